What follows belongs to an exercise in optimizing a design on an open flow for small area and a short achievable clock period; a production flow would make more cautious choices. Only simulation tests tie the RTL to the original design; equivalence was not proved. Order is by start time. A run may have started before the one above it ended, and the first run may already hold edits. Some runs may be left out. An edit can pass the tests and still lose a function that they never use. Power is estimated from default activity; no workload was simulated.

===== run.sh =====
#!/bin/bash
# synth_recipe.tcl (not shown) runs the flow's synth.tcl, then flattens the netlist and writes it again
# the make line also repeats each setting of config.mk as NAME=value (left out here)
make -C /OpenROAD-flow-scripts/flow DESIGN_CONFIG=/design/flow/config.mk WORK_HOME=/design/flow/orfs CLKGATE_MAP_FILE= SYNTH_SCRIPT=/design/flow/synth_recipe.tcl finish

===== config.mk =====
export PLATFORM = sky130hd
export DESIGN_NAME = SingleCPU
export DESIGN_NICKNAME = SingleCPU
export VERILOG_FILES = /design/flow/design.v
export SDC_FILE = /design/flow/constraint.sdc
export NUM_CORES = 4
export LEC_CHECK = 0
export CAP_MARGIN = 20
export CELL_PAD_IN_SITES_DETAIL_PLACEMENT = 3
export CELL_PAD_IN_SITES_GLOBAL_PLACEMENT = 4
export CORE_MARGIN = 2
export CORE_UTILIZATION = 25
export SLEW_MARGIN = 20

===== constraint.sdc =====
create_clock -name core_clock -period 10.0 [get_ports {clk}]
set_input_delay 2.0000 -clock core_clock [delete_from_list [all_inputs] [get_ports {clk}]]
set_output_delay 2.0000 -clock core_clock [all_outputs]
set_load 0.01 [all_outputs]

===== design.v =====
`timescale 1ns/1ns
module Adder(data1, data2, data_o);
input [31:0]data1,data2;
output [31:0]data_o;
assign data_o = data1 + data2;
endmodule
`timescale 1ns/1ns
module MUX5(data1, data2, select, data_o);
input  [4:0] data1;
input  [4:0] data2;
input        select;
output [4:0] data_o;
assign data_o = (select == 0)?data1:data2;
endmodule
`timescale 1ns/1ns
module MUX32_2to1(data1, data2, select, data_o);
input  [31:0] data1;
input  [31:0] data2;
input         select;
output [31:0] data_o;
assign data_o = (select == 0)?data1:data2;
endmodule
`timescale 1ns/1ns
module Sign_Extend(data_i, data_o);
input  [15:0] data_i;
output [31:0] data_o;
assign data_o = (data_i[15] == 0)?{16'd0, data_i}:{16'd65535, data_i};
endmodule
module Control(
Op,
RegDst,
MemRead,
MemtoReg,
ALUOp,  
MemWrite,
ALUSrc,
RegWrite);
input [5:0]Op;
output reg RegDst,MemRead,MemtoReg,MemWrite,ALUSrc,RegWrite;
output reg [2:0]ALUOp;
always@(*)
begin
case(Op)
6'd20:		
begin
RegDst=1;
MemRead=0;
MemtoReg=1; 
ALUOp=2;
MemWrite=0;
ALUSrc=0;
RegWrite=1;
end
6'd41:
begin		 
RegDst=0;
MemRead=0;
MemtoReg=0; 
ALUOp=0;
MemWrite=1;
ALUSrc=1;
RegWrite=0;
end
6'd42:		 
begin
RegDst=0;
MemRead=1;
MemtoReg=0; 
ALUOp=0;
MemWrite=0;
ALUSrc=1;
RegWrite=1;
end
6'd39:		 
begin
RegDst=0;
MemRead=0;
MemtoReg=1; 
ALUOp=0;
MemWrite=0;
ALUSrc=1;
RegWrite=1;
end
6'd40:		 
begin
RegDst=0;
MemRead=0;
MemtoReg=1; 
ALUOp=1;
MemWrite=0;
ALUSrc=1;
RegWrite=1;
end
6'd25:		 
begin
RegDst=1;
MemRead=0;
MemtoReg=1; 
ALUOp=0;
MemWrite=0;
ALUSrc=1;
RegWrite=1;
end
6'd26:		 
begin
RegDst=1;
MemRead=0;
MemtoReg=1; 
ALUOp=0;
MemWrite=0;
ALUSrc=1;
RegWrite=1;
end
default:	 
begin
RegDst=0;
MemRead=0;
MemtoReg=0; 
ALUOp=0;
MemWrite=0;
ALUSrc=0;
RegWrite=0;
end
endcase
end
endmodule
module ALU_Control(
funct,
ALUOp,
operation);
input[5:0]funct;
input [2:0]ALUOp;
output reg [5:0]operation;
always@(*)
begin
case(ALUOp)
2:begin
	case(funct)
	9:operation=7;
	18:operation=14;
	27:operation=21;
	36:operation=28;
	default:operation=0;
	endcase
	end
0:operation=7;
1:operation=14;
default:operation=0;
endcase
end
endmodule
module ALUpro(
src1,
src2,
operation,
result,
zero);
input [31:0]src1,src2;
input [5:0]operation;
output reg [31:0]result;
output zero;
always@(*)
begin
case(operation)
7:result=src1+src2;
14:result=src1-src2;
21:result=src1&src2;
28:result=src1|src2;
default:result=32'b0;
endcase
end 
assign zero = (result==32'b0);
endmodule
module Register(
clk,
rst,
RSaddr,  
RTaddr,  
RDaddr,  
RDdata,  
RTdata,  
RegWrite,  
src1);  
input clk,rst,RegWrite;
input [4:0]RTaddr,RSaddr,RDaddr;
output reg [31:0]RDdata,RTdata;
input [31:0]src1;
reg [31:0]Register[31:0];
always@(negedge clk)
begin
if(rst)
begin
Register[0]<=0;
Register[1]<=75;
Register[2]<=543;
Register[3]<=74;
Register[4]<=57;
Register[5]<=29;
Register[6]<=77;
Register[7]<=83;
Register[8]<=117;
Register[9]<=82;
Register[10]<=37;
Register[11]<=53;
Register[12]<=43;
Register[13]<=107;
Register[14]<=122;
Register[15]<=305;
Register[16]<=123;
Register[17]<=171;
Register[18]<=307;
Register[19]<=24;
Register[20]<=32;
Register[21]<=75;
Register[22]<=369;
Register[23]<=374;
Register[24]<=75;
Register[25]<=75;
Register[26]<=74;
Register[27]<=369;
Register[28]<=22;
Register[29]<=500;
Register[30]<=1000;
Register[31]<=21;
end
else if(RegWrite)
	begin
	Register[RDaddr]<=src1;
	end
end
always@(*)
begin
RDdata=Register[RSaddr];
RTdata=Register[RTaddr];
end
endmodule
`timescale 1ns/1ns
module Data_Memory(clk, rst, addr, data, MemRead, MemWrite, DM_data);
input MemRead,MemWrite,clk,rst;
input [31:0]addr,data;
output [31:0]DM_data;
reg [7:0] Mem0 [31:0];
reg [7:0] Mem1 [31:0];
reg [7:0] Mem2 [31:0];
reg [7:0] Mem3 [31:0];
wire [1:0]off;
wire [4:0]row,rowp;
wire [4:0]r0,r1,r2,r3;
wire [7:0]q0,q1,q2,q3;
reg [7:0]b0,b1,b2,b3;
reg [7:0]d0,d1,d2,d3;
assign off = addr[1:0];
assign row = addr[6:2];
assign rowp = addr[6:2]+5'd1;
assign r0 = (off > 2'd0) ? rowp : row;
assign r1 = (off > 2'd1) ? rowp : row;
assign r2 = (off > 2'd2) ? rowp : row;
assign r3 = row;
assign q0 = Mem0[r0];
assign q1 = Mem1[r1];
assign q2 = Mem2[r2];
assign q3 = Mem3[r3];
always@(*)
begin
case(off)
2'd0: {b0,b1,b2,b3} = {q0,q1,q2,q3};
2'd1: {b0,b1,b2,b3} = {q1,q2,q3,q0};
2'd2: {b0,b1,b2,b3} = {q2,q3,q0,q1};
default: {b0,b1,b2,b3} = {q3,q0,q1,q2};
endcase
end
assign DM_data = (MemRead==1'b1)?{b0,b1,b2,b3}:32'b0;
always@(*)
begin
case(off)
2'd0: {d0,d1,d2,d3} = {data[31:24],data[23:16],data[15:8],data[7:0]};
2'd1: {d1,d2,d3,d0} = {data[31:24],data[23:16],data[15:8],data[7:0]};
2'd2: {d2,d3,d0,d1} = {data[31:24],data[23:16],data[15:8],data[7:0]};
default: {d3,d0,d1,d2} = {data[31:24],data[23:16],data[15:8],data[7:0]};
endcase
end
integer i;
always@(negedge clk)begin
		if(rst) begin
			for (i=0;i<32;i=i+1) begin
				Mem0[i] <= 8'b0;
				Mem1[i] <= 8'b0;
				Mem2[i] <= 8'b0;
				Mem3[i] <= 8'b0;
			end
		end
		else if(MemWrite==1'b1) begin
			Mem0[r0] <= d0;
			Mem1[r1] <= d1;
			Mem2[r2] <= d2;
			Mem3[r3] <= d3;
    		end
			end
endmodule
module IFID(intr,clk,rst,intrReg);
input clk,rst;
input [31:0]intr;
output reg [31:0]intrReg;
always@(posedge clk)
begin
if(rst)
intrReg<=32'b0;
else
intrReg<=intr;
end
endmodule
module IDEX(RegWrite,MemToReg,MemRead,MemWrite,RegDst,ALUOp,ALUSrc,
	clk,rst,RegWriteREG,MemToRegREG,MemReadREG,MemWriteREG,RegDstREG,ALUOpREG,ALUSrcREG,
	ReadData1,ReadData2,SignEx,In2016,IN1511,
	ReadData1REG,ReadData2REG,SignExREG,In2016REG,IN1511REG);
input clk,rst;
input [31:0]ReadData1,ReadData2,SignEx;
input	[4:0] In2016,IN1511;
input RegWrite,MemToReg,	MemRead,MemWrite,	RegDst,ALUSrc;
input [2:0]ALUOp;
output reg RegWriteREG,MemToRegREG,	MemReadREG,MemWriteREG,	RegDstREG,ALUSrcREG;
output reg[2:0]ALUOpREG;
output reg[31:0]ReadData1REG,ReadData2REG,SignExREG;
output	reg[4:0] In2016REG,IN1511REG;
always@(posedge clk)
begin
if(rst)
begin
RegWriteREG<=0;
MemToRegREG<=0;
MemReadREG<=0;
MemWriteREG<=0;
end
else
begin
RegWriteREG<=RegWrite;
MemToRegREG<=MemToReg;
MemReadREG<=MemRead;
MemWriteREG<=MemWrite;
end
RegDstREG<=RegDst;
ALUOpREG<=ALUOp;
ALUSrcREG<=ALUSrc;
ReadData1REG<=ReadData1;
ReadData2REG<=ReadData2;
SignExREG<=SignEx;
In2016REG<=In2016;
IN1511REG<=IN1511;
end
endmodule
module EXMEM(RegWrite,MemToReg,MemRead,MemWrite,clk,rst,RegWriteREG,MemToRegREG,MemReadREG,MemWriteREG
		,ALUresult,ReadData2,intr2011,ALUresultREG,ReadData2REG,intr2011REG);
input clk,rst;
input RegWrite,MemToReg,	MemRead,MemWrite;
input [31:0]ALUresult,ReadData2;
input [4:0]intr2011;
output reg RegWriteREG,MemToRegREG,	MemReadREG,MemWriteREG;
output reg[31:0]ALUresultREG,ReadData2REG;
output reg[4:0]intr2011REG;
always@(posedge clk)
begin
if(rst)
begin
RegWriteREG<=0;
MemToRegREG<=0;
MemReadREG<=0;
MemWriteREG<=0;
end
else
begin
RegWriteREG<=RegWrite;
MemToRegREG<=MemToReg;
MemReadREG<=MemRead;
MemWriteREG<=MemWrite;
end
ALUresultREG<=ALUresult;
ReadData2REG<=ReadData2;
intr2011REG<=intr2011;
end
endmodule
module MEMWB(RegWrite,MemToReg,clk,rst,RegWriteREG,MemToRegREG,
		ReadData,ALUresult,intr2011,ReadDataREG,ALUresultREG,intr2011REG);
input clk,rst;
input RegWrite,MemToReg;
input [31:0]ReadData,ALUresult;
input [4:0]intr2011;
output reg RegWriteREG,MemToRegREG;
output reg[31:0]ReadDataREG,ALUresultREG;
output reg[4:0]intr2011REG;
always@(posedge clk)
begin
if(rst)
begin
RegWriteREG<=0;
MemToRegREG<=0;
end
else
begin
RegWriteREG<=RegWrite;
MemToRegREG<=MemToReg;
end
ReadDataREG<=ReadData;
ALUresultREG<=ALUresult;
intr2011REG<=intr2011;
end
endmodule
module SingleCPU(
Addr_in,
clk,
rst,
instr_i,
Addr_o,
wb_we,
wb_addr,
wb_data);
input [31:0]Addr_in;
input clk;
input rst;
input [31:0]instr_i;
output  [31:0]Addr_o;
output wb_we;
output [4:0]wb_addr;
output [31:0]wb_data;
wire [31:0]intrO;
wire [31:0]intrA;
wire [31:0]SignexA;
wire RegWriteA,MemToRegA,	MemReadA,MemWriteA,RegDstA,ALUSrcA;
wire [31:0]ReadData1A,ReadData2A;
wire [2:0]ALUOpA;
wire RegWriteB,MemToRegB,	MemReadB,MemWriteB,RegDstB,ALUSrcB;
wire [2:0]ALUOpB;
wire [31:0]ReadData1B,ReadData2B;
wire [20:0]instrB;
wire [31:0]SignexB;
wire [31:0]mux321B;
wire [5:0]ALUopB;
wire [4:0]mux5B;
wire [31:0]ALUresultB;
wire a;
wire MemReadC,MemWriteC,RegWriteC,MemToRegC;
wire [31:0]ALUresultC;
wire [31:0]ReadData2C;
wire [31:0]ReaddataC;
wire [4:0]mux5C;
wire RegWriteD,MemToRegD;
wire [31:0]ReaddataD;
wire [31:0]ALUresultD;
wire [31:0]mux322D;
wire [4:0]mux5D;
assign wb_we = RegWriteD;
assign wb_addr = mux5D;
assign wb_data = mux322D;
Adder Adder1(.data1(Addr_in),
 .data2(32'b100),
 .data_o(Addr_o));
assign intrO = instr_i;
IFID IFID1(.intr(intrO),.intrReg(intrA),.clk(clk),.rst(rst));
Register Register1 ( 
 .clk(clk), 
 .rst(rst),
 .RSaddr(intrA[25:21]),   
 .RTaddr(intrA[20:16]),   
 .RDaddr(mux5D),    
 .RDdata(ReadData1A),   
 .RTdata(ReadData2A),   
 .RegWrite(RegWriteD),    
 .src1(mux322D));   
Sign_Extend Sign_Extend1(.data_i(intrA[15:0]),
.data_o(SignexA));
Control Control1(
.Op(intrA[31:26]),
.RegDst(RegDstA),
.MemRead(MemReadA),
.MemtoReg(MemToRegA),
.ALUOp(ALUOpA), 			
.MemWrite(MemWriteA),
.ALUSrc(ALUSrcA),
.RegWrite(RegWriteA));
IDEX IDEX1(.RegWrite(RegWriteA),.MemToReg(MemToRegA),.MemRead(MemReadA),.MemWrite(MemWriteA),.RegDst(RegDstA),.ALUOp(ALUOpA),.ALUSrc(ALUSrcA),
	.clk(clk),.rst(rst),.RegWriteREG(RegWriteB),.MemToRegREG(MemToRegB),.MemReadREG(MemReadB),.MemWriteREG(MemWriteB),.RegDstREG(RegDstB),.ALUOpREG(ALUOpB),.ALUSrcREG(ALUSrcB),
	.ReadData1(ReadData1A),.ReadData2(ReadData2A),.SignEx(SignexA),.In2016(intrA[20:16]),.IN1511(intrA[15:11]),
	.ReadData1REG(ReadData1B),.ReadData2REG(ReadData2B),.SignExREG(SignexB),.In2016REG(instrB[20:16]),.IN1511REG(instrB[15:11]));
MUX32_2to1 MUX32_2to11(.data1(ReadData2B),
.data2(SignexB),
.select(ALUSrcB),
.data_o(mux321B));
MUX5 MUX51(.data1(instrB[20:16]),
.data2(instrB[15:11]),
.select(RegDstB), 
.data_o(mux5B));
ALU_Control ALU_Control(
.funct(SignexB[5:0]),
.ALUOp(ALUOpB),
.operation(ALUopB));
ALUpro ALU_pro1(
.src1(ReadData1B),
.src2(mux321B),
.operation(ALUopB),
.result(ALUresultB),
.zero(a));
EXMEM EXMEM1(.RegWrite(RegWriteB),.MemToReg(MemToRegB),.MemRead(MemReadB),.MemWrite(MemWriteB),.clk(clk),.rst(rst),.RegWriteREG(RegWriteC),.MemToRegREG(MemToRegC),.MemReadREG(MemReadC),.MemWriteREG(MemWriteC)
,.ALUresult(ALUresultB),.ReadData2(ReadData2B),.intr2011(mux5B),.ALUresultREG(ALUresultC),.ReadData2REG(ReadData2C),.intr2011REG(mux5C));
Data_Memory Data_Memory1(.clk(clk), 
.rst(rst),
.addr(ALUresultC),
.data(ReadData2C),
.MemRead(MemReadC),
.MemWrite(MemWriteC),
.DM_data(ReaddataC));
MEMWB MEMWB1(.RegWrite(RegWriteC),.MemToReg(MemToRegC),.clk(clk),.rst(rst),.RegWriteREG(RegWriteD),.MemToRegREG(MemToRegD),.ReadData(ReaddataC),.ALUresult(ALUresultC),.intr2011(mux5C),.ReadDataREG(ReaddataD),.ALUresultREG(ALUresultD),.intr2011REG(mux5D));
MUX32_2to1 MUX32_2to12(.data1(ReaddataD),
.data2(ALUresultD),
.select(MemToRegD),
.data_o(mux322D));
endmodule

==> results of run 1 <==
-- layout make-up --
type	instances	area (sq um)
Inverter	108	410
Timing Repair Buffer	447	4130
Multi-Input combinational cell	5360	45800
Fill cell	51500	316000
Clock buffer	348	8370
Antenna cell	12	30.0
Clock inverter	2262	9790
Tap cell	6149	7690
Sequential cell	2317	66900
-- path summary, 6_finish.rpt --
path / startpoint / endpoint / cells after the start
hold / removal: EXMEM1.ALUresultREG[28] / MEMWB1.ALUresultREG[28] / 0
hold reg to reg: EXMEM1.ALUresultREG[28] / MEMWB1.ALUresultREG[28] / 0
setup / recovery: EXMEM1.ALUresultREG[3] / Data_Memory1.Mem2[28][4] / 8
setup reg to reg: EXMEM1.ALUresultREG[3] / Data_Memory1.Mem2[28][4] / 8
-- cells by family (layout without fill, tap and decap cells) --
kind of cell | Yosys count | in the layout | share of synthesized area [%]
multiplexers | 1546 | 1546 | 23.0
AO/OA/AOI/OAI | 565 | 565 | 3.48
AND/OR/NAND/NOR | 3111 | 3111 | 11.3
buffers and inverters | 802 | 3165 | 2.93
XOR/XNOR | 75 | 75 | 0.584
flip-flops | 2317 | 2317 | 58.1
adder cells (fa/ha/maj) | 63 | 63 | 0.641
other | 0 | 12 | 0
-- power by group through the flow --
| stage | registers (W) | clock network [W] | logic (W) |
|---|---|---|---|
| floorplan | 0.0113 | 0.00121 | 0.00684 |
| global placement | 0.0117 | 0.00121 | 0.0113 |
| detailed placement | 0.0118 | 0.00121 | 0.0115 |
| CTS | 0.0116 | 0.0160 | 0.0115 |
| global route | 0.0117 | 0.0170 | 0.0119 |
| finish | 0.0116 | 0.0154 | 0.0113 |
-- per-stage QoR --
stage / total power (W) / setup slack, ps / cell area [sq um] / hold WS [ps]
CTS: 0.0391 / 1030 / 143000 / 329
detailed placement: 0.0244 / 420 / 125000 / 314
global placement: 0.0242 / 400 / 125000 / 312
floorplan: 0.0194 / 788 / 115000 / 310
global route: 0.0405 / 925 / 143000 / 333
finish: 0.0384 / 1080 / 143000 / 328
-- state kept, by name, indices dropped and copies added, names as in the netlist, 256 cells and up --
register,count
Data_Memory1.Mem1,256
Register1.Register,1024
Data_Memory1.Mem3,256
Data_Memory1.Mem0,256
Data_Memory1.Mem2,256
-- critical path: stages (launching register included) --
cell      delay (ps)
dfxtp_4          460
inv_1            210
ha_4             460
nand3_1          270
nand2_1          420
nor3_1           670
buf_4            320
nand2_1          240
nand2b_1         440
-- metal layers --
layer / up-vias / share of wire [%] / GRT usage, %
met3: 694 / 3.9 / 3.73
met1: 45600 / 43 / 27.7
met4: 2 / 2.7 / 8.04
met5: - / 0.0025 / 0
met2: 2236 / 51 / 37.7
li1: 36100 / - / -
-- placed cells by master, fill, tap and decap left out, types with 88 or more instances in the layout --
cell type        netlist  routed
a21oi_1               93      92
buf_4                 59     280
clkbuf_16              0     329
clkdlybuf4s50_1        0     130
dfxtp_1              269     248
edfxtp_1            2048    2048
inv_1                106    2208
mux2_2               110     110
mux2i_1              568     534
mux4_2               865     865
nand2_1              508     468
nand2b_1             175     143
nand3_1               89      89
nor2_1              2061    2058
o21ai_0               91      88
==> summary.txt, run 1 <==
Status: complete, no violations
CTS H-tree depth: 5
Post-synth EDFFs: 2048
Seq/Total Area, Yosys: 58.1%
Worst EP arrival: 4500 ps
Maximum fanout along the worst path: 25
Largest net degree at the start of global routing: 113
Total track usage: 21.9%
Antenna viol nets, final: 0
Final Util: 31.2%
CTS tree: done
Post-DP HPWL: 344 mm
Drt wl/cell: 30.5 um
Cell count after placement: 14400
Die W: 683 um
Switching part of the total: 40.1%
Ys flop type: edfxtp_1
Grt total ovfl: 0
Cts repair resizes: 0
Fin. Hold Viols: 0
CTS clk-pin slew, worst paths: 60 ps
Area of the core: 459000 sq um
DRT Pass-1 Iters: 6
Switch Pwr: 0.0154 W
Yosys reg bits: 2317
Combinational share of power: 29.5%
Pleak: 56.8 nW
Synth area leader: edfxtp_1
Crit path required time: 5570 ps
First-pass GRT wire length: 736 mm
RSZ-0062 raised after global routing: no
CP Capture Type: flip-flop
DR vias/cell: 4.97
Cts hold-fix bufs: 0
Syn_area_per_cell: 13.6 sq um
Row count: 249
Synth Cell Area: 115000 sq um
Initial DRC Count: 5964
Internal power: 0.0230 W
Fin nets: 10700
Sink count of the clock tree: 2317
Startpoint Class: flip-flop
I/O pin cnt: 136
Initial cell density of the core: 25.1%
Setup violators final: 0
Power density over cell area: 268 nW/um^2
Die span in y: 683 um
Worst VDD drop: 0.361 mV
Ranking of synthesized cells by area: edfxtp_1 (53%), mux4_2 (17%), nor2_1 (6.7%), mux2i_1 (4.9%), dfxtp_1 (4.7%)
Clk pwr share: 40.2%
Seq pwr share: 30.3%
Initial antenna violation count: 43
Vias in the first global route: 99900
Worst-Skew Late Latency: 980 ps
Total routed wirelength: 518 mm
Slew @ Worst Pin: 1270 ps
Synth Instances: 8479
Cell variety after synth: 96
Critical path class: reg2reg
Gpl congestion: 0.816
Vias: 84600
Area added between synthesis and finish: 24.4%
Setup TNS: 0 ps
Yosys top cell area share: 53.4%
Mapped Nets: 8585
R2R Setup Slk: 1080 ps
Setup Buffers After CTS: 0
DRC Markers: 0
Layout Cells excl Fill: 17000
Top-count cell post-synth: nor2_1
Clock Tree Buf Depth: 4
Layout Skew: 63.3 ps
Max-slew violations: 0
Hold WC Path Type: reg2reg
Cts bufs inserted: 312
Yosys Warn Count: 9
Max Cap Viol: 0
Asr flop ratio synth: 0%
Relative max-transition margin: 15.5%
Number of buffers added on ports: 131
Root buffer cell: clkbuf_16
Layout cells sized above 1: 18.3%
Commonest cells in the netlist: nor2_1 (2061), edfxtp_1 (2048), mux4_2 (865)
Die Area: 466000 sq um
==> run 2, diff against run 1 <==
==> design.v (replaced) <==
module SingleCPU(
Addr_in,
clk,
rst,
instr_i,
Addr_o,
wb_we,
wb_addr,
wb_data);
input [31:0]Addr_in;
input clk;
input rst;
input [31:0]instr_i;
output [31:0]Addr_o;
output wb_we;
output [4:0]wb_addr;
output [31:0]wb_data;
assign Addr_o = Addr_in + 32'd4;
reg [5:0] op;
reg [25:0] fld;
always @(posedge clk) begin
  op <= rst ? 6'd0 : instr_i[31:26];
  fld <= instr_i[25:0];
end
wire [4:0] rs = fld[25:21];
wire [4:0] rt = fld[20:16];
wire [4:0] rd = fld[15:11];
wire [5:0] funct = fld[5:0];
wire [31:0] imm = {{16{fld[15]}}, fld[15:0]};
wire rtype = (op == 6'd20);
wire addi  = (op == 6'd39);
wire subi  = (op == 6'd40);
wire addrd = (op == 6'd25) | (op == 6'd26);
wire ld    = (op == 6'd42);
wire st    = (op == 6'd41);
wire we    = rtype | addi | subi | addrd | ld;
wire [4:0] dest = (rtype | addrd) ? rd : rt;
wire [31:0] R [0:31];
wire [31:0] a = R[rs];
wire [31:0] b = R[rt];
wire f_add = (funct == 6'd9);
wire f_sub = (funct == 6'd18);
wire f_and = (funct == 6'd27);
wire f_or  = (funct == 6'd36);
wire sub = subi | (rtype & f_sub);
wire [31:0] y = rtype ? b : imm;
wire [31:0] sum = a + (sub ? ~y : y) + {31'd0, sub};
wire [7:0] M0 [0:31];
wire [7:0] M1 [0:31];
wire [7:0] M2 [0:31];
wire [7:0] M3 [0:31];
wire [6:0] ma = sum[6:0];
wire [1:0] off = ma[1:0];
wire [4:0] row = ma[6:2];
wire [4:0] rowp = row + 5'd1;
wire [4:0] r0 = (off != 2'd0) ? rowp : row;
wire [4:0] r1 = off[1] ? rowp : row;
wire [4:0] r2 = (off == 2'd3) ? rowp : row;
wire [4:0] r3 = row;
wire [7:0] q0 = M0[r0];
wire [7:0] q1 = M1[r1];
wire [7:0] q2 = M2[r2];
wire [7:0] q3 = M3[r3];
reg [31:0] mword;
always @(*) begin
  case (off)
  2'd0: mword = {q0,q1,q2,q3};
  2'd1: mword = {q1,q2,q3,q0};
  2'd2: mword = {q2,q3,q0,q1};
  default: mword = {q3,q0,q1,q2};
  endcase
end
reg [7:0] d0,d1,d2,d3;
always @(*) begin
  case (off)
  2'd0: {d0,d1,d2,d3} = b;
  2'd1: {d1,d2,d3,d0} = b;
  2'd2: {d2,d3,d0,d1} = b;
  default: {d3,d0,d1,d2} = b;
  endcase
end
genvar g;
generate for (g = 0; g < 32; g = g + 1) begin : mrow
  reg [7:0] b0, b1, b2, b3;
  always @(posedge clk) begin
    if (rst | (st & (r0 == g))) b0 <= rst ? 8'd0 : d0;
    if (rst | (st & (r1 == g))) b1 <= rst ? 8'd0 : d1;
    if (rst | (st & (r2 == g))) b2 <= rst ? 8'd0 : d2;
    if (rst | (st & (r3 == g))) b3 <= rst ? 8'd0 : d3;
  end
  assign M0[g] = b0; assign M1[g] = b1; assign M2[g] = b2; assign M3[g] = b3;
end endgenerate
reg [31:0] res;
always @(*) begin
  if (ld) res = mword;
  else if (rtype & f_and) res = a & b;
  else if (rtype & f_or) res = a | b;
  else if (rtype & ~f_add & ~f_sub) res = 32'd0;
  else res = sum;
end
reg s1_we, s2_we, s3_we;
reg [4:0] s1_a, s2_a, s3_a;
reg [31:0] s1_d, s2_d, s3_d;
always @(posedge clk) begin
  s1_we <= ~rst & we;
  s2_we <= ~rst & s1_we;
  s3_we <= ~rst & s2_we;
  s1_a <= dest; s2_a <= s1_a; s3_a <= s2_a;
  s1_d <= res;  s2_d <= s1_d; s3_d <= s2_d;
end
function [31:0] rinit(input [4:0] k);
  case (k)
  0: rinit = 0;    1: rinit = 75;   2: rinit = 543;  3: rinit = 74;
  4: rinit = 57;   5: rinit = 29;   6: rinit = 77;   7: rinit = 83;
  8: rinit = 117;  9: rinit = 82;   10: rinit = 37;  11: rinit = 53;
  12: rinit = 43;  13: rinit = 107; 14: rinit = 122; 15: rinit = 305;
  16: rinit = 123; 17: rinit = 171; 18: rinit = 307; 19: rinit = 24;
  20: rinit = 32;  21: rinit = 75;  22: rinit = 369; 23: rinit = 374;
  24: rinit = 75;  25: rinit = 75;  26: rinit = 74;  27: rinit = 369;
  28: rinit = 22;  29: rinit = 500; 30: rinit = 1000; default: rinit = 21;
  endcase
endfunction
generate for (g = 0; g < 32; g = g + 1) begin : rf
  reg [31:0] q;
  always @(posedge clk)
    if (rst | (s2_we & (s2_a == g))) q <= rst ? rinit(g) : s2_d;
  assign R[g] = q;
end endgenerate
assign wb_we = s3_we;
assign wb_addr = s3_a;
assign wb_data = s3_d;
endmodule
==> run 2 against run 1 <==
  * Worst setup slack worse by 810 ps
  * Core utilization is 0.83 points lower
  * Hold slack worse by 3.7 ps
  * Clock power is 32% lower
  * Critical path depth is 23 higher
  * Register-to-register slack lost 810 ps
  * Non-clock buffer count up 172
  * Design area down 21%
  * Clock skew fell by 3.6 ps
  * Critical endpoint is now s1_d[15]
  * Largest power group is now sequential cells
==> summary.txt, run 2 <==
First-pass GRT wire length: 749 mm
Initial cell density of the core: 25.1%
Fin nets: 7244
Fin. Hold Viols: 0
R2R Setup Slk: 260 ps
Setup TNS: 0 ps
Max reg flops: 1024
Worst-Skew Late Latency: 990 ps
Die W: 617 um
Total routed wirelength: 566 mm
Critical-path top delay cell: a2111oi_2
Grt total ovfl: 0
RSZ-0062 raised after global routing: no
Top-count cell post-synth: edfxtp_1
Slew @ Worst Pin: 1240 ps
Antenna viol nets, final: 0
Gpl congestion: 0.912
Drt wl/cell: 45.6 um
Status: complete, no violations
Maximum fanout along the worst path: 22
Layout cells sized above 1: 15.7%
Worst R2R Start: fld[17]
CTS tree: done
DRC Markers: 0
I/O pin cnt: 136
Period utilisation layout: 97.4%
Synth Cell Area: 93900 sq um
Switching part of the total: 40.1%
Die span in y: 617 um
Commonest non-fill, non-tap cell in the layout: edfxtp_1
Max-slew violations: 0
Critical path class: reg2reg
Yosys reg bits: 2194
Cell variety after synth: 119
Cts hold-fix bufs: 0
Total track usage: 28.9%
Asr flop ratio synth: 0%
Internal power: 0.0218 W
CP Capture Type: flip-flop
Power density over cell area: 320 nW/um^2
Layout Cells excl Fill: 12400
Sink count of the clock tree: 2194
Top delay family on crit path: compound AO/OA/AOI/OAI gates
Synth Instances: 6729
Max Cap Viol: 0
Clk pwr share: 28.4%
Worst path max stage delay: 670 ps
Layout Skew: 59.7 ps
Yosys Warn Count: 1
Worst VDD drop: 0.176 mV
CTS H-tree depth: 5
DRT Pass-1 Iters: 7
DR vias/cell: 5.94
Ys flop type: edfxtp_1
Die Area: 380000 sq um
F_max: 103 MHz
Syn_area_per_cell: 14.0 sq um
Commonest non-fill, non-tap cells in the layout: edfxtp_1 (2048), a22oi_1 (498), nand2_1 (494)
Worst r2r dst: s1_d[15]
CTS clk-pin slew, worst paths: 70 ps
Vias in the first global route: 77600
Levels on crit path: 31
Worst path bufs/invs: 4
Mapped Nets: 6833
Initial antenna violation count: 33
Biggest register: rf.q
R2R cell count: 31
Final Util: 30.3%
Ranking of synthesized cells by area: edfxtp_1 (66%), a22oi_1 (4.0%), a221oi_1 (3.2%), dfxtp_1 (3.1%), a22o_1 (2.9%)
Cell count after placement: 11800
Vias: 73600
Largest net degree at the start of global routing: 79
Root buffer cell: clkbuf_16
Startpoint Class: flip-flop
Seq pwr share: 38.5%
Hold WC Path Type: reg2reg
Cts bufs inserted: 280
Number of buffers added on ports: 131
Switch Pwr: 0.0146 W
Pleak: 38.5 nW
Post-DP HPWL: 374 mm
Row count: 225
Synth area leader: edfxtp_1
Hold_ws: 324 ps
Commonest cells in the netlist: edfxtp_1 (2048), nand2_1 (512), a22oi_1 (498)
Combinational share of power: 33.1%
Crit path required time: 10670 ps
Area added between synthesis and finish: 21.1%
Post-synth EDFFs: 2048
Seq/Total Area, Yosys: 68.6%
Area of the core: 375000 sq um
Clock Tree Buf Depth: 4
Minimum clock period: 9740 ps
Setup crit end: s1_d[15]
Crit. Startpoint: fld[17]
Setup violators final: 0
Yosys top cell area share: 65.5%
Initial DRC Count: 8687
Relative max-transition margin: 17.3%
Worst EP arrival: 10400 ps
-- run 2: repair_timing --
action	in CTS	in global routing
gates cloned	0	0
pin swaps	0	1
endpoints found under the setup margin	2	8
setup buffers	0	3
resized for setup	1	6
-- run 2: layout make-up --
cell class	instances	area, sq um
inverter	43	170
multi-input combinational	4002	28600
antenna	33	82.6
sequential	2194	64400
clock buffer	355	7390
timing repair buffer	619	5120
clock inverter	150	1650
fill	40500	261000
tap	4994	6250
-- run 2: per-layer routing --
| metal | global-route usage, % | wire (um) | vias to the layer above |
|---|---|---|---|
| li1 | - | - | 28500 |
| met1 | 36.4 | 228000 | 40400 |
| met2 | 48.7 | 272000 | 3441 |
| met3 | 4.31 | 35400 | 1161 |
| met4 | 13.7 | 30800 | 18 |
| met5 | 0 | 112 | - |
-- run 2: worst min-delay path by stage --
stage | from | to | slack, ps | depth (start not counted)
6_report | s1_a[0] | s2_a[0] | 320 | 0
5_1_grt | s1_d[22] | s2_d[22] | 320 | 0
4_1_cts | s1_d[22] | s2_d[22] | 310 | 0
3_5_place_dp | s1_d[25] | s2_d[25] | 320 | 0
3_3_place_gp | s1_a[1] | s2_a[1] | 310 | 0
2_1_floorplan | s1_a[0] | s2_a[0] | 310 | 0
-- run 2: cell families after synthesis --
family	count (synthesis)	share of synthesized area, %
adder cells (fa/ha/maj)	38	0.514
XOR/XNOR	89	0.846
AND/OR/NAND/NOR	1562	8.27
flip-flops	2194	68.6
buffers and inverters	533	2.32
AO/OA/AOI/OAI	2186	18.0
multiplexers	127	1.44
-- run 2: power by group through the flow --
stage                     Clock, W  Sequential (W)  Combinational, W
final                       0.0104          0.0140            0.0120
after global routing        0.0108          0.0142            0.0124
after CTS                   0.0105          0.0140            0.0120
after detailed placement         0          0.0142            0.0119
after global placement           0          0.0141            0.0118
after floorplan                  0          0.0134           0.00540
-- run 2: per-stage QoR --
| stage | instance area, sq um | setup WS, ps | total power, W |
|---|---|---|---|
| after floorplan | 93900 | 1800 | 0.0188 |
| after global placement | 104000 | -163 | 0.0259 |
| after detailed placement | 104000 | -4.61 | 0.0261 |
| after CTS | 114000 | 15.1 | 0.0365 |
| after global routing | 114000 | 9.44 | 0.0374 |
| final | 114000 | 265 | 0.0364 |
==> run 3, diff against run 2 <==
==> design.v (replaced) <==
module Adder(data1, data_o);
input [31:0] data1;
output [31:0] data_o;
assign data_o = {data1[31:2] + 30'd1, data1[1:0]};
endmodule
module AOI222(a1, a2, b1, b2, c1, c2, y);
input a1, a2, b1, b2, c1, c2;
output y;
assign y = ~((a1 & a2) | (b1 & b2) | (c1 & c2));
endmodule
module AOI22(a1, a2, b1, b2, y);
input a1, a2, b1, b2;
output y;
assign y = ~((a1 & a2) | (b1 & b2));
endmodule
module RDBIT(sel, d, q);
input [31:0] sel, d;
output q;
wire [10:0] t;
genvar j;
generate for (j = 0; j < 10; j = j + 1) begin : g
  AOI222 u(.a1(sel[3*j]), .a2(d[3*j]), .b1(sel[3*j+1]), .b2(d[3*j+1]),
           .c1(sel[3*j+2]), .c2(d[3*j+2]), .y(t[j]));
end endgenerate
AOI22 u10(.a1(sel[30]), .a2(d[30]), .b1(sel[31]), .b2(d[31]), .y(t[10]));
assign q = ~&t;
endmodule
module SingleCPU(
Addr_in,
clk,
rst,
instr_i,
Addr_o,
wb_we,
wb_addr,
wb_data);
input [31:0]Addr_in;
input clk;
input rst;
input [31:0]instr_i;
output [31:0]Addr_o;
output wb_we;
output [4:0]wb_addr;
output [31:0]wb_data;
Adder Adder1(.data1(Addr_in), .data_o(Addr_o));
reg [5:0] op;
reg [25:0] fld;
always @(posedge clk) begin
  op <= rst ? 6'd0 : instr_i[31:26];
  fld <= instr_i[25:0];
end
wire [4:0] rs = fld[25:21];
wire [4:0] rt = fld[20:16];
wire [4:0] rd = fld[15:11];
wire [5:0] funct = fld[5:0];
wire [31:0] imm = {{16{fld[15]}}, fld[15:0]};
wire rtype = (op == 6'd20);
wire addi  = (op == 6'd39);
wire subi  = (op == 6'd40);
wire addrd = (op == 6'd25) | (op == 6'd26);
wire ld    = (op == 6'd42);
wire st    = (op == 6'd41);
wire we    = rtype | addi | subi | addrd | ld;
wire [4:0] dest = (rtype | addrd) ? rd : rt;
wire f_add = (funct == 6'd9);
wire f_sub = (funct == 6'd18);
wire f_and = (funct == 6'd27);
wire f_or  = (funct == 6'd36);
wire [31:0] rq [0:31];
wire [31:0] ssel, tsel;
genvar g;
generate for (g = 0; g < 32; g = g + 1) begin : dec
  assign ssel[g] = (rs == g);
  assign tsel[g] = (rt == g);
end endgenerate
wire [31:0] ra, rb;
generate for (g = 0; g < 32; g = g + 1) begin : rport
  RDBIT ua(.sel(ssel), .d(rq[g]), .q(ra[g]));
  RDBIT ub(.sel(tsel), .d(rq[g]), .q(rb[g]));
end endgenerate
reg x_we, x_ld, x_st, x_sub, x_and, x_or, x_zero;
reg [4:0] x_dest;
reg [31:0] a, y;
reg [6:0] ma;
always @(posedge clk) begin
  x_we <= ~rst & we;
  x_st <= ~rst & st;
  x_ld <= ld;
  x_sub <= subi | (rtype & f_sub);
  x_and <= rtype & f_and;
  x_or <= rtype & f_or;
  x_zero <= rtype & ~f_add & ~f_sub & ~f_and & ~f_or;
  x_dest <= dest;
  a <= ra;
  y <= (rtype | st) ? rb : imm;
  ma <= ra[6:0] + fld[6:0];
end
wire [31:0] sum = a + (x_sub ? ~y : y) + {31'd0, x_sub};
wire [1:0] off = ma[1:0];
wire [4:0] row = ma[6:2];
wire [31:0] dr;
generate for (g = 0; g < 32; g = g + 1) begin : mdec
  assign dr[g] = (row == g);
end endgenerate
wire [31:0] drp = {dr[30:0], dr[31]};
wire [31:0] s0 = (off != 2'd0) ? drp : dr;
wire [31:0] s1 = off[1] ? drp : dr;
wire [31:0] s2 = (off == 2'd3) ? drp : dr;
wire [31:0] s3 = dr;
wire [31:0] mq [0:31];
wire [7:0] q0, q1, q2, q3;
generate for (g = 0; g < 8; g = g + 1) begin : mport
  RDBIT u0(.sel(s0), .d(mq[g]), .q(q0[g]));
  RDBIT u1(.sel(s1), .d(mq[8+g]), .q(q1[g]));
  RDBIT u2(.sel(s2), .d(mq[16+g]), .q(q2[g]));
  RDBIT u3(.sel(s3), .d(mq[24+g]), .q(q3[g]));
end endgenerate
reg [31:0] mword;
always @(*) begin
  case (off)
  2'd0: mword = {q0,q1,q2,q3};
  2'd1: mword = {q1,q2,q3,q0};
  2'd2: mword = {q2,q3,q0,q1};
  default: mword = {q3,q0,q1,q2};
  endcase
end
reg [7:0] d0,d1,d2,d3;
always @(*) begin
  case (off)
  2'd0: {d0,d1,d2,d3} = y;
  2'd1: {d1,d2,d3,d0} = y;
  2'd2: {d2,d3,d0,d1} = y;
  default: {d3,d0,d1,d2} = y;
  endcase
end
generate for (g = 0; g < 32; g = g + 1) begin : mrow
  reg [7:0] b0, b1, b2, b3;
  always @(posedge clk) begin
    if (rst | (x_st & s0[g])) b0 <= rst ? 8'd0 : d0;
    if (rst | (x_st & s1[g])) b1 <= rst ? 8'd0 : d1;
    if (rst | (x_st & s2[g])) b2 <= rst ? 8'd0 : d2;
    if (rst | (x_st & s3[g])) b3 <= rst ? 8'd0 : d3;
  end
end endgenerate
genvar k;
generate for (k = 0; k < 8; k = k + 1) begin : mbits
  for (g = 0; g < 32; g = g + 1) begin : r
    assign mq[k][g] = mrow[g].b0[k];
    assign mq[8+k][g] = mrow[g].b1[k];
    assign mq[16+k][g] = mrow[g].b2[k];
    assign mq[24+k][g] = mrow[g].b3[k];
  end
end endgenerate
reg [31:0] alu;
always @(*) begin
  if (x_and) alu = a & y;
  else if (x_or) alu = a | y;
  else if (x_zero) alu = 32'd0;
  else alu = sum;
end
wire [31:0] res = x_ld ? mword : alu;
reg s2_we, s3_we;
reg [4:0] s2_a, s3_a;
reg [31:0] s2_d, s3_d;
always @(posedge clk) begin
  s2_we <= ~rst & x_we;
  s3_we <= ~rst & s2_we;
  s2_a <= x_dest; s3_a <= s2_a;
  s2_d <= res;  s3_d <= s2_d;
end
function [31:0] rinit(input [4:0] n);
  case (n)
  0: rinit = 0;    1: rinit = 75;   2: rinit = 543;  3: rinit = 74;
  4: rinit = 57;   5: rinit = 29;   6: rinit = 77;   7: rinit = 83;
  8: rinit = 117;  9: rinit = 82;   10: rinit = 37;  11: rinit = 53;
  12: rinit = 43;  13: rinit = 107; 14: rinit = 122; 15: rinit = 305;
  16: rinit = 123; 17: rinit = 171; 18: rinit = 307; 19: rinit = 24;
  20: rinit = 32;  21: rinit = 75;  22: rinit = 369; 23: rinit = 374;
  24: rinit = 75;  25: rinit = 75;  26: rinit = 74;  27: rinit = 369;
  28: rinit = 22;  29: rinit = 500; 30: rinit = 1000; default: rinit = 21;
  endcase
endfunction
generate for (g = 0; g < 32; g = g + 1) begin : rf
  reg [31:0] q;
  always @(posedge clk)
    if (rst | (s2_we & (s2_a == g))) q <= rst ? rinit(g) : s2_d;
end endgenerate
generate for (k = 0; k < 32; k = k + 1) begin : rbits
  for (g = 0; g < 32; g = g + 1) begin : r
    assign rq[k][g] = rf[g].q[k];
  end
end endgenerate
assign wb_we = s3_we;
assign wb_addr = s3_a;
assign wb_data = s3_d;
endmodule
==> config.mk (replaced) <==
export PLATFORM = sky130hd
export DESIGN_NAME = SingleCPU
export DESIGN_NICKNAME = SingleCPU
export VERILOG_FILES = /design/flow/design.v
export SDC_FILE = /design/flow/constraint.sdc
export NUM_CORES = 4
export LEC_CHECK = 0
export CAP_MARGIN = 10
export CELL_PAD_IN_SITES_DETAIL_PLACEMENT = 1
export CELL_PAD_IN_SITES_GLOBAL_PLACEMENT = 2
export CORE_MARGIN = 2
export CORE_UTILIZATION = 45
export SETUP_SLACK_MARGIN = 5.0
export SLEW_MARGIN = 10
export SYNTH_HIERARCHICAL = 1
==> run 3 against run 2 <==
  * Hold slack is essentially flat
  * Core utilization increased by 22 points
  * Clock-buffer cell count shrank 35
  * Register-to-register slack better by 4900 ps
  * Critical path depth decreased by 22
==> summary.txt, run 3 <==
Fin. Hold Viols: 0
Synth area leader: edfxtp_1
Internal power: 0.0193 W
Synth Area in Adders: 0.694%
Worst EP arrival: 3270 ps
Routing usage on met2: 57.2%
WHS Endpoint: s2_a[2]
Top-count cell post-synth: edfxtp_1
F_max: 190 MHz
Die W: 448 um
Mux cell area share after synthesis: 1.90%
CTS H-tree depth: 4
Total routed wirelength: 358 mm
Cell-by-cell trace of the critical path: buf_8 > ha_4 > and4_4 > buf_12 > nand3_4 > buf_4 > nor3_2 > xor2_1 > buf_2
Ranking of synthesized cells by area: edfxtp_1 (69%), a222oi_1 (11%), dfxtp_1 (4.3%), mux4_2 (1.6%), a21o_1 (1.6%)
Gpl congestion: 0.879
Root buffer cell: clkbuf_16
Combinational share of power: 19.8%
Critical path class: in2out
Hold WC Path Type: reg2reg
Min-delay src: x_dest[2]
Total power: 0.0279 W
First-pass GRT wire length: 490 mm
Grt total ovfl: 0
Vias: 62000
Worst path max stage delay: 260 ps
Cell count after placement: 8124
Sink count of the clock tree: 2239
Synth Instances: 5232
Area added between synthesis and finish: 17.0%
Max Cap Viol: 0
Max reg flops: 1024
Post-synthesis xor/xnor area fraction: 0.839%
Crit path required time: 8000 ps
Worst R2R Start: fld[22]
Total track usage: 35.1%
Worst r2r dst: ma[6]
Commonest cells in the netlist: edfxtp_1 (2048), a222oi_1 (961), nand2_1 (215)
Yosys reg bits: 2239
I/O pin cnt: 136
Layout Skew: 47.1 ps
Largest net degree at the start of global routing: 87
R2R cell count: 15
Cts bufs inserted: 235
Clock Tree Buf Depth: 3
DR vias/cell: 7.19
Biggest register: rf.q
Synth Cell Area: 88700 sq um
Area of the core: 197000 sq um
Cell variety after synth: 76
Die span in y: 448 um
Mapped Nets: 5346
Worst Hold Depth: 0
Fin nets: 5866
Minimum clock period: 5270 ps
Ys flop type: edfxtp_1
Seq pwr share: 48.5%
Critical-path top delay cell: and4_4
CTS tree: done
Cts hold-fix bufs: 0
Switching part of the total: 30.7%
Yosys top cell area share: 69.3%
Post-synth EDFFs: 2048
Status: complete, no violations
Pleak: 36.3 nW
Drt wl/cell: 41.6 um
Max-slew violations: 0
Placed cell area: 95600 sq um
RSZ-0062 raised after global routing: yes
Layout Cells excl Fill: 8618
Worst-Skew Late Latency: 890 ps
Switch Pwr: 0.00855 W
Layout cells sized above 1: 18.1%
Vias in the first global route: 61600
R2R Setup Slk: 5130 ps
Antenna viol nets, final: 0
Global-route met1 utilization: 45.8%
Relative max-transition margin: 21.6%
Commonest non-fill, non-tap cells in the layout: edfxtp_1 (2048), a222oi_1 (961), buf_4 (267)
Initial cell density of the core: 45.1%
Period utilisation layout: 52.7%
Worst VDD drop: 0.199 mV
Largest family of logic cells by synthesized area: compound AO/OA/AOI/OAI gates
Initial DRC Count: 11500
Commonest non-fill, non-tap cell in the layout: edfxtp_1
Synth Area in Simple Gates: 6.07%
Die Area: 201000 sq um
Row count: 163
Final Cell Area: 104000 sq um
Number of buffers added on ports: 131
DRC Markers: 0
Clk pwr share: 31.7%
Initial antenna violation count: 14
Yosys Warn Count: 7
DRT Pass-1 Iters: 13
Seq/Total Area, Yosys: 73.6%
Most used routing layer: met2
Setup violators final: 0
Fraction of the mapped netlist area in compound gates: 16.0%
Power density over cell area: 268 nW/um^2
CP Capture Type: primary output
CTS clk-pin slew, worst paths: 50 ps
Asr flop ratio synth: 0%
Met3 global-route usage: 6.81%
Startpoint Class: input pin
Syn_area_per_cell: 17.0 sq um
Post-DP HPWL: 215 mm
Maximum fanout along the worst path: 4
Setup TNS: 0 ps
Slew @ Worst Pin: 1170 ps
[run 3: worst max path at each step]
stage	start	end	slack, ps
after floorplan	Addr_in[2]	Addr_o[22]	4980
after global placement	Addr_in[2]	Addr_o[20]	3610
after detailed placement	Addr_in[2]	Addr_o[20]	3640
after CTS	Addr_in[3]	Addr_o[20]	4730
after global routing	Addr_in[6]	Addr_o[20]	4680
final	Addr_in[3]	Addr_o[22]	4730
[run 3: per-stage QoR]
step | util (%) | hold WS [ps] | worst slack [ps]
after detailed placement | 48.6 | 313 | 3640
after global placement | 48.6 | 311 | 3610
final | 52.8 | 325 | 4730
after floorplan | - | 310 | 4980
after CTS | 52.7 | 327 | 4730
after global routing | 52.8 | 331 | 4680
[run 3: what timing repair did]
action	CTS	global route
setup endpoints to repair	32	28
pin swaps	27	22
setup buffers	22	8
resized for setup	274	12
gates cloned	1	0
[run 3: area by class of cell]
class | count | area (sq um)
Timing Repair Buffer | 414 | 3330
Clock buffer | 320 | 6550
Antenna cell | 21 | 52.6
Clock inverter | 122 | 1270
Inverter | 67 | 251
Tap cell | 2640 | 3300
Sequential cell | 2239 | 65300
Multi-Input combinational cell | 2795 | 23700
Fill cell | 18300 | 92800
[run 3: worst max-delay path: cells and delay by family]
| kind | cells | cell delay [ps] |
|---|---|---|
| buffers and inverters | 4 | 500 |
| AND/OR/NAND/NOR | 3 | 470 |
| XOR/XNOR | 1 | 160 |
| adder cells (fa/ha/maj) | 1 | 130 |
[run 3: power by group through the flow]
stage	clock, W	sequential [W]	combinational (W)
final	0.00884	0.0135	0.00550
after global routing	0.00925	0.0136	0.00573
after CTS	0.00891	0.0135	0.00543
after detailed placement	0	0.0137	0.00540
after global placement	0	0.0136	0.00534
after floorplan	0	0.0132	0.00276
[run 3: per-layer routing]
layer	vias up	wire [um]	share of wire, %
met5	-	84	0.023
met4	12	17000	4.7
met3	918	35800	10
met2	3961	170000	48
met1	32400	135000	38
li1	24600	-	-
[run 3: per-module statistics from Yosys, one instance, submodules excluded]
module     cell area [sq um]  times used  flip-flops and latches  cells
AOI222                  10.0         960                       0      1
RDBIT                   23.8          96                       0      4
SingleCPU              75000           1                    2239   3703
AOI22                   12.5          96                       0      1
Adder                    621           1                       0     89
[run 3: kinds of logic after synthesis]
family,after synthesis
adders and majority gates,48
and+or+nand+nor,1009
xor gates and xnor gates,85
buffers and inverters,199
AOI/OAI and AO/OA,1566
muxes,86
DFF,2239
==> run 4, diff against run 3 <==
--- a/config.mk
+++ b/config.mk
@@ -10,5 +10,7 @@
 export CELL_PAD_IN_SITES_GLOBAL_PLACEMENT = 2
 export CORE_MARGIN = 2
-export CORE_UTILIZATION = 45
+export CORE_UTILIZATION = 50
+export CTS_CLUSTER_DIAMETER = 70
+export CTS_CLUSTER_SIZE = 24
 export SETUP_SLACK_MARGIN = 5.0
 export SLEW_MARGIN = 10
==> run 4 against run 3 <==
  * Still clean on timing, DRC and antenna
  * Clock power decreased by 29%
  * Combinational power hardly changed
  * Total power is 9.2% lower
  * Critical path type unchanged
  * Critical endpoint is now Addr_o[18]
  * Largest cell class unchanged
==> summary.txt, run 4 <==
Total routed wirelength: 349 mm
Clock Tree Buf Depth: 3
Synth Instances: 5232
Largest net degree at the start of global routing: 123
Post-synth EDFFs: 2048
CTS clk-pin slew, worst paths: 90 ps
Synth Cell Area: 88700 sq um
Ranking of synthesized cells by area: edfxtp_1 (69%), a222oi_1 (11%), dfxtp_1 (4.3%), mux4_2 (1.6%), a21o_1 (1.6%)
Setup violators final: 0
Layout cells sized above 1: 16.3%
Worst-Skew Late Latency: 850 ps
Number of buffers added on ports: 131
DR vias/cell: 7.67
Hold WC Path Type: reg2reg
Total track usage: 37.8%
Grt total ovfl: 0
RSZ-0062 raised after global routing: yes
Period utilisation layout: 51.9%
Vias in the first global route: 60900
Seq/Total Area, Yosys: 73.6%
Yosys top cell area share: 69.3%
Hold_ws: 337 ps
Top-count cell post-synth: edfxtp_1
Root buffer cell: clkbuf_16
F_max: 193 MHz
Filler instances: 15900
Commonest non-fill, non-tap cells in the layout: edfxtp_1 (2048), a222oi_1 (961), buf_4 (246)
Max-slew violations: 0
Most used routing layer: met2
Slew @ Worst Pin: 1240 ps
Synth area leader: edfxtp_1
DRC Markers: 0
Initial antenna violation count: 15
Setup TNS: 0 ps
Syn_area_per_cell: 17.0 sq um
Final Cell Area: 100000 sq um
Die Area: 181000 sq um
Area added between synthesis and finish: 12.9%
Yosys reg bits: 2239
Max reg flops: 1024
Met3 global-route usage: 9.01%
Relative max-transition margin: 16.4%
Commonest cells in the netlist: edfxtp_1 (2048), a222oi_1 (961), nand2_1 (215)
CTS tree: done
Max Cap Viol: 0
Layout Skew: 43.4 ps
DRT Pass-1 Iters: 13
Cell variety after synth: 76
Antenna viol nets, final: 0
Ys flop type: edfxtp_1
Maximum fanout along the worst path: 5
Commonest non-fill, non-tap cell in the layout: edfxtp_1
Die span in y: 425 um
I/O pin cnt: 136
First-pass GRT wire length: 476 mm
Final Util: 56.8%
CTS H-tree depth: 4
Post-DP HPWL: 205 mm
Area of the core: 176000 sq um
Crit path required time: 8000 ps
Sink count of the clock tree: 2239
Routing usage on met2: 59.9%
Worst EP arrival: 3190 ps
Drt wl/cell: 43.1 um
Die W: 425 um
Row count: 154
Initial DRC Count: 13600
Fin. Hold Viols: 0
Minimum clock period: 5190 ps
Biggest register: rf.q
Global-route met1 utilization: 48.6%
Asr flop ratio synth: 0%
Vias: 62000
Status: complete, no violations
Fin nets: 5746
Startpoint Class: input pin
Initial cell density of the core: 50.3%
Yosys Warn Count: 7
CP Capture Type: primary output
Placed cell area: 95000 sq um
Critical path class: in2out
Gpl congestion: 0.915
Pleak: 34.7 nW
Power density over cell area: 253 nW/um^2
R2R Setup Slk: 5210 ps
Worst VDD drop: 0.218 mV
Cts bufs inserted: 140
Mapped Nets: 5346
==> run 4: cell counts after synthesis <==
No cell type changed its count.
==> run 4: logic make-up (layout without fill, tap and decap cells) <==
logic type / Yosys count / count (layout) / synth area share [%]
AOI/OAI and AO/OA: 1566 / 1566 / 16.0
xor gates and xnor gates: 85 / 85 / 0.839
adders and majority gates: 48 / 48 / 0.694
buffers and inverters: 199 / 705 / 0.866
DFF: 2239 / 2239 / 73.6
muxes: 86 / 86 / 1.90
other: 0 / 8 / 0
and+or+nand+nor: 1009 / 1010 / 6.07
==> run 4: path summary, 6_finish.rpt <==
| path | startpoint | end | depth (start not counted) |
|---|---|---|---|
| max reg2reg | ma[4] | s2_d[29] | 13 |
| max | Addr_in[3] | Addr_o[18] | 8 |
| min reg2reg | x_dest[0] | s2_a[0] | 0 |
| min | x_dest[0] | s2_a[0] | 0 |
==> run 4: layout make-up <==
type | count | area, sq um | area share, %
antenna | 8 | 20.0 | 0.0200
inverter | 67 | 255 | 0.255
sequential | 2239 | 65300 | 65.2
clock buffer | 161 | 3820 | 3.82
multi-input combinational | 2795 | 23700 | 23.7
clock inverter | 88 | 888 | 0.887
timing repair buffer | 389 | 3240 | 3.23
tap | 2340 | 2930 | 2.92
==> run 4: per-module statistics from Yosys (local to each module, per instance) <==
module | flops+latches | copies in the design
SingleCPU | 2239 | 1
Adder | 0 | 1
RDBIT | 0 | 96
AOI22 | 0 | 96
AOI222 | 0 | 960
==> run 4: metrics by stage <==
| step | instances | total power (W) | setup WS [ps] |
|---|---|---|---|
| finish | 8087 | 0.0253 | 4810 |
| global route | 8079 | 0.0259 | 4720 |
| CTS | 8071 | 0.0252 | 4830 |
| detailed placement | 7799 | 0.0190 | 3630 |
| global placement | 7799 | 0.0188 | 3620 |
| floorplan | 5232 | 0.0160 | 4980 |
==> run 4: what timing repair did <==
| action | in CTS | in global routing |
|---|---|---|
| hold buffers | 0 | 0 |
| endpoints found under the setup margin | 34 | 32 |
| cloned | 1 | 0 |
| pin swaps | 27 | 21 |
| resized for setup | 290 | 19 |
| buffers inserted | 22 | 8 |
==> run 4: routing by layer <==
| metal | part of all wire [%] | up-vias | wire [um] |
|---|---|---|---|
| met5 | 0.024 | - | 82 |
| met4 | 6.0 | 12 | 21100 |
| met3 | 12 | 1082 | 41400 |
| met2 | 47 | 4631 | 162000 |
| met1 | 36 | 32000 | 124000 |
| li1 | - | 24300 | - |
==> run 4: power breakdown <==
group	internal (W)	leakage, nW	switching (W)
clock	0.00295	2.29	0.00337
combinational	0.00175	10.1	0.00376
sequential	0.0125	22.3	0.00100
total	0.0172	34.7	0.00813
==> run 4: worst max-delay path: stages <==
cell and delay, ps:
buf_8 80, ha_4 120, and4_4 240, buf_6 110, nand3_4 120, nor2_4 120
xnor2_1 140, clkdlybuf4s15_2 260
==> run 5, diff against run 4 <==
--- a/design.v
+++ b/design.v
@@ -25,4 +25,12 @@
 AOI22 u10(.a1(sel[30]), .a2(d[30]), .b1(sel[31]), .b2(d[31]), .y(t[10]));
 assign q = ~&t;
+endmodule
+module SEL4(sel, d, q);
+input [3:0] sel, d;
+output q;
+wire t, u;
+AOI222 u0(.a1(sel[0]), .a2(d[0]), .b1(sel[1]), .b2(d[1]), .c1(sel[2]), .c2(d[2]), .y(t));
+assign u = ~(sel[3] & d[3]);
+assign q = ~(t & u);
 endmodule
 module SingleCPU(
@@ -70,4 +78,5 @@
 wire [31:0] ssel, tsel;
 genvar g;
+genvar k;
 generate for (g = 0; g < 32; g = g + 1) begin : dec
   assign ssel[g] = (rs == g);
@@ -116,22 +125,20 @@
   RDBIT u3(.sel(s3), .d(mq[24+g]), .q(q3[g]));
 end endgenerate
-reg [31:0] mword;
-always @(*) begin
-  case (off)
-  2'd0: mword = {q0,q1,q2,q3};
-  2'd1: mword = {q1,q2,q3,q0};
-  2'd2: mword = {q2,q3,q0,q1};
-  default: mword = {q3,q0,q1,q2};
-  endcase
-end
-reg [7:0] d0,d1,d2,d3;
-always @(*) begin
-  case (off)
-  2'd0: {d0,d1,d2,d3} = y;
-  2'd1: {d1,d2,d3,d0} = y;
-  2'd2: {d2,d3,d0,d1} = y;
-  default: {d3,d0,d1,d2} = y;
-  endcase
-end
+wire [3:0] oh = {off == 2'd3, off == 2'd2, off == 2'd1, off == 2'd0};
+wire [7:0] yb [0:3];
+assign yb[0] = y[31:24]; assign yb[1] = y[23:16]; assign yb[2] = y[15:8]; assign yb[3] = y[7:0];
+wire [7:0] qb [0:3];
+assign qb[0] = q0; assign qb[1] = q1; assign qb[2] = q2; assign qb[3] = q3;
+wire [7:0] mb [0:3];
+wire [7:0] db [0:3];
+genvar i;
+generate for (i = 0; i < 4; i = i + 1) begin : rot
+  for (k = 0; k < 8; k = k + 1) begin : b
+    SEL4 ur(.sel(oh), .d({qb[(i+3)%4][k], qb[(i+2)%4][k], qb[(i+1)%4][k], qb[i][k]}), .q(mb[i][k]));
+    SEL4 uw(.sel(oh), .d({yb[(i+1)%4][k], yb[(i+2)%4][k], yb[(i+3)%4][k], yb[i][k]}), .q(db[i][k]));
+  end
+end endgenerate
+wire [31:0] mword = {mb[0], mb[1], mb[2], mb[3]};
+wire [7:0] d0 = db[0], d1 = db[1], d2 = db[2], d3 = db[3];
 generate for (g = 0; g < 32; g = g + 1) begin : mrow
   reg [7:0] b0, b1, b2, b3;
@@ -143,5 +150,4 @@
   end
 end endgenerate
-genvar k;
 generate for (k = 0; k < 8; k = k + 1) begin : mbits
   for (g = 0; g < 32; g = g + 1) begin : r
--- a/config.mk
+++ b/config.mk
@@ -10,5 +10,5 @@
 export CELL_PAD_IN_SITES_GLOBAL_PLACEMENT = 2
 export CORE_MARGIN = 2
-export CORE_UTILIZATION = 50
+export CORE_UTILIZATION = 45
 export CTS_CLUSTER_DIAMETER = 70
 export CTS_CLUSTER_SIZE = 24
==> run 5 against run 4 <==
  * Critical endpoint is now Addr_o[30]
  * Sequential power hardly changed
  * Clock-buffer cell count increased by 3
  * Combinational power increased by 13%
  * Flip-flop and latch count is the same
  * Cell count is 5.1% higher
  * Worst setup slack got worse by 26 ps
  * Largest cell class unchanged
  * First-iteration DRC count fell by 11%
  * Still clean on timing, DRC and antenna
  * Sequential share of layout area shrank 0.55 points
  * Critical path depth unchanged
==> summary.txt, run 5 <==
Asr flop ratio synth: 0%
CP Capture Type: primary output
Area of the core: 195000 sq um
Startpoint Class: input pin
Worst EP arrival: 3220 ps
Row count: 162
Yosys Warn Count: 7
Mapped Nets: 5411
CTS tree: done
Yosys top cell area share: 69.3%
Max-slew violations: 0
First-pass GRT wire length: 486 mm
Setup TNS: 0 ps
Area added between synthesis and finish: 13.9%
Synth area leader: edfxtp_1
Biggest register: rf.q
R2R Setup Slk: 4890 ps
Critical path class: in2out
Power density over cell area: 260 nW/um^2
Total track usage: 34.9%
CTS H-tree depth: 4
Clock Tree Buf Depth: 3
Gpl congestion: 0.892
Seq/Total Area, Yosys: 73.6%
Min-delay src: x_dest[2]
Largest net degree at the start of global routing: 135
Post-DP HPWL: 221 mm
DR vias/cell: 7.21
Fin nets: 5861
Period utilisation layout: 52.2%
Yosys reg bits: 2239
Commonest non-fill, non-tap cells in the layout: edfxtp_1 (2048), a222oi_1 (1024), buf_4 (278)
Top-count cell post-synth: edfxtp_1
CTS clk-pin slew, worst paths: 90 ps
Minimum clock period: 5220 ps
Pleak: 35.4 nW
DRC Markers: 0
Placed cell area: 95600 sq um
Vias in the first global route: 60900
Root buffer cell: clkbuf_16
Sink count of the clock tree: 2239
Status: complete, no violations
Grt total ovfl: 0
R2R cell count: 17
Max reg flops: 1024
Worst r2r dst: s2_d[30]
Setup violators final: 0
Cts bufs inserted: 144
Ys flop type: edfxtp_1
Antenna viol nets, final: 0
Slew @ Worst Pin: 1270 ps
Crit path required time: 8000 ps
Synth Instances: 5299
Worst R2R Start: ma[4]
Final worst setup slack: 4780 ps
Worst-Skew Late Latency: 850 ps
Cell variety after synth: 88
Commonest cells in the netlist: edfxtp_1 (2048), a222oi_1 (1024), nand2_1 (240)
Final Cell Area: 101000 sq um
Worst VDD drop: 0.200 mV
DRT Pass-1 Iters: 14
I/O pin cnt: 136
Pre-CTS worst setup slack: 3630 ps
Syn_area_per_cell: 16.7 sq um
Initial antenna violation count: 16
Layout Skew: 41.9 ps
Die span in y: 448 um
Die W: 448 um
Number of buffers added on ports: 131
Synth Cell Area: 88700 sq um
Initial DRC Count: 12100
Cts hold-fix bufs: 0
Layout cells sized above 1: 15.9%
Fin. Hold Viols: 0
Max Cap Viol: 0
Worst Hold Depth: 0
Die Area: 201000 sq um
Initial cell density of the core: 45.4%
Vias: 61300
Total routed wirelength: 357 mm
Drt wl/cell: 42.0 um
Hold WC Path Type: reg2reg
Post-synth EDFFs: 2048
Relative max-transition margin: 15.2%
Commonest non-fill, non-tap cell in the layout: edfxtp_1
Maximum fanout along the worst path: 3
F_max: 192 MHz
Ranking of synthesized cells by area: edfxtp_1 (69%), a222oi_1 (12%), dfxtp_1 (4.3%), a21o_1 (1.5%), nand4_1 (1.5%)
WHS Endpoint: s2_a[2]
RSZ-0062 raised after global routing: yes
run 5: Yosys stat by module (local to each module, per instance):
| module | copies in the design | cells | flops+latches | cell area [sq um] |
|---|---|---|---|---|
| AOI222 | 1024 | 1 | 0 | 10.0 |
| AOI22 | 96 | 1 | 0 | 12.5 |
| SingleCPU | 1 | 3642 | 2239 | 73700 |
| SEL4 | 64 | 1 | 0 | 10.0 |
| Adder | 1 | 89 | 0 | 621 |
| RDBIT | 96 | 4 | 0 | 23.8 |
run 5: stage by stage:
stage	utilization, %	hold WS [ps]	power, W	cells
floorplan	-	310	0.0161	5299
global placement	48.9	312	0.0196	8187
detailed placement	48.9	316	0.0198	8188
CTS	51.6	337	0.0262	8469
global route	51.7	346	0.0270	8490
finish	51.7	335	0.0263	8497
run 5: layout make-up:
type                            instances  area, sq um
Multi-Input combinational cell       2875        23700
Timing Repair Buffer                  424         3530
Sequential cell                      2239        65300
Inverter                               65          248
Clock buffer                          164         3910
Fill cell                           18200        94400
Tap cell                             2624         3280
Clock inverter                         90          996
Antenna cell                           16         40.0
run 5: critical path, cell delays in order:
cell and delay [ps]:
buf_8 80, ha_4 120, and4_4 250, buf_6 120
nand2_4 50, nor4_4 290, xor2_1 160, buf_2 140
run 5: per-layer routing:
layer / global-route usage [%] / wire length, um
met1: 45.0 / 133000
met2: 55.3 / 166000
met3: 5.54 / 32400
met4: 22.0 / 26000
met5: 0 / 48
run 5: logic make-up after synthesis:
kind of cell	synth area share (%)
and+or+nand+nor	6.19
xor gates and xnor gates	0.839
adders and majority gates	0.666
buffers and inverters	0.874
muxes	0.338
AOI/OAI and AO/OA	17.5
DFF	73.6
run 5: how the worst max path moves through the flow:
| stage | startpoint | end | slack [ps] | depth (start not counted) |
|---|---|---|---|---|
| floorplan | Addr_in[2] | Addr_o[22] | 4980 | 6 |
| finish | Addr_in[3] | Addr_o[30] | 4780 | 8 |
| global route | Addr_in[3] | Addr_o[30] | 4710 | 8 |
| CTS | Addr_in[3] | Addr_o[30] | 4770 | 8 |
| detailed placement | Addr_in[2] | Addr_o[20] | 3630 | 7 |
| global placement | Addr_in[2] | Addr_o[22] | 3650 | 7 |
run 5: power by group:
| part | switching, W | internal, W | leakage (nW) |
|---|---|---|---|
| combinational | 0.00450 | 0.00173 | 10.7 |
| clock | 0.00352 | 0.00303 | 2.36 |
| sequential | 0.000912 | 0.0126 | 22.3 |
| total | 0.00893 | 0.0173 | 35.4 |
run 5: repair_timing:
action / in CTS / in global routing
endpoints found under the setup margin: 51 / 25
gates resized for setup: 291 / 31
setup buffers: 25 / 11
pin swaps: 31 / 22
cloned: 2 / 0
==> run 6, diff against run 5 <==
==> flow/run.sh (new file) <==
#!/bin/bash
# The standard layout with two changes: the port buffers are buf_2 cells
# instead of delay buffers, and each Addr_in pin is placed next to its Addr_o
# pin. All tool output goes to standard.log.
set -e
export BUFFER_PORTS_ARGS="-buffer_cell sky130_fd_sc_hd__buf_2"
export PRE_IO_PLACEMENT_TCL="$(pwd)/flow/pins.tcl"
bash standard.sh > standard.log 2>&1
==> flow/pins.tcl (new file) <==
# Keep each Addr_in bit next to its Addr_o bit, in order along one edge, so the
# Addr_o = Addr_in + 4 logic sits between its own pins.
set_io_pin_constraint -group -order -pin_names {Addr_in[0] Addr_o[0] Addr_in[1] Addr_o[1] Addr_in[2] Addr_o[2] Addr_in[3] Addr_o[3] Addr_in[4] Addr_o[4] Addr_in[5] Addr_o[5] Addr_in[6] Addr_o[6] Addr_in[7] Addr_o[7] Addr_in[8] Addr_o[8] Addr_in[9] Addr_o[9] Addr_in[10] Addr_o[10] Addr_in[11] Addr_o[11] Addr_in[12] Addr_o[12] Addr_in[13] Addr_o[13] Addr_in[14] Addr_o[14] Addr_in[15] Addr_o[15] Addr_in[16] Addr_o[16] Addr_in[17] Addr_o[17] Addr_in[18] Addr_o[18] Addr_in[19] Addr_o[19] Addr_in[20] Addr_o[20] Addr_in[21] Addr_o[21] Addr_in[22] Addr_o[22] Addr_in[23] Addr_o[23] Addr_in[24] Addr_o[24] Addr_in[25] Addr_o[25] Addr_in[26] Addr_o[26] Addr_in[27] Addr_o[27] Addr_in[28] Addr_o[28] Addr_in[29] Addr_o[29] Addr_in[30] Addr_o[30] Addr_in[31] Addr_o[31]}
==> standard.sh (new file) <==
#!/bin/bash
# synth_recipe.tcl (not shown) runs the flow's synth.tcl, then flattens the netlist and writes it again
# the make line also repeats each setting of config.mk as NAME=value (left out here)
make -C /OpenROAD-flow-scripts/flow DESIGN_CONFIG=/design/flow/config.mk WORK_HOME=/design/flow/orfs CLKGATE_MAP_FILE= SYNTH_SCRIPT=/design/flow/synth_recipe.tcl "${@:-finish}"
--- a/config.mk
+++ b/config.mk
@@ -10,5 +10,5 @@
 export CELL_PAD_IN_SITES_GLOBAL_PLACEMENT = 2
 export CORE_MARGIN = 2
-export CORE_UTILIZATION = 45
+export CORE_UTILIZATION = 50
 export CTS_CLUSTER_DIAMETER = 70
 export CTS_CLUSTER_SIZE = 24
removed: run.sh
==> run 6 against run 5 <==
  * Synthesized area stayed put
  * Register-to-register slack got worse by 40 ps
  * Clock skew is 5.1 ps lower
  * Global-route usage up 3.5 points
  * Design area fell by 0.99%
  * Clock power is 3.1% lower
  * Largest cell class unchanged
  * Core utilization up 5.0 points
  * Clock-buffer cell count down 3
  * Critical path type unchanged
==> summary.txt, run 6 <==
Status: complete, no violations
Area of the core: 176000 sq um
Pleak: 35.1 nW
Initial DRC Count: 13700
R2R Setup Slk: 4850 ps
Vias in the first global route: 60800
I/O pin cnt: 136
Setup violators final: 0
Worst VDD drop: 0.208 mV
Max Cap Viol: 0
Period utilisation layout: 52.1%
Crit path required time: 8000 ps
Top-count cell post-synth: edfxtp_1
Fin. Hold Viols: 0
Routing usage on met2: 60.3%
Largest net degree at the start of global routing: 113
Setup TNS: 0 ps
Worst R2R Start: ma[4]
CTS clk-pin slew, worst paths: 80 ps
Combinational share of power: 23.6%
Syn_area_per_cell: 16.7 sq um
Worst-Skew Late Latency: 850 ps
Layout Cells excl Fill: 8196
Min-delay src: x_dest[2]
Top delay family on crit path: buffers and inverters
Post-DP HPWL: 226 mm
Total track usage: 38.4%
First-pass GRT wire length: 484 mm
Max reg flops: 1024
Worst r2r dst: s2_d[30]
Critical-path top delay cell: and4_4
Die W: 425 um
Commonest cells in the netlist: edfxtp_1 (2048), a222oi_1 (1024), nand2_1 (240)
Cell count after placement: 7900
Worst path max stage delay: 280 ps
Levels on crit path: 8
Grt total ovfl: 0
Yosys Warn Count: 7
Maximum fanout along the worst path: 3
Relative max-transition margin: 14.9%
Cts hold-fix bufs: 0
Register Area: 65300 sq um
Die Area: 181000 sq um
F_max: 192 MHz
R2R cell count: 17
Met3 global-route usage: 6.96%
Total routed wirelength: 354 mm
Switch Pwr: 0.00884 W
Minimum clock period: 5210 ps
Commonest non-fill, non-tap cells in the layout: edfxtp_1 (2048), a222oi_1 (1024), buf_4 (281)
Synth Instances: 5299
Cell variety after synth: 88
Global-route met1 utilization: 48.6%
Setup crit end: Addr_o[26]
Internal power: 0.0173 W
Initial antenna violation count: 22
Seq/Total Area, Yosys: 73.6%
CTS tree: done
DRT Pass-1 Iters: 13
Synth Cell Area: 88700 sq um
Max-slew violations: 0
Worst EP arrival: 3210 ps
Crit. Startpoint: Addr_in[3]
Worst path bufs/invs: 4
Row count: 154
Yosys top cell area share: 69.3%
Mapped Nets: 5411
Antenna viol nets, final: 0
Post-synth EDFFs: 2048
Die span in y: 425 um
Seq pwr share: 52.1%
Hold WC Path Type: reg2reg
Clk pwr share: 24.3%
Layout cells sized above 1: 17.2%
Commonest non-fill, non-tap cell in the layout: edfxtp_1
Most used routing layer: met2
Drt wl/cell: 43.1 um
Vias: 62000
Sink count of the clock tree: 2239
Layout Skew: 36.8 ps
Initial cell density of the core: 50.3%
Cts bufs inserted: 139
Area added between synthesis and finish: 12.7%
DRC Markers: 0
Ranking of synthesized cells by area: edfxtp_1 (69%), a222oi_1 (12%), dfxtp_1 (4.3%), a21o_1 (1.5%), nand4_1 (1.5%)
CP Capture Type: primary output
Asr flop ratio synth: 0%
DR vias/cell: 7.57
Biggest register: rf.q
Yosys reg bits: 2239
Cell-by-cell trace of the critical path: buf_8 > ha_4 > and4_4 > buf_12 > buf_6 > nand4_1 > xnor2_1 > buf_2
Slew @ Worst Pin: 1260 ps
Root buffer cell: clkbuf_16
Fin nets: 5851
Ys flop type: edfxtp_1
Number of buffers added on ports: 131
Critical path class: in2out
Power density over cell area: 261 nW/um^2
CTS H-tree depth: 4
Synth area leader: edfxtp_1
Switching part of the total: 33.9%
Area taken by multi-input logic gates: 23700 sq um
Startpoint Class: input pin
Gpl congestion: 0.915
Filler instances: 15900
RSZ-0062 raised after global routing: yes
Clock Tree Buf Depth: 3
-- run 6: cell counts after synthesis --
No cell type changed its count.
-- run 6: per-layer routing --
metal  vias to the layer above  part of all wire [%]
met5                         -                 0.031
met4                        16                   8.0
met3                       859                    10
met2                      4332                    46
met1                     32100                    35
li1                      24700                     -
-- run 6: layout make-up --
| cell class | instances | share of cell area [%] |
|---|---|---|
| Sequential cell | 2239 | 65.3 |
| Multi-Input combinational cell | 2875 | 23.7 |
| Clock buffer | 161 | 3.77 |
| Timing Repair Buffer | 419 | 3.05 |
| Tap cell | 2340 | 2.93 |
| Clock inverter | 80 | 0.908 |
| Inverter | 65 | 0.293 |
| Antenna cell | 17 | 0.0425 |
-- run 6: repair_timing --
item	CTS	global route
cloned	0	2
endpoints found under the setup margin	45	35
buffers inserted	20	15
pin swaps	13	25
gates resized for setup	57	72
-- run 6: per-module statistics from Yosys, one instance, submodules excluded --
module,cell area [sq um],cells,flops+latches
AOI22,12.5,1,0
Adder,621,89,0
SEL4,10.0,1,0
RDBIT,23.8,4,0
SingleCPU,73700,3642,2239
AOI222,10.0,1,0
-- run 6: how the worst min path moves through the flow --
stage | slack [ps] | end | cells after the start
global route | 350 | s2_a[4] | 0
detailed placement | 310 | s2_a[0] | 0
global placement | 310 | s2_a[0] | 0
CTS | 330 | s2_a[0] | 0
floorplan | 310 | s2_a[0] | 0
finish | 330 | s2_a[2] | 0
-- run 6: through the flow --
step	power (W)	hold slack, ps	area (sq um)	util, %	worst slack [ps]
floorplan	0.0161	310	88700	-	4980
detailed placement	0.0197	314	94500	53.6	4320
CTS	0.0259	327	99600	56.5	4840
global placement	0.0194	311	94500	53.6	4270
global route	0.0267	346	100000	56.7	4740
finish	0.0261	334	100000	56.7	4790
-- run 6: cells by family after synthesis --
logic type	share of synthesized area (%)
flip-flops	73.6
AO/OA/AOI/OAI	17.5
AND/OR/NAND/NOR	6.19
buffers and inverters	0.874
XOR/XNOR	0.839
adder cells (fa/ha/maj)	0.666
multiplexers	0.338
-- run 6: power groups by stage --
stage / Sequential, W / Clock, W / Combinational [W]
after floorplan: 0.0133 / 0 / 0.00280
after global placement: 0.0136 / 0 / 0.00581
after detailed placement: 0.0138 / 0 / 0.00590
after CTS: 0.0136 / 0.00639 / 0.00595
after global routing: 0.0137 / 0.00668 / 0.00628
final: 0.0136 / 0.00635 / 0.00616
==> run 7, diff against run 6 <==
--- a/config.mk
+++ b/config.mk
@@ -10,7 +10,7 @@
 export CELL_PAD_IN_SITES_GLOBAL_PLACEMENT = 2
 export CORE_MARGIN = 2
-export CORE_UTILIZATION = 50
-export CTS_CLUSTER_DIAMETER = 70
-export CTS_CLUSTER_SIZE = 24
+export CORE_UTILIZATION = 55
+export CTS_CLUSTER_DIAMETER = 76
+export CTS_CLUSTER_SIZE = 28
 export SETUP_SLACK_MARGIN = 5.0
 export SLEW_MARGIN = 10
==> run 7 against run 6 <==
  * Synthesized area is the same
  * Clock-buffer cell count shrank 10
  * Critical path depth shrank 1
  * Core utilization grew 5.3 points
  * Die area shrank 9.0%
  * Non-clock buffer count shrank 4
  * Cell count shrank 2.5%
  * Via count grew 2.0%
  * Clock power shrank 3%
  * Sequential power is essentially flat
  * Critical endpoint is now Addr_o[12]
==> summary.txt, run 7 <==
Initial DRC Count: 16000
RSZ-0062 raised after global routing: yes
Cts hold-fix bufs: 0
Setup violators final: 0
Initial antenna violation count: 12
Relative max-transition margin: 9.76%
Sink count of the clock tree: 2239
Drt wl/cell: 41.5 um
Biggest register: rf.q
Commonest non-fill, non-tap cells in the layout: edfxtp_1 (2048), a222oi_1 (1024), buf_4 (273)
Vias: 63300
Pre-CTS worst setup slack: 4490 ps
Worst Hold Depth: 0
Pleak: 35.2 nW
Crit. Startpoint: Addr_in[3]
Post-DP HPWL: 209 mm
Max-slew violations: 0
First-pass GRT wire length: 457 mm
Row count: 147
Number of buffers added on ports: 131
Fin nets: 5838
Fin. Hold Viols: 0
Worst path max stage delay: 490 ps
CP Capture Type: primary output
Synth Cell Area: 88700 sq um
Worst-Skew Late Latency: 800 ps
R2R cell count: 15
Layout Skew: 46.9 ps
Asr flop ratio synth: 0%
Gpl congestion: 0.880
Root buffer cell: clkbuf_16
Critical-path top delay cell: xnor2_1
Final Cell Area: 99500 sq um
Status: complete, no violations
Ranking of synthesized cells by area: edfxtp_1 (69%), a222oi_1 (12%), dfxtp_1 (4.3%), a21o_1 (1.5%), nand4_1 (1.5%)
Final worst setup slack: 4360 ps
Critical path class: in2out
Min-delay src: x_dest[4]
Startpoint Class: input pin
Period utilisation layout: 56.4%
Worst r2r dst: ma[6]
Total routed wirelength: 331 mm
Commonest non-fill, non-tap cell in the layout: edfxtp_1
Vias in the first global route: 61400
DRT Pass-1 Iters: 11
Power density over cell area: 256 nW/um^2
Synth Instances: 5299
CTS clk-pin slew, worst paths: 110 ps
Clock Tree Buf Depth: 3
Syn_area_per_cell: 16.7 sq um
Synth area leader: edfxtp_1
Total track usage: 39.3%
DR vias/cell: 7.92
Area added between synthesis and finish: 12.2%
F_max: 177 MHz
Setup TNS: 0 ps
Minimum clock period: 5640 ps
Seq/Total Area, Yosys: 73.6%
Commonest cells in the netlist: edfxtp_1 (2048), a222oi_1 (1024), nand2_1 (240)
Cts bufs inserted: 131
Maximum fanout along the worst path: 4
Max reg flops: 1024
Yosys Warn Count: 7
Worst EP arrival: 3640 ps
Yosys top cell area share: 69.3%
Top-count cell post-synth: edfxtp_1
Yosys reg bits: 2239
Die Area: 165000 sq um
Worst R2R Start: fld[24]
Cell variety after synth: 88
Area of the core: 160000 sq um
Slew @ Worst Pin: 1340 ps
Placed cell area: 94400 sq um
Hold WC Path Type: reg2reg
CTS tree: done
Antenna viol nets, final: 0
Post-synth EDFFs: 2048
DRC Markers: 0
I/O pin cnt: 136
Max Cap Viol: 0
Die span in y: 406 um
Cell-by-cell trace of the critical path: buf_8 > ha_4 > and4_4 > buf_4 > nand4_1 > xnor2_1 > buf_2
Initial cell density of the core: 55.3%
Crit path required time: 8000 ps
Ys flop type: edfxtp_1
R2R Setup Slk: 5000 ps
Worst VDD drop: 0.196 mV
Mapped Nets: 5411
Die W: 406 um
Largest net degree at the start of global routing: 108
WHS Endpoint: s2_a[4]
CTS H-tree depth: 4
Grt total ovfl: 0
Layout cells sized above 1: 16.7%
## run 7: changes by cell type in the layout (fill, tap and decap cells not counted), moves of 5 or more
cell	change
buf_4	-8
nand2_1	+5
diode_2	-12
clkinvlp_4	-14
clkinv_1	-5
buf_8	+5
inv_6	+8
inv_1	+13
nor2b_2	-5
nand2_2	-5
clkbuf_16	-9
## run 7: kinds of logic after synthesis
| logic type | Yosys count | share of synthesized area [%] |
|---|---|---|
| DFF | 2239 | 73.6 |
| xor gates and xnor gates | 85 | 0.839 |
| muxes | 26 | 0.338 |
| adders and majority gates | 46 | 0.666 |
| AOI/OAI and AO/OA | 1683 | 17.5 |
| and+or+nand+nor | 1033 | 6.19 |
| buffers and inverters | 187 | 0.874 |
## run 7: worst max path at each step
stage | end | slack [ps] | cells past startpoint
after global routing | Addr_o[12] | 4400 | 7
after detailed placement | Addr_o[20] | 4490 | 7
after global placement | Addr_o[20] | 4550 | 7
after floorplan | Addr_o[22] | 4980 | 6
after CTS | Addr_o[30] | 4840 | 7
final | Addr_o[12] | 4360 | 7
## run 7: modules after synthesis (local to each module, per instance)
module,cells inside,copies in the design,cell area (sq um)
SingleCPU,3642,1,73700
Adder,89,1,621
RDBIT,4,96,23.8
AOI22,1,96,12.5
AOI222,1,1024,10.0
SEL4,1,64,10.0
## run 7: stage by stage
step | std cells | hold WS, ps | power [W] | util (%)
final | 7990 | 325 | 0.0255 | 62.1
after global routing | 7986 | 328 | 0.0261 | 62.1
after CTS | 7965 | 326 | 0.0253 | 61.9
after detailed placement | 7722 | 313 | 0.0193 | 58.8
after global placement | 7702 | 312 | 0.0190 | 58.7
after floorplan | 5299 | 310 | 0.0161 | -
## run 7: repair_timing
action                                  4_1_cts  5_1_grt
pin swaps                                    21       21
buffers inserted                             11       15
resized for setup                            62       36
gates cloned                                  0        1
endpoints found under the setup margin       28       33
## run 7: report_power, final
part / leakage, nW / switching (W) / internal [W]
logic: 10.7 / 0.00400 / 0.00163
clock network: 2.19 / 0.00333 / 0.00285
registers: 22.3 / 0.00111 / 0.0126
total: 35.2 / 0.00843 / 0.0171
## run 7: worst max-delay path: cells and delay by family
kind	cells	cell delay, ps
XOR/XNOR	1	490
adder cells (fa/ha/maj)	1	130
buffers and inverters	3	460
AND/OR/NAND/NOR	2	540
## run 7: layout make-up
cell class                      count  area (sq um)
Antenna cell                        5          12.5
Clock buffer                      151          3530
Clock inverter                     81          1000
Fill cell                       14200         60800
Inverter                           65           244
Multi-Input combinational cell   2874         23700
Sequential cell                  2239         65300
Tap cell                         2160          2700
Timing Repair Buffer              415          3000
## run 7: routing by layer
metal / GRT usage [%] / routed length, um
met4: 16.9 / 16800
met3: 8.73 / 49100
met5: 0.476 / 148
met1: 57.8 / 124000
met2: 56.3 / 142000
==> run 8, diff against run 7 <==
==> run.sh (new file) <==
#!/bin/bash
# synth_recipe.tcl (not shown) runs the flow's synth.tcl, then flattens the netlist and writes it again
# the make line also repeats each setting of config.mk as NAME=value (left out here)
make -C /OpenROAD-flow-scripts/flow DESIGN_CONFIG=/design/flow/config.mk WORK_HOME=/design/flow/orfs CLKGATE_MAP_FILE= SYNTH_SCRIPT=/design/flow/synth_recipe.tcl finish
--- a/config.mk
+++ b/config.mk
@@ -10,7 +10,7 @@
 export CELL_PAD_IN_SITES_GLOBAL_PLACEMENT = 2
 export CORE_MARGIN = 2
-export CORE_UTILIZATION = 55
-export CTS_CLUSTER_DIAMETER = 76
-export CTS_CLUSTER_SIZE = 28
+export CORE_UTILIZATION = 50
+export CTS_CLUSTER_DIAMETER = 70
+export CTS_CLUSTER_SIZE = 24
 export SETUP_SLACK_MARGIN = 5.0
 export SLEW_MARGIN = 10
removed: flow/run.sh
removed: flow/pins.tcl
removed: standard.sh
==> run 8 against run 7 <==
  * Non-clock buffer count rose by 4
  * Sequential power barely moved
  * Clock power is 3.7% higher
  * Sequential share of layout area shrank 0.58 points
  * Largest power group unchanged
  * Core utilization decreased by 5.1 points
  * Global-route usage decreased by 2.3 points
  * Still clean on timing, DRC and antenna
  * Maximum frequency increased by 8.7%
==> summary.txt, run 8 <==
Die W: 425 um
F_max: 193 MHz
Post-DP HPWL: 213 mm
Worst Hold Depth: 0
Syn_area_per_cell: 16.7 sq um
Worst VDD drop: 0.220 mV
Top delay family on crit path: simple AND/OR/NAND/NOR gates
Area of the core: 176000 sq um
DRC Markers: 0
Cell variety after synth: 88
Relative max-transition margin: 11.8%
Largest net degree at the start of global routing: 108
Die span in y: 425 um
Placed cell area: 95200 sq um
Vias in the first global route: 61000
Critical-path top delay cell: and4_4
Root buffer cell: clkbuf_16
Max reg flops: 1024
CP Capture Type: primary output
Synth Instances: 5299
Post-synth EDFFs: 2048
Period utilisation layout: 51.9%
Total routed wirelength: 340 mm
Commonest cells in the netlist: edfxtp_1 (2048), a222oi_1 (1024), nand2_1 (240)
Yosys top cell area share: 69.3%
Top-count cell post-synth: edfxtp_1
Power density over cell area: 259 nW/um^2
Max-slew violations: 0
Crit path required time: 8000 ps
Startpoint Class: input pin
Worst EP arrival: 3190 ps
Vias: 61100
Asr flop ratio synth: 0%
Initial antenna violation count: 22
Levels on crit path: 7
Row count: 154
Minimum clock period: 5190 ps
Fin nets: 5851
CTS H-tree depth: 4
Setup TNS: 0 ps
Commonest non-fill, non-tap cell in the layout: edfxtp_1
Die Area: 181000 sq um
Worst path bufs/invs: 2
Final Util: 57.0%
Setup violators final: 0
Initial cell density of the core: 50.3%
Hold WC Path Type: reg2reg
I/O pin cnt: 136
Maximum fanout along the worst path: 5
CTS clk-pin slew, worst paths: 70 ps
Layout Skew: 41.7 ps
Yosys Warn Count: 7
Synth area leader: edfxtp_1
DR vias/cell: 7.46
Fin. Hold Viols: 0
Critical path class: in2out
R2R cell count: 15
Ranking of synthesized cells by area: edfxtp_1 (69%), a222oi_1 (12%), dfxtp_1 (4.3%), a21o_1 (1.5%), nand4_1 (1.5%)
Cell-by-cell trace of the critical path: buf_8 > ha_4 > and4_4 > nand3_4 > nor3_4 > xor2_1 > buf_2
Worst path max stage delay: 260 ps
Number of buffers added on ports: 131
Worst-Skew Late Latency: 840 ps
Gpl congestion: 0.893
Area added between synthesis and finish: 13.2%
Seq/Total Area, Yosys: 73.6%
Max Cap Viol: 0
Layout cells sized above 1: 15.6%
CTS tree: done
Antenna viol nets, final: 0
Total track usage: 36.9%
Final Cell Area: 100000 sq um
Cts hold-fix bufs: 0
Yosys reg bits: 2239
Initial DRC Count: 12500
RSZ-0062 raised after global routing: yes
Grt total ovfl: 0
Clock Tree Buf Depth: 3
Commonest non-fill, non-tap cells in the layout: edfxtp_1 (2048), a222oi_1 (1024), buf_4 (280)
Sink count of the clock tree: 2239
Mapped Nets: 5411
DRT Pass-1 Iters: 13
Pleak: 35.3 nW
Drt wl/cell: 41.5 um
First-pass GRT wire length: 468 mm
Biggest register: rf.q
Hold_ws: 331 ps
Status: complete, no violations
Synth Cell Area: 88700 sq um
Cts bufs inserted: 140
Ys flop type: edfxtp_1
Slew @ Worst Pin: 1320 ps
run 8: cell count changes in the layout (fill, tap and decap cells not counted), sizes merged:
cell,previous run,this run
clkdlybuf4s50,0,73
bufinv,6,12
buf,415,339
inv,102,96
diode,5,16
clkdlybuf4s15,0,1
dlymetal6s2s,0,1
clkinvlp,8,9
clkbuf,151,150
dlygate4sd2,0,5
clkinv,30,38
run 8: final cells by class:
type	count	area [sq um]
Sequential cell	2239	65300
Antenna cell	16	40.0
Fill cell	15900	75900
Timing Repair Buffer	419	3460
Clock buffer	150	3630
Tap cell	2340	2930
Inverter	65	259
Clock inverter	90	1110
Multi-Input combinational cell	2874	23700
run 8: worst paths after layout:
| check | from | endpoint | slack, ps |
|---|---|---|---|
| hold / removal | x_dest[0] | s2_a[0] | 330 |
| setup / recovery | Addr_in[3] | Addr_o[24] | 4810 |
| setup reg to reg | ma[5] | s2_d[30] | 4910 |
| hold reg to reg | x_dest[0] | s2_a[0] | 330 |
run 8: Yosys stat by module (local to each module, per instance):
module,cells inside,flip-flops and latches,copies in the design
SingleCPU,3642,2239,1
Adder,89,0,1
RDBIT,4,0,96
AOI22,1,0,96
AOI222,1,0,1024
SEL4,1,0,64
run 8: what timing repair did:
action / CTS / global route
cloned: 1 / 0
setup endpoints to repair: 33 / 27
resized for setup: 305 / 23
pin swaps: 40 / 23
endpoints found under the hold margin: 0 / 0
buffers inserted: 20 / 11
run 8: through the flow:
| step | instances | setup WS (ps) | total power [W] |
|---|---|---|---|
| 3_5_place_dp | 7905 | 3650 | 0.0196 |
| 6_report | 8193 | 4810 | 0.0261 |
| 5_1_grt | 8187 | 4760 | 0.0267 |
| 4_1_cts | 8166 | 4850 | 0.0259 |
| 3_3_place_gp | 7903 | 3660 | 0.0194 |
| 2_1_floorplan | 5299 | 4980 | 0.0161 |
run 8: cell families after synthesis:
family                     count (synthesis)  synth area share (%)
xor gates and xnor gates                  85                 0.839
muxes                                     26                 0.338
AOI/OAI and AO/OA                       1683                  17.5
buffers and inverters                    187                 0.874
and+or+nand+nor                         1033                  6.19
DFF                                     2239                  73.6
adders and majority gates                 46                 0.666
run 8: per-layer routing:
metal  routed length, um  part of all wire, %  global-route usage [%]
met1              120000                   35                    45.9
met5                  49                0.014                       0
met3               33600                  9.9                    6.61
met2              156000                   46                    57.7
met4               31000                  9.1                    28.6
run 8: power by group:
group	leakage, nW	switching, W	internal [W]
sequential	22.3	0.000957	0.0126
clock	2.31	0.00334	0.00306
combinational	10.6	0.00438	0.00171
total	35.3	0.00868	0.0174

-- static timing again, ports no longer ideal --
Ports are ideal in the flow. The routed layouts listed here were re-timed in OpenROAD.
Step 1: set_driving_cell puts a clkbuf_16 on clk and a buf_2 on each other input, an assumption about the parent block.
Step 2 adds t to the input delays and takes it off the output delays; t is the mean of the earliest and latest rising clock arrival at the registers after step 1. Input paths then give back, and output paths get back, about the clock's delay inside the block.
Slacks: ideal / step 1 / step 2; pairs: ideal / step 1.
run | shift t [ns] | slack for setup (ns) | hold WS [ns] | worst setup path after step 2
run 2 | 1.069 | 0.265 / 0.265 / 0.265 | 0.324 / 0.324 / 0.324 | register to register
run 3 | 0.963 | 4.726 / 4.673 / 4.673 | 0.325 / 0.325 / 0.325 | input to output
run 4 | 0.922 | 4.806 / 4.750 / 4.750 | 0.337 / 0.337 / 0.337 | input to output
run 5 | 0.921 | 4.780 / 4.708 / 4.708 | 0.335 / 0.335 / 0.335 | input to output
run 6 | 0.928 | 4.790 / 4.734 / 4.734 | 0.334 / 0.334 / 0.334 | input to output
run 7 | 0.870 | 4.362 / 4.307 / 4.307 | 0.325 / 0.325 / 0.325 | input to output
run 8 | 0.913 | 4.812 / 4.755 / 4.755 | 0.331 / 0.331 / 0.331 | input to output
After both steps every run listed still meets setup and hold. The setup slack of run 5, which loses most, moves by -0.072 ns with the drivers and by -0.072 ns with both steps.
